Source: an optimization exercise on an open RTL-to-GDS flow (aim: small area). Production flows keep margins and buffers that such runs may drop.
In this exercise RTL edits were held to simulation tests only and were not proved equivalent to the original.
Runs are listed by start time; runs that overlapped did not see each other's results, and the first one shown may already differ from the original design.
The series may have gaps, and a smaller design here may also do less where the tests do not look.
The clock port is modelled as an ideal driver; clocking choices that lean on that would not hold on a real chip.
No activity file was given, so power comes from the tool's default toggle rates.

<file path="design/flow/design.v">
module Projeto_lcd
(
	clk,	reset, enter, cima, esquerda, switch1,
	enable, rs, rw,
	data, on
);
	input clk, enter, reset, cima, esquerda, switch1;
	output reg enable, rs, rw, on;
	output reg [7:0]data;
	reg		[6:0]state;
	reg		[6:0]nstate;
	reg [2:0]counter;
	reg [2:0]counter2;
	reg clk_100hz;
	reg [1:0]controle;
	reg bit1; 
	reg [3:0]bit2;
	reg [3:0]bit3;
	reg [3:0]bit4;
	reg [3:0]bit5;
	reg [3:0]bit6;
	reg [3:0]bit7;
	reg [3:0]bit8;
	reg [3:0]bit_atual;
	wire baixo, direita; 
	assign baixo = (~switch1 || cima);  
	assign direita = (~switch1 || esquerda);  
	wire esq, dir, baix, cim;
	assign cim = (!cima && baixo); 
	assign dir = (!direita && !esquerda);
	assign baix = (!baixo && !cima);
	assign esq = (!esquerda && direita); 
	parameter power_on = 0, function_set = 1, function_set1 = 2, function_set2 = 3,
				function_set3 = 4,display_off = 5,display_clear = 6, display_on=7,
				entry_mode_set=8, write0 = 9, write1 = 10, write2 = 11, write3 = 12, 
				write4 = 13, write5 = 14, write6 = 15, write7 = 16, write8 = 17, 
				write9 = 18, write10 = 19, write11 = 20, write12 = 21, set_line2 = 22, 
				write13 = 23, write14 = 24, write15 = 25, write16 = 26, write17 = 27, 
				write18 = 28, write19 = 29, write20 = 30, write21 = 31, menu_1 = 32,
				display_clear2 = 33, write22 = 34, write23 = 35, write24 = 36, 
				write25 = 37, write26 = 38, write27 = 39, write28 = 40, write29 = 41,
				write30 = 42, write31 = 43, write32 = 44, set_line2_2 = 45, 
				write33 = 46, write34 = 47, write35 = 48, write36 = 49, write37 = 50,
				write38 = 51, write39 = 52, write40 = 53, menu_2 = 54, remove = 55, 
				set_line2_3 = 56, write41 = 57, display_clear3 = 58, write42 = 59, 
				write43 = 60, write44 = 61, write45 = 62, write46 = 63, write47 = 64,
				write48 = 65, write49 = 66, write50 = 67, write51 = 68, write52 = 69,
				write53 = 70, set_line2_4 = 71, write54 = 72, write55 = 73,
				write56 = 74, write57 = 75, write58 = 76, primeira_posicao = 77, 
				segunda_posicao = 78, terceira_posicao = 79, quarta_posicao = 80, 
				quinta_posicao = 81, sexta_posicao = 82, setima_posicao = 83, 
				oitava_posicao = 84, incrementar = 85, decrementar = 86, next = 87, 
				display_clear4 = 88, write59 = 89, write60 = 90, write61 = 91, write62 = 92,
				write63 = 93, write64 = 94, write65 = 95, write66 = 96, write67 = 97, 
				write68 = 98, write69 = 99, write70 = 100, write71 = 101, hold = 102
;
	 always @ (posedge clk or negedge reset) begin
		if(!reset)
		begin
		counter <= 3'd0;
		clk_100hz <= 1'b0;
		end
		else if(counter < 3'd4)  
	 begin									  
	 counter <= counter + 1'b1;
	 end
	 else
	 begin
	 counter <= 3'd0;
	 clk_100hz <= ~clk_100hz;
		end
		end
	wire tick;
	assign tick = (counter >= 3'd4) && !clk_100hz;
	always @ (posedge clk or negedge reset) begin
	if(!reset)
		begin
			state <= power_on;
			enable <= 1'b0;
			rs <= 1'b0;
			rw <= 1'b0;
			on <= 1'b0;
			data <= 8'h00;
			counter2 <= 3'd0;
			end
			else if(tick)
			begin
			case (state)	
				power_on:
				begin
					state <= next;
					nstate <= function_set;  
					end
				next:	 
				begin
				if((cim)||(baix)||(dir)||(esq))  
				state <= next;							 
				else
				begin
				enable <= 1'b0;  
				on <= 1'b1;		 
				state <= nstate;
				end
				end
				function_set:
				begin
					enable <= 1'b1;
					rs <= 1'b0;
					rw <= 1'b0;
					data <= 8'b00111000;
					state <= next;
					nstate <= function_set1;
					end
				function_set1:
				begin
					enable <= 1'b1;
					rs <= 1'b0;
					rw <= 1'b0;
					data <= 8'b00111000;
					state <= next;
					nstate <= function_set2;
				end
				function_set2:
				begin
					enable <= 1'b1;
					rs <= 1'b0;
					rw <= 1'b0;
					data <= 8'b00111000;
					state <= next;
					nstate <= function_set3;
				end
				function_set3:
				begin
					enable <= 1'b1;
					rs <= 1'b0;
					rw <= 1'b0;
					data <= 8'b00111000;
					state <= next;
					nstate <= display_off;
					end
				display_off:
				begin
					enable <= 1'b1;
					rs <= 1'b0;
					rw <= 1'b0;
					data <= 8'b00001000;
					state <= next;
					nstate <= display_clear;
				end
				display_clear:
				begin
					enable <= 1'b1;
					rs <= 1'b0;
					rw <= 1'b0;
					data <= 8'b00000001;
					state <= next;
					nstate <= display_on;
					end
				display_on:
				begin
					enable <= 1'b1;
					rs <= 1'b0;
					rw <= 1'b0;
					data <= 8'b00001100;
					state <= next;
					nstate <= entry_mode_set;
					end
				entry_mode_set:
				begin
					enable <= 1'b1;
					rs <= 1'b0;
					rw <= 1'b0;
					data <= 8'b00000110;
					state <= next;
					nstate <= write0;
					end
				write0:
				begin
					enable <= 1'b1;
					rs <= 1'b1;
					rw <= 1'b0;
					data <= 8'h54;  
					state <= next;
					nstate <= write1;
				end
				write1:
				begin
					enable <= 1'b1;
					rs <= 1'b1;
					rw <= 1'b0;
					data <= 8'h69;  
					state <= next;
					nstate <= write2;
				end
				write2:
				begin
					enable <= 1'b1;
					rs <= 1'b1;
					rw <= 1'b0;
					data <= 8'h70;  
					state <= next;
					nstate <= write3;
				end
				write3:
				begin
					enable <= 1'b1;
					rs <= 1'b1;
					rw <= 1'b0;
					data <= 8'h6F;  
					state <= next;
					nstate <= write4;
				end
				write4:
				begin
					enable <= 1'b1;
					rs <= 1'b1;
					rw <= 1'b0;
					data <= 8'h20;  
					state <= next;
					nstate <= write5;
				end
				write5:
				begin
					enable <= 1'b1;
					rs <= 1'b1;
					rw <= 1'b0;
					data <= 8'h64;  
					state <= next;
					nstate <= write6;
				end
				write6:
				begin
					enable <= 1'b1;
					rs <= 1'b1;
					rw <= 1'b0;
					data <= 8'h65;  
					state <= next;
					nstate <= write7;
				end
				write7:
				begin
					enable <= 1'b1;
					rs <= 1'b1;
					rw <= 1'b0;
					data <= 8'h20;  
					state <= next;
					nstate <= write8;
				end
					write8:
				begin
					enable <= 1'b1;
					rs <= 1'b1;
					rw <= 1'b0;
					data <= 8'h6F;  
					state <= next;
					nstate <= write9;
				end
				write9:
				begin
					enable <= 1'b1;
					rs <= 1'b1;
					rw <= 1'b0;
					data <= 8'h6E;  
					state <= next;
					nstate <= write10;
				end
				write10:
				begin
					enable <= 1'b1;
					rs <= 1'b1;
					rw <= 1'b0;
					data <= 8'h64;  
					state <= next;
					nstate <= write11;
				end
				write11:
				begin
					enable <= 1'b1;
					rs <= 1'b1;
					rw <= 1'b0;
					data <= 8'h61;  
					state <= next;
					nstate <= write12;
				end
				write12:
				begin
					enable <= 1'b1;
					rs <= 1'b1;
					rw <= 1'b0;
					data <= 8'h3A;  
					state <= next;
					nstate <= set_line2;
				end
				set_line2:
				begin
					enable <= 1'b1;
					rs <= 1'b0;
					rw <= 1'b0;
					data <= 8'b11000000;  
					state <= next;
					nstate <= write13;
				end
				write13:
				begin
					enable <= 1'b1;
					rs <= 1'b1;
					rw <= 1'b0;
					data <= 8'h3E;  
					state <= next;
					nstate <= write14;
				end
				write14:
				begin
					enable <= 1'b1;
					rs <= 1'b1;
					rw <= 1'b0;
					data <= 8'h51;  
					state <= next;
					nstate <= write15;
				end
				write15:
				begin
					enable <= 1'b1;
					rs <= 1'b1;
					rw <= 1'b0;
					data <= 8'h75;  
					state <= next;
					nstate <= write16;
				end
				write16:
				begin
					enable <= 1'b1;
					rs <= 1'b1;
					rw <= 1'b0;
					data <= 8'h61;  
					state <= next;
					nstate <= write17;
				end
				write17:
				begin
					enable <= 1'b1;
					rs <= 1'b1;
					rw <= 1'b0;
					data <= 8'h64;  
					state <= next;
					nstate <= write18;
				end
				write18:
				begin
					enable <= 1'b1;
					rs <= 1'b1;
					rw <= 1'b0;
					data <= 8'h72;  
					state <= next;
					nstate <= write19;
				end
				write19:
				begin
					enable <= 1'b1;
					rs <= 1'b1;
					rw <= 1'b0;
					data <= 8'h61;  
					state <= next;
					nstate <= write20;
				end
					write20:
				begin
					enable <= 1'b1;
					rs <= 1'b1;
					rw <= 1'b0;
					data <= 8'h64;  
					state <= next;
					nstate <= write21;
				end
				write21:
				begin
					enable <= 1'b1;
					rs <= 1'b1;
					rw <= 1'b0;
					data <= 8'h61;  
					state <= next;
					nstate <= menu_1;
				end
				menu_1:  
				begin
					enable <= 1'b1;
					rs <= 1'b0;
					rw <= 1'b0;
					data <= 8'h80;  
					if(baix)  
					begin
					state <= next;
					nstate <= display_clear2;
					controle <= 2'd0;
					end
					else if(!enter)
					begin
					state <= next;
					nstate <= display_clear3;
					end
					else
					state <= menu_1;
				end
				display_clear2:
					begin
					enable <= 1'b1;
					rs <= 1'b0;
					rw <= 1'b0;
					data <= 8'b00000001;
					state <= next;
					nstate <= write22;
					end
				write22:
				begin
					enable <= 1'b1;
					rs <= 1'b1;
					rw <= 1'b0;
					data <= 8'h3E;  
					state <= next;
					nstate <= write23;
				end
				write23:
				begin
					enable <= 1'b1;
					rs <= 1'b1;
					rw <= 1'b0;
					data <= 8'h54;  
					state <= next;
					nstate <= write24;
				end
				write24:
				begin
					enable <= 1'b1;
					rs <= 1'b1;
					rw <= 1'b0;
					data <= 8'h72;  
					state <= next;
					nstate <= write25;
				end
				write25:
				begin
					enable <= 1'b1;
					rs <= 1'b1;
					rw <= 1'b0;
					data <= 8'h69;  
					state <= next;
					nstate <= write26;
				end
				write26:
				begin
					enable <= 1'b1;
					rs <= 1'b1;
					rw <= 1'b0;
					data <= 8'h61;  
					state <= next;
					nstate <= write27;
				end
				write27:
				begin
					enable <= 1'b1;
					rs <= 1'b1;
					rw <= 1'b0;
					data <= 8'h6E;  
					state <= next;
					nstate <= write28;
				end
				write28:
				begin
					enable <= 1'b1;
					rs <= 1'b1;
					rw <= 1'b0;
					data <= 8'h67;  
					state <= next;
					nstate <= write29;
				end
					write29:
				begin
					enable <= 1'b1;
					rs <= 1'b1;
					rw <= 1'b0;
					data <= 8'h75;  
					state <= next;
					nstate <= write30;
				end
				write30:
				begin
					enable <= 1'b1;
					rs <= 1'b1;
					rw <= 1'b0;
					data <= 8'h6C;  
					state <= next;
					nstate <= write31;
				end
				write31:
				begin
					enable <= 1'b1;
					rs <= 1'b1;
					rw <= 1'b0;
					data <= 8'h61;  
					state <= next;
					nstate <= write32;
				end
				write32:
				begin
					enable <= 1'b1;
					rs <= 1'b1;
					rw <= 1'b0;
					data <= 8'h72;  
					state <= next;
					nstate <= set_line2_2;
				end				
				set_line2_2:
				begin
				enable <= 1'b1;
					rs <= 1'b0;
					rw <= 1'b0;
					data <= 8'b11000001;  
					state <= next;
					nstate <= write33;
				end
				write33:
				begin
					enable <= 1'b1;
					rs <= 1'b1;
					rw <= 1'b0;
					data <= 8'h53;  
					state <= next;
					nstate <= write34;
				end
				write34:
				begin
					enable <= 1'b1;
					rs <= 1'b1;
					rw <= 1'b0;
					data <= 8'h65;  
					state <= next;
					nstate <= write35;
				end
				write35:
				begin
					enable <= 1'b1;
					rs <= 1'b1;
					rw <= 1'b0;
					data <= 8'h6E;  
					state <= next;
					nstate <= write36;
				end
				write36:
				begin
					enable <= 1'b1;
					rs <= 1'b1;
					rw <= 1'b0;
					data <= 8'h6F;  
					state <= next;
					nstate <= write37;
				end
				write37:
				begin
					enable <= 1'b1;
					rs <= 1'b1;
					rw <= 1'b0;
					data <= 8'h69;  
					state <= next;
					nstate <= write38;
				end
				write38:
				begin
					enable <= 1'b1;
					rs <= 1'b1;
					rw <= 1'b0;
					data <= 8'h64;  
					state <= next;
					nstate <= write39;
				end
					write39:
				begin
					enable <= 1'b1;
					rs <= 1'b1;
					rw <= 1'b0;
					data <= 8'h61;  
					state <= next;
					nstate <= write40;
				end
				write40:
				begin
					enable <= 1'b1;
					rs <= 1'b1;
					rw <= 1'b0;
					data <= 8'h6C;  
					state <= next;
					nstate <= menu_2;
				end
				menu_2:
				begin
				enable <= 1'b1;
					rs <= 1'b0;
					rw <= 1'b0;
					data <= 8'b10000000;  
				if(cim)
				begin
				if(controle == 2'd0) 
				begin            
				state <= next;	  
				nstate <= display_clear;  
				end
				else if(controle == 2'd1)  
				begin								 
				data <= 8'b11000000;  
				state <= next;
				nstate <= remove;
				end
				end
				else if(baix)  
				begin
				state <= next;
				nstate <= remove;
				controle <= 2'd2;  
				end
				else if(!enter)  
				begin
				state <= next;
				nstate <= display_clear3;
				end
				else
				state <= menu_2;
				end
				remove:
				begin
					enable <= 1'b1;
					rs <= 1'b1;
					rw <= 1'b0;
					data <= 8'h20;  
					state <= next;
					nstate <= set_line2_3;
				end	
				set_line2_3:
				begin
				if(controle == 2'd1)
				begin
				enable <= 1'b1;
					rs <= 1'b0;
					rw <= 1'b0;
					data <= 8'b10000000;  
					controle <= 2'd0;  
					state <= next;
					nstate <= write41;
					end
				else if(controle == 2'd2)
				begin
				enable <= 1'b1;
					rs <= 1'b0;
					rw <= 1'b0;
					data <= 8'b11000000;  
					controle <= 2'd1;  
					state <= next;		 
					nstate <= write41;
					end
				end
				write41:
				begin
					enable <= 1'b1;
					rs <= 1'b1;
					rw <= 1'b0;
					data <= 8'h3E;  
					state <= next;
					nstate <= menu_2;
				end
				display_clear3:
				begin
					enable <= 1'b1;
					rs <= 1'b0;
					rw <= 1'b0;
					data <= 8'b00000001;
					state <= next;
					nstate <= write42;
					end
				write42:
				begin
					enable <= 1'b1;
					rs <= 1'b1;
					rw <= 1'b0;
					data <= 8'h46;  
					state <= next;
					nstate <= write43;
				end
				write43:
				begin
					enable <= 1'b1;
					rs <= 1'b1;
					rw <= 1'b0;
					data <= 8'h72;  
					state <= next;
					nstate <= write45;
				end
				write45:
				begin
					enable <= 1'b1;
					rs <= 1'b1;
					rw <= 1'b0;
					data <= 8'h65;  
					state <= next;
					nstate <= write46;
				end
				write46:
				begin
					enable <= 1'b1;
					rs <= 1'b1;
					rw <= 1'b0;
					data <= 8'h71;  
					state <= next;
					nstate <= write47;
				end
				write47:
				begin
					enable <= 1'b1;
					rs <= 1'b1;
					rw <= 1'b0;
					data <= 8'h75;  
					state <= next;
					nstate <= write48;
				end
				write48:
				begin
					enable <= 1'b1;
					rs <= 1'b1;
					rw <= 1'b0;
					data <= 8'h65;  
					state <= next;
					nstate <= write49;
				end
				write49:
				begin
					enable <= 1'b1;
					rs <= 1'b1;
					rw <= 1'b0;
					data <= 8'h6E;  
					state <= next;
					nstate <= write50;
				end
				write50:
				begin
					enable <= 1'b1;
					rs <= 1'b1;
					rw <= 1'b0;
					data <= 8'h63;  
					state <= next;
					nstate <= write51;
				end
					write51:
				begin
					enable <= 1'b1;
					rs <= 1'b1;
					rw <= 1'b0;
					data <= 8'h69;  
					state <= next;
					nstate <= write52;
				end
				write52:
				begin
					enable <= 1'b1;
					rs <= 1'b1;
					rw <= 1'b0;
					data <= 8'h61;  
					state <= next;
					nstate <= write53;
				end
				write53:
				begin
					enable <= 1'b1;
					rs <= 1'b1;
					rw <= 1'b0;
					data <= 8'h3A;  
					state <= next;
					nstate <= set_line2_4;
				end
				set_line2_4:
				begin
				enable <= 1'b1;
					rs <= 1'b0;
					rw <= 1'b0;
					data <= 8'b11000000;  
					state <= next;
					nstate <= write54;
				end
				write54:
				begin
					if(counter2 < 3'd7)  
					begin
					enable <= 1'b1;
					rs <= 1'b1;
					rw <= 1'b0;
					data <= 8'h30;  
					counter2 <= counter2 + 1'd1;
					state <= next;
					nstate <= write54;
					end
					else
					begin
					counter2 <= 3'd0;
					bit1 <= 1'd0;
					bit2 <= 1'd0;
					bit3 <= 1'd0;
					bit4 <= 1'd0;
					bit5 <= 1'd0;
					bit6 <= 1'd0;
					bit7 <= 1'd0;
					state <= next;
					nstate <= write55;
					end
				end
					write55:
				begin
					enable <= 1'b1;
					rs <= 1'b1;
					rw <= 1'b0;
					data <= 8'h31;  
					bit8 <= 4'd1;  
					state <= next;
					nstate <= write56;
				end
				write56:
				begin
					enable <= 1'b1;
					rs <= 1'b1;
					rw <= 1'b0;
					data <= 8'h20;  
					state <= next;
					nstate <= write57;
				end
				write57:
				begin
					enable <= 1'b1;
					rs <= 1'b1;
					rw <= 1'b0;
					data <= 8'h48;  
					state <= next;
					nstate <= write58;
				end
				write58:
				begin
					enable <= 1'b1;
					rs <= 1'b1;
					rw <= 1'b0;
					data <= 8'h7A;  
					state <= next;
					nstate <= primeira_posicao;
				end
				primeira_posicao: 
				begin
				enable <= 1'b1;
					rs <= 1'b0;
					rw <= 1'b0;
					data <= 8'b11000000;  
					bit_atual <= 4'd1;
				if(dir)  
				begin
				state <= next;
				nstate <= segunda_posicao;
				end
				else if(cim || baix)  
				begin						 
				state <= next;
				nstate <= incrementar;
				end
				else if(esq)  
				begin
				state <= next;
				nstate <= oitava_posicao;
				end
				else if(!enter)  
				begin
				state <= next;
				nstate <= display_clear4;
				end
				else
				state <= primeira_posicao;
				end
				segunda_posicao:
				begin
				enable <= 1'b1;
					rs <= 1'b0;
					rw <= 1'b0;
					data <= 8'b11000001;  
					bit_atual <= 4'd2; 
				if(baix)
				begin
				bit2 <= bit2 - 1'b1;
				state <= next;
				nstate <= decrementar;
				end
				else if(cim)
				begin
				bit2<=bit2 + 1'b1;
				state <= next;
				nstate <= incrementar;
				end
				else if(dir)
				begin
				state <= next;
				nstate <= terceira_posicao;
				end
				else if(esq)
				begin
				state <= next;
				nstate <= primeira_posicao;
				end
				else if(!enter)
				begin
				state <= next;
				nstate <= display_clear4;
				end
				else
				state <= segunda_posicao;
				end
					terceira_posicao:
				begin
				enable <= 1'b1;
					rs <= 1'b0;
					rw <= 1'b0;
					data <= 8'b11000010;  
					bit_atual <= 4'd3; 
				if(cim)
				begin
				bit3 <= bit3 + 1'b1;
				state <= next;
				nstate <= incrementar;
				end
				else if(baix)
				begin
				bit3 <= bit3 - 1'b1;
				state <= next;
				nstate <= decrementar;
				end
				else if(dir)
				begin
				state <= next;
				nstate <= quarta_posicao;
				end
				else if(esq)
				begin
				state <= next;
				nstate <= segunda_posicao;
				end
				else if(!enter)
				begin
				state <= next;
				nstate <= display_clear4;
				end
				else
				state <= terceira_posicao;
				end
				quarta_posicao:
				begin
				enable <= 1'b1;
					rs <= 1'b0;
					rw <= 1'b0;
					data <= 8'b11000011;  
					bit_atual <= 4'd4; 
				if(cim)
				begin
				bit4 <= bit4 + 1'b1;
				state <= next;
				nstate <= incrementar;
				end
				else if(baix)
				begin
				bit4 <= bit4 - 1'b1;
				state <= next;
				nstate <= decrementar;
				end
				else if(dir)
				begin
				state <= next;
				nstate <= quinta_posicao;
				end
				else if(esq)
				begin
				state <= next;
				nstate <= terceira_posicao;
				end
				else if(!enter)
				begin
				state <= next;
				nstate <= display_clear4;
				end
				else
				state <= quarta_posicao;
				end
				quinta_posicao:
				begin
				enable <= 1'b1;
					rs <= 1'b0;
					rw <= 1'b0;
					data <= 8'b11000100;  
					bit_atual <= 4'd5; 
				if(cim)
				begin
				bit5 <= bit5 + 1'b1;
				state <= next;
				nstate <= incrementar;
				end
				else if(baix)
				begin
				bit5 <= bit5 - 1'b1;
				state <= next;
				nstate <= decrementar;
				end
				else if(dir)
				begin
				state <= next;
				nstate <= sexta_posicao;
				end
				else if(esq)
				begin
				state <= next;
				nstate <= quarta_posicao;
				end
				else if(!enter)
				begin
				state <= next;
				nstate <= display_clear4;
				end
				else
				state <= quinta_posicao;
				end
				sexta_posicao:
				begin
				enable <= 1'b1;
					rs <= 1'b0;
					rw <= 1'b0;
					data <= 8'b11000101;  
					bit_atual <= 4'd6; 
				if(cim)
				begin
				bit6 <= bit6 + 1'b1;
				state <= next;
				nstate <= incrementar;
				end
				else if(baix)
				begin
				bit6 <= bit6 - 1'b1;
				state <= next;
				nstate <= decrementar;
				end
				else if(dir)
				begin
				state <= next;
				nstate <= setima_posicao;
				end
				else if(esq)
				begin
				state <= next;
				nstate <= quinta_posicao;
				end
				else if(!enter)
				begin
				state <= next;
				nstate <= display_clear4;
				end
				else
				state <= sexta_posicao;
				end
				setima_posicao:
				begin
				enable <= 1'b1;
					rs <= 1'b0;
					rw <= 1'b0;
					data <= 8'b11000110;  
					bit_atual <= 4'd7; 
				if(cim)
				begin
				bit7 <= bit7 + 1'b1;
				state <= next;
				nstate <= incrementar;
				end
				else if(baix)
				begin
				bit7 <= bit7 - 1'b1;
				state <= next;
				nstate <= decrementar;
				end
				else if(dir)
				begin
				state <= next;
				nstate <= oitava_posicao;
				end
				else if(esq)
				begin
				state <= next;
				nstate <= sexta_posicao;
				end
				else if(!enter)
				begin
				state <= next;
				nstate <= display_clear4;
				end
				else
				state <= setima_posicao;
				end
				oitava_posicao:  
				begin
				enable <= 1'b1;
					rs <= 1'b0;
					rw <= 1'b0;
					data <= 8'b11000111;  
					bit_atual <= 4'd8; 
				if(cim)
				begin
				bit8 <= bit8 + 1'b1;
				state <= next;
				nstate <= incrementar;
				end
				else if(baix)
				begin
				bit8 <= bit8 - 1'b1;
				state <= next;
				nstate <= decrementar;
				end
				else if(dir)
				begin
				state <= next;
				nstate <= primeira_posicao;
				end
				else if(esq)
				begin
				state <= next;
				nstate <= setima_posicao;
				end
				else if(!enter)
				begin
				state <= next;
				nstate <= display_clear4;
				end
				else
				state <= oitava_posicao;
				end
				incrementar:
				begin
				enable <= 1'b1;
					rs <= 1'b1;
					rw <= 1'b0;
				case(bit_atual)
				4'd1:	 
				begin
				if(bit1 == 1'b0)
				begin
				data <= 8'h31;  
				bit1 = 1'b1;  
				end
				else
				begin
				data <= 8'h30;  
				bit1 = 1'b0;  
				end 
				state <= next;
				nstate <= primeira_posicao;
				end
				4'd2:  
				begin
				data <= {4'h3, bit2};  
				if(bit2 == 4'd10)  
				begin
				bit2 <= 4'd0; 
				data <= 8'h30;
				end
				state <= next;
				nstate <= segunda_posicao;
				end
				4'd3:  
				begin
				data <= {4'h3, bit3};  
				if(bit3 == 4'd10)  
				begin
				bit3 <= 4'd0; 
				data <= 8'h30;
				end
				state <= next;
				nstate <= terceira_posicao;
				end
				4'd4:  
				begin
				data <= {4'h3, bit4};  
				if(bit4 == 4'd10)  
				begin
				bit4 <= 4'd0; 
				data <= 8'h30;
				end
				state <= next;
				nstate <= quarta_posicao;
				end
				4'd5:  
				begin
				data <= {4'h3, bit5};  
				if(bit5 == 4'd10)  
				begin
				bit5 <= 4'd0; 
				data <= 8'h30;
				end
				state <= next;
				nstate <= quinta_posicao;
				end
				4'd6:  
				begin
				data <= {4'h3, bit6};  
				if(bit6 == 4'd10)  
				begin
				bit6 <= 4'd0; 
				data <= 8'h30;
				end
				state <= next;
				nstate <= sexta_posicao;
				end
				4'd7:  
				begin
				data <= {4'h3, bit7};  
				if(bit7 == 4'd10)  
				begin
				bit7 <= 4'd0; 
				data <= 8'h30;
				end
				state <= next;
				nstate <= setima_posicao;
				end
				4'd8:  
				begin
				data <= {4'h3, bit8};  
				if(bit8 == 4'd10)  
				begin
				bit8 <= 4'd0; 
				data <= 8'h30;
				end
				state <= next;
				nstate <= oitava_posicao;
				end
				endcase
				end
				decrementar:
				begin
				enable <= 1'b1;
					rs <= 1'b1;
					rw <= 1'b0;
				case(bit_atual)
				4'd2:	 
				begin
				data <= {4'h3, bit2};  
				if(bit2 == -4'd1) 
				begin
				bit2 <= 4'd9;
				data <= 8'h39; 
				end
				state <= next;
				nstate <= segunda_posicao;
				end
				4'd3:	 
				begin
				data <= {4'h3, bit3};  
				if(bit3 == -4'd1) 
				begin
				bit3 <= 4'd9;
				data <= 8'h39; 
				end
				state <= next;
				nstate <= terceira_posicao;
				end
				4'd4:	 
				begin
				data <= {4'h3, bit4};  
				if(bit4 == -4'd1) 
				begin
				bit4 <= 4'd9;
				data <= 8'h39; 
				end
				state <= next;
				nstate <= quarta_posicao;
				end
				4'd5:	 
				begin
				data <= {4'h3, bit5};  
				if(bit5 == -4'd1) 
				begin
				bit5 <= 4'd9;
				data <= 8'h39; 
				end
				state <= next;
				nstate <= quinta_posicao;
				end
				4'd6:	 
				begin
				data <= {4'h3, bit6};  
				if(bit6 == -4'd1) 
				begin
				bit6 <= 4'd9;
				data <= 8'h39; 
				end
				state <= next;
				nstate <= sexta_posicao;
				end
				4'd7:	 
				begin
				data <= {4'h3, bit7};  
				if(bit7 == -4'd1) 
				begin
				bit7 <= 4'd9;
				data <= 8'h39; 
				end
				state <= next;
				nstate <= setima_posicao;
				end
				4'd8:	 
				begin
				data <= {4'h3, bit8};  
				if(bit8 == -4'd1) 
				begin
				bit8 <= 4'd9;
				data <= 8'h39; 
				end
				state <= next;
				nstate <= oitava_posicao;
				end
				endcase
				end
				display_clear4:
				begin
					enable <= 1'b1;
					rs <= 1'b0;
					rw <= 1'b0;
					data <= 8'b00000001;
					state <= next;
					nstate <= write59;
					end
				write59:	
					begin
					enable <= 1'b1;
					rs <= 1'b1;
					rw <= 1'b0;
					data <= 8'h45;  
					state <= next;
					nstate <= write60;
				end
				write60:	
					begin
					enable <= 1'b1;
					rs <= 1'b1;
					rw <= 1'b0;
					data <= 8'h78;  
					state <= next;
					nstate <= write61;
				end
				write61:	
					begin
					enable <= 1'b1;
					rs <= 1'b1;
					rw <= 1'b0;
					data <= 8'h65;  
					state <= next;
					nstate <= write62;
				end
				write62:	
					begin
					enable <= 1'b1;
					rs <= 1'b1;
					rw <= 1'b0;
					data <= 8'h63;  
					state <= next;
					nstate <= write63;
				end
				write63:	
					begin
					enable <= 1'b1;
					rs <= 1'b1;
					rw <= 1'b0;
					data <= 8'h75;  
					state <= next;
					nstate <= write64;
				end
				write64:	
					begin
					enable <= 1'b1;
					rs <= 1'b1;
					rw <= 1'b0;
					data <= 8'h74;  
					state <= next;
					nstate <= write65;
				end
			write65:	
					begin
					enable <= 1'b1;
					rs <= 1'b1;
					rw <= 1'b0;
					data <= 8'h61;  
					state <= next;
					nstate <= write66;
				end
			write66:	
					begin
					enable <= 1'b1;
					rs <= 1'b1;
					rw <= 1'b0;
					data <= 8'h6E;  
					state <= next;
					nstate <= write67;
				end
			write67:	
					begin
					enable <= 1'b1;
					rs <= 1'b1;
					rw <= 1'b0;
					data <= 8'h64;  
					state <= next;
					nstate <= write68;
				end
		write68:	
			begin
			enable <= 1'b1;
			rs <= 1'b1;
			rw <= 1'b0;
			data <= 8'h6F;  
			state <= next;
			nstate <= write69;
		end
		write69:	
			begin
			enable <= 1'b1;
			rs <= 1'b1;
			rw <= 1'b0;
			data <= 8'h2E;  
			state <= next;
			nstate <= write70;
			end
		write70:	
			begin
			enable <= 1'b1;
			rs <= 1'b1;
			rw <= 1'b0;
			data <= 8'h2E;  
			state <= next;
			nstate <= write71;
			end	
		write71:	
			begin
			enable <= 1'b1;
			rs <= 1'b1;
			rw <= 1'b0;
			data <= 8'h2E;  
			state <= next;
			nstate <= hold;
			end
		hold:	 
			begin
			state<=hold;
			enable <= 1'b1;
			rs <= 1'b0;
			rw <= 1'b0;
			data <= 8'h80;
		end
			endcase
			end
		end
endmodule
</file>
<file path="design/flow/run.sh">
#!/bin/bash
# synth_recipe.tcl (not shown) runs the flow's synth.tcl, then flattens the netlist and writes it again
# the make line also repeats each setting of config.mk as NAME=value (left out here)
make -C /OpenROAD-flow-scripts/flow DESIGN_CONFIG=/design/flow/config.mk WORK_HOME=/design/flow/orfs CLKGATE_MAP_FILE= SYNTH_SCRIPT=/design/flow/synth_recipe.tcl finish
</file>
<file path="design/flow/config.mk">
export PLATFORM = sky130hd
export DESIGN_NAME = Projeto_lcd
export DESIGN_NICKNAME = Projeto_lcd
export VERILOG_FILES = /design/flow/design.v
export SDC_FILE = /design/flow/constraint.sdc
export NUM_CORES = 4
export LEC_CHECK = 0
export CAP_MARGIN = 20
export CORE_MARGIN = 2
export CORE_UTILIZATION = 40
export SLEW_MARGIN = 20
</file>
<file path="design/flow/constraint.sdc">
create_clock -name core_clock -period 10.0 [get_ports {clk}]
set_input_delay 2.0000 -clock core_clock [delete_from_list [all_inputs] [get_ports {clk}]]
set_output_delay 2.0000 -clock core_clock [all_outputs]
set_load 0.01 [all_outputs]
</file>
==> run summary, run 1 <==
CP top delay family buffers and inverters; Tcrit/Tclk final 0.551; count of cell types in the netlist 106; clock skew slightly below 0.008 ns; clock sinks 67; Post-CTS Setup Inserts 0; worst min path class reg2reg; slowest stage delay, CP 1.07 ns; Max clock buf depth 2; post-route DRC violation count 0; Final Net Count ~1100; CP Capture Type register; Final HPWL DP ~26 mm; Synth Area in Compound Gates 0.300; Rel. slew slack 0.194; Hold WS 0.432 ns; Post-Synth XOR/XNOR Area 0.0303; # setup viols final 0; Vias/cell 7.13; aggregate global-route resource usage 0.329; Slew Viols, Final 0; mux contribution to synthesized area 0.0122; Die Height 149 um; Syn. warnings 1; DRT iter0 DRCs 1851; CTS root buf clkbuf_16; initial antenna violation count 0; maximum number of pins on one net before global-route repair 84; CP arrival ~5.6 ns; core region area about 20000 sq um; DP Worst Slack 4.12 ns; final wirelength 36.4 mm; drt wl/cell 27.6 um; final hold viol count 0; Total Power 2260 uW; Worst Max-Slew Pin Slew 1.19 ns; Vias between 9000 and 10000; sequential-to-total area share from yosys stat 0.225; Starting Density 0.411; R2R Setup Slk 5.61 ns; Post-synth EDFFs between 40 and 50; hold_buf cts 0; Pleak 0.00317 uW; GP Congestion 1.03; R2R cell count 6; Peak VDD IR 0.213 mV; ANT nets after route 0; first-pass GRT wire length 55.0 mm; worst-path cell chain clkdlybuf4s50_1, nor2_2, inv_1, ha_1, a21o_1, a21oi_1, xnor2_1, o21ai_0; Die ar. 22100 sq um; synthesized instance count 1094; Antenna Cells 0; Mapped Area roughly 8400 sq um; minimum clock period 5.51 ns; Post-synth top flop edfxtp_1; Reg clk slew, reported paths 0.06 ns; # IOs 18; port bufs 16; area grow syn2layout 5.00%; H-Tree Depth 3; Detailed Routing Iterations Pass 1 6; crit path max fanout 22; Required @ worst endpoint between 10 and 15 ns; syn avg cell area 7.67 sq um; worst setup slack after layout 4.49 ns; Sum Neg Setup Slack 0 ns; outcome complete, no violations; post-synthesis register bit count 67; Setup CP Type in2reg; top-area cell type share of the netlist area 0.150; Clk Latency, worst-skew pair between 0.3 and 0.4 ns; Synth Net Count between 1000 and 1500; max_cap viols 0; number of global-route vias before repair 8736; simple-gate portion of the synthesized area 0.304; chip width 149 um; RSZ-0062 raised after global routing false; CTS Buf Count 9; Power Density 256 nW/um^2; Post-synth ARST share 0.373; crit path max-delay cell type nor2_2; Synth area leaders edfxtp_1 (15%), dfrtp_1 (7.5%), a21oi_1 (4.8%); Worst path depth 8; fraction of layout cells with a size suffix above 1 0.0774; largest family of logic cells by synthesized area simple AND/OR/NAND/NOR gates; adder-cell share of the synthesized area 0.0435; post-synth top area cell edfxtp_1; post_cts resized 0; Cell Rows 52; Critical path buffers and inverters 2; CTS tree built; grt ovf 0; Hold Path Depth 1; timing-limited maximum frequency 181 MHz; Critical Path Source Type input pin
[state kept, by name, summed over array words and instances (netlist names)]
| name | flops |
|---|---|
| bit5 | 4 |
| bit2 | 4 |
| controle | 2 |
| rs | 1 |
| counter2 | 3 |
| data | 8 |
| bit_atual | 4 |
| enable | 1 |
| counter | 3 |
| bit3 | 4 |
| nstate | 7 |
| bit4 | 4 |
| clk_100hz | 1 |
| bit8 | 4 |
| on | 1 |
| bit6 | 4 |
| state | 7 |
| bit7 | 4 |
| bit1 | 1 |
[synthesized netlist by cell type, types with 26 or more instances]
cell / instances
nor3_1: 30
nor2_1: 97
nand3_1: 43
nand2_1: 83
a21oi_1: 80
inv_1: 37
o21ai_0: 80
a31oi_1: 26
nor2b_1: 26
buf_2: 32
edfxtp_1: 42
clkbuf_1: 34
[power breakdown]
group / switching (uW) / total [uW] / internal (uW)
Combinational: 1050 / 1520 / 464
Sequential: 42.9 / 387 / 344
Clock: 126 / 351 / 225
Total: 1220 / 2260 / 1030
[metrics by stage]
stage	utilization	instance area, sq um	cells
2_1_floorplan	-	8390	1094
3_3_place_gp	0.415	8490	1300
3_5_place_dp	0.415	8490	1300
4_1_cts	0.431	8810	1316
5_1_grt	0.431	8810	1316
6_report	0.431	8810	1316
[area by class of cell]
class | instances | area, sq um
fillers | 2123 | 11600
multi-input cells | 890 | 5810
flip-flops and latches | 67 | 1890
well taps | 270 | 338
repair buffers | 35 | 303
clock buffers | 12 | 246
inverters | 38 | 143
clock inverters | 4 | 73.8
[worst paths after layout]
path                                       from                    to
max                                        cima     bit7[3]$_DFFE_PP_
max reg2reg                state[1]$_DFFE_PN0P_     bit6[2]$_DFFE_PP_
min reg2reg                counter[0]$_DFF_PN0_  counter[0]$_DFF_PN0_
min                        counter[0]$_DFF_PN0_  counter[0]$_DFF_PN0_
max in group asynchronous                 reset  state[4]$_DFFE_PN0P_
min in group asynchronous                 reset  counter[0]$_DFF_PN0_
[metal layers]
| layer | global-route usage | up-vias | wire (um) |
|---|---|---|---|
| li1 | - | 4069 | - |
| met1 | 0.458 | 4445 | 15000 |
| met2 | 0.458 | 722 | 14600 |
| met3 | 0.108 | 151 | 4860 |
| met4 | 0.152 | 0 | 1910 |
| met5 | 0 | - | 0 |
[cell usage in the layout, fill, tap and decap left out, types with 7 or more instances in the layout]
master and n:
nand4_1 16, and2_1 9, nand2b_1 21, nor2b_1 26
nand3_1 43, nand4b_1 9, and3_1 9, or3_1 7
nor4b_1 8, o32ai_1 7, nor3_1 29, dfrtp_1 19
xnor2_1 14, a21oi_1 80, o22ai_1 25, nand3b_1 7
or4_1 7, mux2i_1 8, o211ai_1 12, nor2_1 96
ha_1 18, nand2_1 83, buf_4 19, a31oi_1 26
o21a_1 9, nor4bb_1 9, o21ai_0 80, xor2_1 15
or2_2 8, a211oi_1 16, clkdlybuf4s50_1 16, a21o_1 12
fa_1 7, inv_1 37, a22oi_1 10, nor4_1 11
edfxtp_1 42, clkbuf_16 9
[logic make-up (layout without fill, tap and decap cells)]
family / count (synthesis) / count (layout)
AND/OR/NAND/NOR: 449 / 449
AO/OA/AOI/OAI: 376 / 376
buffers and inverters: 137 / 89
flip-flops: 67 / 67
XOR/XNOR: 29 / 29
adder cells (fa/ha/maj): 25 / 25
multiplexers: 10 / 10
other: 1 / 1
==> run 2, diff against run 1 <==
==> design/flow/design.v (replaced) <==
module Projeto_lcd
(
	clk,	reset, enter, cima, esquerda, switch1,
	enable, rs, rw,
	data, on
);
	input clk, enter, reset, cima, esquerda, switch1;
	output reg enable, rs, on;
	output rw;
	output reg [7:0] data;
	assign rw = 1'b0;
	wire up = ~cima & ~switch1;
	wire dn = ~cima &  switch1;
	wire rt = ~esquerda &  switch1;
	wire lf = ~esquerda & ~switch1;
	wire key = ~cima | ~esquerda;
	reg [3:0] dv;
	wire tick = (dv == 4'd4);
	always @(posedge clk or negedge reset)
		if (!reset) dv <= 4'd0;
		else dv <= (dv == 4'd9) ? 4'd0 : dv + 4'd1;
	reg P;
	reg [6:0] st;
	reg [2:0] j;       
	reg [3:0] cur;     
	localparam PON = 7'd0;
	localparam M1 = 7'd32;
	localparam M2A = 7'd99;
	localparam M2B = 7'd100;
	localparam POS = 7'd101;
	localparam INC = 7'd102;
	localparam DEC = 7'd103;
	localparam HOLD = 7'd104;
	localparam A0 = 7'd1;
	localparam B0 = 7'd33;
	localparam U0 = 7'd54;
	localparam V0 = 7'd57;
	localparam C0 = 7'd60;
	localparam D0 = 7'd85;
	wire editing = (st == POS) | (st == INC) | (st == DEC);
	wire pend = ~P & ((st == INC) | (st == DEC));
	reg [3:0] nv;
	always @* begin
		if (st == DEC) nv = (cur == 4'd0) ? 4'd9 : cur - 4'd1;
		else nv = ((cur == 4'd9) | ((j == 3'd0) & cur[0])) ? 4'd0 : cur + 4'd1;
	end
	reg [31:0] ring;
	reg [2:0] rc;
	wire hit = (rc == j);
	wire [3:0] hin = ~editing ? {3'b000, rc == 3'd7} : (hit & pend) ? nv : ring[3:0];
	always @(posedge clk) begin
		ring <= {hin, ring[31:4]};
		if (hit & ~pend) cur <= ring[3:0];
	end
	always @(posedge clk or negedge reset)
		if (!reset) rc <= 3'd0;
		else rc <= rc + 3'd1;
	reg t_rs; reg [7:0] t_d; reg t_sil;
	reg [6:0] t_nx;
	always @* begin
		t_rs = 1'b0; t_d = 8'h80; t_sil = 1'b0; t_nx = st + 7'd1;
		case (st)
		7'd1: begin t_rs = 1'b0; t_d = 8'h38; end
		7'd2: begin t_rs = 1'b0; t_d = 8'h38; end
		7'd3: begin t_rs = 1'b0; t_d = 8'h38; end
		7'd4: begin t_rs = 1'b0; t_d = 8'h38; end
		7'd5: begin t_rs = 1'b0; t_d = 8'h08; end
		7'd6: begin t_rs = 1'b0; t_d = 8'h01; end
		7'd7: begin t_rs = 1'b0; t_d = 8'h0C; end
		7'd8: begin t_rs = 1'b0; t_d = 8'h06; end
		7'd9: begin t_rs = 1'b1; t_d = 8'h54; end
		7'd10: begin t_rs = 1'b1; t_d = 8'h69; end
		7'd11: begin t_rs = 1'b1; t_d = 8'h70; end
		7'd12: begin t_rs = 1'b1; t_d = 8'h6F; end
		7'd13: begin t_rs = 1'b1; t_d = 8'h20; end
		7'd14: begin t_rs = 1'b1; t_d = 8'h64; end
		7'd15: begin t_rs = 1'b1; t_d = 8'h65; end
		7'd16: begin t_rs = 1'b1; t_d = 8'h20; end
		7'd17: begin t_rs = 1'b1; t_d = 8'h6F; end
		7'd18: begin t_rs = 1'b1; t_d = 8'h6E; end
		7'd19: begin t_rs = 1'b1; t_d = 8'h64; end
		7'd20: begin t_rs = 1'b1; t_d = 8'h61; end
		7'd21: begin t_rs = 1'b1; t_d = 8'h3A; end
		7'd22: begin t_rs = 1'b0; t_d = 8'hC0; end
		7'd23: begin t_rs = 1'b1; t_d = 8'h3E; end
		7'd24: begin t_rs = 1'b1; t_d = 8'h51; end
		7'd25: begin t_rs = 1'b1; t_d = 8'h75; end
		7'd26: begin t_rs = 1'b1; t_d = 8'h61; end
		7'd27: begin t_rs = 1'b1; t_d = 8'h64; end
		7'd28: begin t_rs = 1'b1; t_d = 8'h72; end
		7'd29: begin t_rs = 1'b1; t_d = 8'h61; end
		7'd30: begin t_rs = 1'b1; t_d = 8'h64; end
		7'd31: begin t_rs = 1'b1; t_d = 8'h61; t_nx = M1; end
		7'd33: begin t_rs = 1'b0; t_d = 8'h01; end
		7'd34: begin t_rs = 1'b1; t_d = 8'h3E; end
		7'd35: begin t_rs = 1'b1; t_d = 8'h54; end
		7'd36: begin t_rs = 1'b1; t_d = 8'h72; end
		7'd37: begin t_rs = 1'b1; t_d = 8'h69; end
		7'd38: begin t_rs = 1'b1; t_d = 8'h61; end
		7'd39: begin t_rs = 1'b1; t_d = 8'h6E; end
		7'd40: begin t_rs = 1'b1; t_d = 8'h67; end
		7'd41: begin t_rs = 1'b1; t_d = 8'h75; end
		7'd42: begin t_rs = 1'b1; t_d = 8'h6C; end
		7'd43: begin t_rs = 1'b1; t_d = 8'h61; end
		7'd44: begin t_rs = 1'b1; t_d = 8'h72; end
		7'd45: begin t_rs = 1'b0; t_d = 8'hC1; end
		7'd46: begin t_rs = 1'b1; t_d = 8'h53; end
		7'd47: begin t_rs = 1'b1; t_d = 8'h65; end
		7'd48: begin t_rs = 1'b1; t_d = 8'h6E; end
		7'd49: begin t_rs = 1'b1; t_d = 8'h6F; end
		7'd50: begin t_rs = 1'b1; t_d = 8'h69; end
		7'd51: begin t_rs = 1'b1; t_d = 8'h64; end
		7'd52: begin t_rs = 1'b1; t_d = 8'h61; end
		7'd53: begin t_rs = 1'b1; t_d = 8'h6C; t_nx = M2A; end
		7'd54: begin t_rs = 1'b1; t_d = 8'h20; end
		7'd55: begin t_rs = 1'b0; t_d = 8'h80; end
		7'd56: begin t_rs = 1'b1; t_d = 8'h3E; t_nx = M2A; end
		7'd57: begin t_rs = 1'b1; t_d = 8'h20; end
		7'd58: begin t_rs = 1'b0; t_d = 8'hC0; end
		7'd59: begin t_rs = 1'b1; t_d = 8'h3E; t_nx = M2B; end
		7'd60: begin t_rs = 1'b0; t_d = 8'h01; end
		7'd61: begin t_rs = 1'b1; t_d = 8'h46; end
		7'd62: begin t_rs = 1'b1; t_d = 8'h72; end
		7'd63: begin t_rs = 1'b1; t_d = 8'h65; end
		7'd64: begin t_rs = 1'b1; t_d = 8'h71; end
		7'd65: begin t_rs = 1'b1; t_d = 8'h75; end
		7'd66: begin t_rs = 1'b1; t_d = 8'h65; end
		7'd67: begin t_rs = 1'b1; t_d = 8'h6E; end
		7'd68: begin t_rs = 1'b1; t_d = 8'h63; end
		7'd69: begin t_rs = 1'b1; t_d = 8'h69; end
		7'd70: begin t_rs = 1'b1; t_d = 8'h61; end
		7'd71: begin t_rs = 1'b1; t_d = 8'h3A; end
		7'd72: begin t_rs = 1'b0; t_d = 8'hC0; end
		7'd73: begin t_rs = 1'b1; t_d = 8'h30; end
		7'd74: begin t_rs = 1'b1; t_d = 8'h30; end
		7'd75: begin t_rs = 1'b1; t_d = 8'h30; end
		7'd76: begin t_rs = 1'b1; t_d = 8'h30; end
		7'd77: begin t_rs = 1'b1; t_d = 8'h30; end
		7'd78: begin t_rs = 1'b1; t_d = 8'h30; end
		7'd79: begin t_rs = 1'b1; t_d = 8'h30; end
		7'd80: begin t_sil = 1'b1; end
		7'd81: begin t_rs = 1'b1; t_d = 8'h31; end
		7'd82: begin t_rs = 1'b1; t_d = 8'h20; end
		7'd83: begin t_rs = 1'b1; t_d = 8'h48; end
		7'd84: begin t_rs = 1'b1; t_d = 8'h7A; t_nx = POS; end
		7'd85: begin t_rs = 1'b0; t_d = 8'h01; end
		7'd86: begin t_rs = 1'b1; t_d = 8'h45; end
		7'd87: begin t_rs = 1'b1; t_d = 8'h78; end
		7'd88: begin t_rs = 1'b1; t_d = 8'h65; end
		7'd89: begin t_rs = 1'b1; t_d = 8'h63; end
		7'd90: begin t_rs = 1'b1; t_d = 8'h75; end
		7'd91: begin t_rs = 1'b1; t_d = 8'h74; end
		7'd92: begin t_rs = 1'b1; t_d = 8'h61; end
		7'd93: begin t_rs = 1'b1; t_d = 8'h6E; end
		7'd94: begin t_rs = 1'b1; t_d = 8'h64; end
		7'd95: begin t_rs = 1'b1; t_d = 8'h6F; end
		7'd96: begin t_rs = 1'b1; t_d = 8'h2E; end
		7'd97: begin t_rs = 1'b1; t_d = 8'h2E; end
		7'd98: begin t_rs = 1'b1; t_d = 8'h2E; t_nx = HOLD; end
		default: ;
		endcase
	end
	always @(posedge clk or negedge reset)
		if (!reset) begin
			P <= 1'b0; st <= PON; enable <= 1'b0; rs <= 1'b0; on <= 1'b0; data <= 8'h00;
		end else if (tick) begin
			if (P) begin
				if (!key) begin P <= 1'b0; enable <= 1'b0; on <= 1'b1; end
			end else begin
				case (st)
				PON: begin P <= 1'b1; st <= A0; end
				M1: begin
					enable <= 1'b1; rs <= 1'b0; data <= 8'h80;
					if (dn) begin P <= 1'b1; st <= B0; end
					else if (!enter) begin P <= 1'b1; st <= C0; end
				end
				M2A, M2B: begin
					enable <= 1'b1; rs <= 1'b0; data <= 8'h80;
					if (up) begin P <= 1'b1; if (st == M2A) st <= 7'd6; else begin st <= U0; data <= 8'hC0; end end
					else if (dn) begin P <= 1'b1; st <= V0; end
					else if (!enter) begin P <= 1'b1; st <= C0; end
				end
				POS: begin
					enable <= 1'b1; rs <= 1'b0; data <= {5'b11000, j};
					if (rt & (j == 3'd0)) begin P <= 1'b1; end
					else if (up) begin P <= 1'b1; st <= INC; end
					else if (dn) begin P <= 1'b1; st <= (j == 3'd0) ? INC : DEC; end
					else if (rt | lf) begin P <= 1'b1; end
					else if (!enter) begin P <= 1'b1; st <= D0; end
				end
				INC, DEC: begin
					enable <= 1'b1; rs <= 1'b1; data <= {4'h3, nv}; P <= 1'b1; st <= POS;
				end
				HOLD: begin enable <= 1'b1; rs <= 1'b0; data <= 8'h80; end
				default: begin
					if (!t_sil) begin enable <= 1'b1; rs <= t_rs; data <= t_d; end
					P <= 1'b1; st <= t_nx;
				end
				endcase
			end
		end
	always @(posedge clk)
		if (!editing) j <= 3'd0;
		else if (tick & ~P & (st == POS)) begin
			if (rt & ((j == 3'd0) | ~(up | dn))) j <= j + 3'd1;
			else if (lf & ~(up | dn)) j <= j - 3'd1;
		end
endmodule
--- a/design/flow/config.mk
+++ b/design/flow/config.mk
@@ -7,2 +7,3 @@
 export LEC_CHECK = 0
+export ABC_AREA = 1
 export CAP_MARGIN = 20
==> run summary, run 2 <==
Vias/cell approximately 5.4; R2R Setup Slk 7.35 ns; CTS Buf Count 9; Worst Max-Slew Pin Slew 0.619 ns; final hold viol count 0; post_cts resized 0; Die ar. 11900 sq um; Synth area leaders dfxtp_1 (16%), dfrtp_1 (15%), nor2_1 (13%); Synth Net Count approximately 690; # placed instances between 800 and 900; Peak VDD IR 0.118 mV; chip width 109 um; hold_sp ring[11]$_DFF_P_; H-Tree Depth 3; syn avg cell area 6.60 sq um; Post-CTS Setup Inserts 0; max reg flops 32; Hold Path Sink ring[7]$_DFF_P_; CTS root buf clkbuf_8; Final Net Count between 700 and 800; Reg clk slew, reported paths roughly 0.080 ns; first-pass GRT wire length approximately 22 mm; top-area cell type share of the netlist area 0.159; initial antenna violation count 0; clock skew between 0.01 and 0.015 ns; GP Congestion 1.00; r2r startpoint st[3]$_DFFE_PN0P_; Sum Neg Setup Slack 0 ns; Vias 4452; Total Power 783 uW; synthesized instance count 669; Pleak about 0.0025 uW; CP Capture Type register; Rel. slew slack 0.587; most common cell after layout, fill and taps aside nor2_1; clock sinks between 60 and 70; sequential-to-total area share from yosys stat 0.333; Final HPWL DP 10.5 mm; ANT nets after route 0; post-synthesis register bit count 65; core region area 10800 sq um; most common cell in the netlist nor2_1; Non-Filler Instances 832; R2R cell count 9; top flop regs ring x32, data x8, st x7; outcome complete, no violations; # setup viols final 0; most frequent cells in the layout nor2_1 (157), nand2_1 (148), inv_1 (69); Syn. warnings 1; worst min path class reg2reg; r2r endpoint st[6]$_DFFE_PN0P_; Detailed Routing Iterations Pass 1 5; aggregate global-route resource usage 0.246; area grow syn2layout 10.1%; final wirelength 13.7 mm; post-route DRC violation count 0; fraction of layout cells with a size suffix above 1 0.0997; port bufs 16; # IOs 18; Mapped Area 4420 sq um; hold_buf cts 0; count of cell types in the netlist ~50; max_cap viols 0; Post-synth top flop dfxtp_1; Clk Latency, worst-skew pair 0.35 ns; DRT iter0 DRCs approximately 360; Power Density 161 nW/um^2; minimum clock period approximately 3.5 ns; Slew Viols, Final 0; CTS tree built; Antenna Cells 0; top cells by count, synth nor2_1 (157), nand2_1 (148), inv_1 (69), nand3_1 (39), dfxtp_1 (35); Setup CP Type in2reg; number of global-route vias before repair roughly 4300; Max clock buf depth 2; Required @ worst endpoint a little over 10 ns; maximum number of pins on one net before global-route repair 27; RSZ-0062 raised after global routing false; Cell Rows 38; Post-synth EDFFs 4; post-synth top area cell dfxtp_1; Die Height 109 um; grt ovf 0; fillers 1105; CP arrival 3.81 ns; Tcrit/Tclk final 0.355; drt wl/cell roughly 16 um; Critical Path Source Type input pin; Hold Path Depth 0; Top reg by flops ring; Post-synth ARST share 0.400; Starting Density 0.409; crit path max fanout 3; timing-limited maximum frequency 282 MHz
-- run 2: cell types whose count changed in the layout (fill, tap and decap cells not counted), sizes merged, moves of 38 or more --
cell,previous run,this run
a21oi,81,26
edfxtp,42,4
nand2,83,150
o21ai,87,41
inv,37,83
nor2,98,165
-- run 2: cell type report --
type                       count  area [sq um]  area share
clock buffer                  10           138      0.0283
clock inverter                 6          41.3     0.00849
inverter                      81           312      0.0640
multi-input combinational    513          2560       0.526
sequential                    65          1470       0.302
tap                          140           175      0.0360
timing repair buffer          17           168      0.0345
-- run 2: how the worst max path moves through the flow --
stage	startpoint	to	slack, ns
6_report	switch1	j[2]$_SDFFE_PP0P_	6.45
5_1_grt	switch1	j[2]$_SDFFE_PP0P_	6.30
4_1_cts	switch1	j[2]$_SDFFE_PP0P_	6.47
3_5_place_dp	switch1	j[2]$_SDFFE_PP0P_	6.08
3_3_place_gp	switch1	j[2]$_SDFFE_PP0P_	6.10
2_1_floorplan	cima	j[2]$_SDFFE_PP0P_	6.58
-- run 2: cell families after synthesis --
group                      synth area share
buffers and inverters                0.0872
and+or+nand+nor                       0.417
xor gates and xnor gates             0.0198
AOI/OAI and AO/OA                     0.110
other                              0.000849
muxes                               0.00227
DFF                                   0.333
adders and majority gates            0.0300
-- run 2: metrics by stage --
step | utilization | worst slack [ns] | instance area (sq um) | hold slack, ns
after floorplan | - | 6.58 | 4420 | 0.310
after global placement | 0.434 | 6.10 | 4690 | 0.310
after detailed placement | 0.434 | 6.08 | 4690 | 0.312
after CTS | 0.451 | 6.47 | 4870 | 0.324
after global routing | 0.451 | 6.30 | 4870 | 0.332
final | 0.451 | 6.45 | 4870 | 0.324
-- run 2: metal layers --
| metal | share of wire | wire, um | vias up | GRT usage |
|---|---|---|---|---|
| met2 | 0.43 | 5950 | 147 | 0.380 |
| met5 | 0 | 0 | - | 0 |
| met1 | 0.46 | 6340 | 2075 | 0.328 |
| met3 | 0.055 | 749 | 48 | 0.0418 |
| li1 | - | - | 2182 | - |
| met4 | 0.048 | 664 | 0 | 0.130 |
-- run 2: power by group --
| part | switching (uW) | internal, uW | total, uW |
|---|---|---|---|
| registers | 25.8 | 279 | 304 |
| clock network | 109 | 97.1 | 206 |
| logic | 178 | 94.3 | 272 |
| total | 313 | 470 | 783 |
-- run 2: worst max-delay path, cell delays in order --
cell             delay, ns
clkdlybuf4s50_1       0.48
inv_1                 0.07
nor2_1                0.11
o21ai_0               0.17
fa_1                  0.41
or2_2                 0.29
nand3_1               0.10
a21oi_1               0.07
o21a_1                0.10
==> run 3, diff against run 2 <==
==> design/flow/flow/run.sh (new file) <==
#!/bin/bash
# Own layout flow: the standard synthesis, then the combinational logic between the
# standard synthesis's registers re-optimised for area with ABC (registers, their names
# and cell types untouched, checked equivalent with Yosys), then the standard ORFS
# layout steps with smaller port buffers and a clock tree without dummy loads.
set -uo pipefail
W=$(pwd)
F=$W/flow
R=$W/orfs/results/sky130hd/Projeto_lcd/base
LIB=$FLOW_HOME/platforms/sky130hd/lib/sky130_fd_sc_hd__tt_025C_1v80.lib
YOSYS=$(command -v yosys || echo $FLOW_HOME/../tools/install/yosys/bin/yosys)

# 1. standard synthesis
bash standard.sh synth > $W/log_1_synth_std.txt 2>&1 || exit 1
cp $R/1_2_yosys.v $W/std_1_2_yosys.v

# 2. re-optimise the combinational logic
cat > $W/resyn.ys <<EOY
read_liberty -ignore_miss_func $LIB
read_verilog $W/std_1_2_yosys.v
hierarchy -top Projeto_lcd
setattr -mod -set keep_hierarchy 1 sky130_fd_sc_hd__dfrtp_1 sky130_fd_sc_hd__dfxtp_1 sky130_fd_sc_hd__edfxtp_1 sky130_fd_sc_hd__conb_1 sky130_fd_sc_hd__dfstp_1 sky130_fd_sc_hd__dfrtn_1 sky130_fd_sc_hd__dfbbn_1 sky130_fd_sc_hd__dfsbp_1 sky130_fd_sc_hd__dfrbp_1 sky130_fd_sc_hd__dfxbp_1
flatten
rename -hide w:*.*
opt -purge
abc -liberty $LIB $(cat $F/dontuse.txt) -script $F/resyn.abc
opt_clean -purge
stat -liberty $LIB
select Projeto_lcd
write_verilog -noattr -selected $W/resyn_1_2_yosys.v
EOY
cat > $W/equiv.ys <<EOY
read_liberty -ignore_miss_func $LIB
read_verilog $W/std_1_2_yosys.v
rename Projeto_lcd gold
read_verilog $W/resyn_1_2_yosys.v
rename Projeto_lcd gate
hierarchy -check
flatten
async2sync
opt_clean
equiv_make gold gate equiv
hierarchy -top equiv
equiv_simple -seq 2
equiv_induct -seq 2
equiv_status -assert
EOY
ok=0
if (cd $W && timeout 1200 $YOSYS -l $W/log_2_resyn.txt -q $W/resyn.ys > /dev/null 2>&1); then
  if (cd $W && timeout 1200 $YOSYS -l $W/log_3_equiv.txt -q $W/equiv.ys > /dev/null 2>&1); then
    # same register instances as the standard synthesis
    grep -oE '^\s*sky130_fd_sc_hd__(df|edf|sdf|dl)[a-z0-9_]* \S+' $W/std_1_2_yosys.v | awk '{print $1,$2}' | sort > $W/regs_std.txt
    grep -oE '^\s*sky130_fd_sc_hd__(df|edf|sdf|dl)[a-z0-9_]* \S+' $W/resyn_1_2_yosys.v | awk '{print $1,$2}' | sort > $W/regs_resyn.txt
    if cmp -s $W/regs_std.txt $W/regs_resyn.txt; then ok=1; fi
  fi
fi
echo "resynthesis used: $ok" > $W/log_resyn_status.txt
if [[ $ok == 1 ]]; then
  cp $W/resyn_1_2_yosys.v $R/1_2_yosys.v
  rm -f $R/1_synth.odb $R/1_synth.sdc
  bash standard.sh synth > $W/log_4_synth_odb.txt 2>&1 || exit 1
fi

# 3. layout
export BUFFER_PORTS_ARGS="-buffer_cell sky130_fd_sc_hd__buf_1"
export CTS_ARGS="-sink_clustering_enable -repair_clock_nets -dont_use_dummy_load"
bash standard.sh > $W/log_5_layout.txt 2>&1 || exit 1
==> design/flow/flow/dontuse.txt (new file) <==
-dont_use sky130_fd_sc_hd__lpflow_bleeder_1 -dont_use sky130_fd_sc_hd__lpflow_clkbufkapwr_1 -dont_use sky130_fd_sc_hd__lpflow_clkbufkapwr_16 -dont_use sky130_fd_sc_hd__lpflow_clkbufkapwr_2 -dont_use sky130_fd_sc_hd__lpflow_clkbufkapwr_4 -dont_use sky130_fd_sc_hd__lpflow_clkbufkapwr_8 -dont_use sky130_fd_sc_hd__lpflow_clkinvkapwr_1 -dont_use sky130_fd_sc_hd__lpflow_clkinvkapwr_16 -dont_use sky130_fd_sc_hd__lpflow_clkinvkapwr_2 -dont_use sky130_fd_sc_hd__lpflow_clkinvkapwr_4 -dont_use sky130_fd_sc_hd__lpflow_clkinvkapwr_8 -dont_use sky130_fd_sc_hd__lpflow_decapkapwr_12 -dont_use sky130_fd_sc_hd__lpflow_decapkapwr_3 -dont_use sky130_fd_sc_hd__lpflow_decapkapwr_4 -dont_use sky130_fd_sc_hd__lpflow_decapkapwr_6 -dont_use sky130_fd_sc_hd__lpflow_decapkapwr_8 -dont_use sky130_fd_sc_hd__lpflow_inputiso0n_1 -dont_use sky130_fd_sc_hd__lpflow_inputiso0p_1 -dont_use sky130_fd_sc_hd__lpflow_inputiso1n_1 -dont_use sky130_fd_sc_hd__lpflow_inputiso1p_1 -dont_use sky130_fd_sc_hd__lpflow_inputisolatch_1 -dont_use sky130_fd_sc_hd__lpflow_isobufsrc_1 -dont_use sky130_fd_sc_hd__lpflow_isobufsrc_16 -dont_use sky130_fd_sc_hd__lpflow_isobufsrc_2 -dont_use sky130_fd_sc_hd__lpflow_isobufsrc_4 -dont_use sky130_fd_sc_hd__lpflow_isobufsrc_8 -dont_use sky130_fd_sc_hd__lpflow_isobufsrckapwr_16 -dont_use sky130_fd_sc_hd__lpflow_lsbuf_lh_hl_isowell_tap_1 -dont_use sky130_fd_sc_hd__lpflow_lsbuf_lh_hl_isowell_tap_2 -dont_use sky130_fd_sc_hd__lpflow_lsbuf_lh_hl_isowell_tap_4 -dont_use sky130_fd_sc_hd__lpflow_lsbuf_lh_isowell_4 -dont_use sky130_fd_sc_hd__lpflow_lsbuf_lh_isowell_tap_1 -dont_use sky130_fd_sc_hd__lpflow_lsbuf_lh_isowell_tap_2 -dont_use sky130_fd_sc_hd__lpflow_lsbuf_lh_isowell_tap_4 -dont_use sky130_fd_sc_hd__probe_p_8 -dont_use sky130_fd_sc_hd__probec_p_8 
==> design/flow/flow/resyn.abc (new file) <==
strash; &get -n; &deepsyn -T 60; &put; balance -l; resub -K 6 -l; rewrite -l; resub -K 6 -N 2 -l; refactor -l; resub -K 8 -l; balance -l; resub -K 8 -N 2 -l; rewrite -l; resub -K 10 -l; rewrite -z -l; resub -K 10 -N 2 -l; balance -l; resub -K 12 -l; refactor -z -l; resub -K 12 -N 2 -l; rewrite -z -l; balance -l; dch -f; amap; topo
==> design/flow/standard.sh (new file) <==
#!/bin/bash
# synth_recipe.tcl (not shown) runs the flow's synth.tcl, then flattens the netlist and writes it again
# the make line also repeats each setting of config.mk as NAME=value (left out here)
make -C /OpenROAD-flow-scripts/flow DESIGN_CONFIG=/design/flow/config.mk WORK_HOME=/design/flow/orfs CLKGATE_MAP_FILE= SYNTH_SCRIPT=/design/flow/synth_recipe.tcl "${@:-finish}"
removed: design/flow/run.sh
==> run summary, run 3 <==
port bufs 16; hold_sp ring[17]$_DFF_P_; Critical Path Start st[1]$_DFFE_PN0P_; drt wl/cell 18.5 um; # setup viols final 0; DRT iter0 DRCs 418; Rel. slew slack 0.526; Worst Max-Slew Pin Slew 0.704 ns; most frequent cells in the layout nor2_1 (72), clkinv_1 (55), dfxtp_1 (35); Vias 3098; post-route DRC violation count 0; Setup CP Type reg2reg; Final Net Count 417; Peak VDD IR between 0.09 and 0.1 mV; Sum Neg Setup Slack 0 ns; clock skew roughly 0.027 ns; Max clock buf depth 2; outcome complete, no violations; area grow syn2layout 10.8%; fraction of layout cells with a size suffix above 1 0.0293; Post-CTS Setup Inserts 0; Critical Path Source Type register; post_cts resized 0; Die Height 91.6 um; Die ar. 8390 sq um; minimum clock period slightly below 4 ns; Required @ worst endpoint approximately 10 ns; ANT nets after route 0; placed inst area ~3300 sq um; maximum number of pins on one net before global-route repair 27; RSZ-0062 raised after global routing false; Cell Rows 31; aggregate global-route resource usage 0.237; Detailed Routing Iterations Pass 1 6; core region area 7330 sq um; Synth Net Count 387; synthesized instance count 381; CTS Buf Count 9; worst-path cell chain clkinv_1, nor2_1, clkinv_1, nand3_1, o21ai_0, o21ai_0, o21ai_0, nor2_1, o21ai_0, nor3_1, o2111ai_1, nand2b_1, nor4_1, a31oi_1; Slew Viols, Final 0; crit path max-delay cell type dfrtp_1; Reg clk slew, reported paths roughly 0.08 ns; Clk Latency, worst-skew pair 0.35 ns; final core utilization 0.464; Starting Density 0.419; hold_buf cts 0; Syn. warnings 1; r2r startpoint st[1]$_DFFE_PN0P_; chip width 91.6 um; timing-limited maximum frequency 253 MHz; Power Density 201 nW/um^2; number of global-route vias before repair between 2000 and 3000; # IOs 18; clock sinks 65; most common cell after layout, fill and taps aside nor2_1; first-pass GRT wire length between 15 and 20 mm; Vias/cell 6.10; CTS tree built; initial antenna violation count 0; top flop regs ring x32, data x8, st x7; Top reg by flops ring; syn avg cell area 8.05 sq um; crit path max fanout 18; final hold viol count 0; max reg flops 32; Tcrit/Tclk final 0.396; final wirelength roughly 9.4 mm; max_cap viols 0; worst min path class reg2reg; GP Congestion 1.10; Pleak 0.00121 uW; CTS root buf clkbuf_8; CP Capture Type register; Total Power 683 uW; Antenna Cells 0; Final HPWL DP 6.89 mm; Final Instance Area 3400 sq um; grt ovf 0; most frequent cell on the critical path o21ai_0; slowest stage delay, CP 0.75 ns; CP arrival approximately 4.2 ns; Hold WS approximately 0.31 ns; Mapped Area 3070 sq um; H-Tree Depth 3
## run 3: area by class of cell
class | count | area (sq um)
Clock buffer | 9 | 124
Fill cell | 715 | 3930
Inverter | 55 | 206
Multi-Input combinational cell | 261 | 1390
Sequential cell | 65 | 1470
Tap cell | 99 | 124
Timing Repair Buffer | 19 | 82.6
## run 3: per-stage QoR
stage	cells	setup slack (ns)
2_1_floorplan	381	6.71
3_3_place_gp	499	5.99
3_5_place_dp	499	6.19
4_1_cts	508	6.25
5_1_grt	508	5.69
6_report	508	6.04
## run 3: power breakdown
| group | internal (uW) | leakage [uW] | switching (uW) |
|---|---|---|---|
| Sequential | 282 | 0.000629 | 33.4 |
| Combinational | 63.3 | 0.000512 | 140 |
| Clock | 79.8 | 0.0000647 | 84.7 |
| Total | 425 | 0.00121 | 259 |
## run 3: per-layer routing
metal  GRT usage  part of all wire  vias to the layer above
met1       0.303              0.41                     1413
met5           0                 0                        -
met2       0.358              0.44                      215
li1            -                 -                     1419
met3      0.0639             0.098                       51
met4       0.136             0.049                        0
## run 3: final timing paths
kind	to	slack [ns]	depth (start not counted)
setup / recovery	data[6]$_DFFE_PN0P_	6.04	14
hold / removal	ring[13]$_DFF_P_	0.31	0
setup reg to reg	data[6]$_DFFE_PN0P_	6.04	14
hold reg to reg	ring[13]$_DFF_P_	0.31	0
max in group asynchronous	dv[3]$_DFF_PN0_	8.07	2
min in group asynchronous	st[4]$_DFFE_PN0P_	1.65	2
## run 3: worst max-delay path: cells and delay by family, from the launching register on
family	cells	cell delay, ns
AOI/OAI and AO/OA	6	0.91
and+or+nand+nor	6	1.58
buffers and inverters	2	0.60
DFF	1	0.75
==> run 4, diff against run 3 <==
==> design/flow/design.v (replaced) <==
module Projeto_lcd
(
	clk,	reset, enter, cima, esquerda, switch1,
	enable, rs, rw,
	data, on
);
	input clk, enter, reset, cima, esquerda, switch1;
	output reg enable, rs, on;
	output rw;
	output reg [7:0] data;
	assign rw = 1'b0;
	wire up = ~cima & ~switch1;
	wire dn = ~cima &  switch1;
	wire rt = ~esquerda &  switch1;
	wire lf = ~esquerda & ~switch1;
	wire key = ~cima | ~esquerda;
	reg [2:0] dv;
	reg [2:0] rc;
	wire tick = ~rc[0] & dv[2] & ~dv[1];
	always @(posedge clk or negedge reset)
		if (!reset) dv <= 3'd0;
		else dv <= {dv[1:0], ~(dv[1] | dv[2])};
	localparam RST0 = 7'd0;
	localparam PWR = 7'd1;
	localparam M1_S = 7'd104;
	localparam M1_DN = 7'd33;
	localparam M_EN = 7'd63;
	localparam M2A_S = 7'd105;
	localparam M2B_S = 7'd106;
	localparam M2_UPA = 7'd107;
	localparam M2_UPB = 7'd55;
	localparam M2_DN = 7'd59;
	localparam HOLD = 7'd108;
	localparam POS_S = 7'd109;
	localparam POS_UP = 7'd112;
	localparam POS_DN = 7'd114;
	localparam POS_RT = 7'd110;
	localparam POS_LF = 7'd111;
	localparam POS_EN = 7'd89;
	localparam INCX = 7'd113;
	localparam DECX = 7'd115;
	localparam A_FIRST = 7'd2;
	localparam A_LAST = 7'd32;
	localparam B_FIRST = 7'd34;
	localparam B_LAST = 7'd54;
	localparam U_FIRST = 7'd56;
	localparam U_LAST = 7'd58;
	localparam V_FIRST = 7'd60;
	localparam V_LAST = 7'd62;
	localparam C_FIRST = 7'd64;
	localparam C_LAST = 7'd88;
	localparam D_FIRST = 7'd90;
	localparam D_LAST = 7'd103;
	localparam A_CLEAR = 7'd7;
	reg [6:0] st;    
	reg P;           
	reg [2:0] j;     
	reg [3:0] cur;   
	wire editing = (st == POS_S) | (st == POS_UP) | (st == POS_DN) | (st == POS_RT) | (st == POS_LF) | (st == POS_EN) | (st == INCX) | (st == DECX);
	wire wr = (st == INCX) | (st == DECX);
	wire [2:0] jn = (st == POS_RT) ? j + 3'd1 : (st == POS_LF) ? j - 3'd1 : j;
	wire [3:0] inc = ((cur == 4'd9) | ((j == 3'd0) & cur[0])) ? 4'd0 : cur + 4'd1;
	wire [3:0] dec = (cur == 4'd0) ? 4'd9 : cur - 4'd1;
	reg [31:0] ring;
	wire hit = (rc == j);
	wire [3:0] hin = ~editing ? {3'b000, rc == 3'd7} : (hit & wr) ? cur : ring[3:0];
	always @(posedge clk)
		ring <= {hin, ring[31:4]};
	always @(posedge clk or negedge reset)
		if (!reset) rc <= 3'd0;
		else rc <= rc + 3'd1;
	reg [6:0] nx;
	reg np;
	always @* begin
		nx = st + 7'd1;
		np = 1'b1;
		case (st)
		M1_S, A_LAST: if (dn) nx = M1_DN; else if (!enter) nx = M_EN; else begin nx = M1_S; np = 1'b0; end
		M2A_S, B_LAST, U_LAST: if (up) nx = M2_UPA; else if (dn) nx = M2_DN; else if (!enter) nx = M_EN; else begin nx = M2A_S; np = 1'b0; end
		M2B_S, V_LAST: if (up) nx = M2_UPB; else if (dn) nx = M2_DN; else if (!enter) nx = M_EN; else begin nx = M2B_S; np = 1'b0; end
		POS_S, POS_RT, POS_LF, INCX, DECX, C_LAST: if (rt & (jn == 3'd0)) nx = POS_RT; else if (up | (dn & (jn == 3'd0))) nx = POS_UP; else if (dn) nx = POS_DN; else if (rt) nx = POS_RT; else if (lf) nx = POS_LF; else if (!enter) nx = POS_EN; else begin nx = POS_S; np = 1'b0; end
		HOLD, D_LAST: begin nx = HOLD; np = 1'b0; end
		M2_UPA: nx = A_CLEAR;
		default: ;
		endcase
	end
	always @(posedge clk or negedge reset)
		if (!reset) begin
			st <= RST0; P <= 1'b0;
		end else if (tick) begin
			if (P) begin
				if (!key) P <= 1'b0;
			end else begin
				st <= nx; P <= np;
			end
		end
	always @(posedge clk) begin
		if (~editing) j <= 3'd0;
		else if (tick & ~P) j <= jn;
		if (tick & ~P & (st == POS_UP)) cur <= inc;
		else if (tick & ~P & (st == POS_DN)) cur <= dec;
		else if (hit & ~wr) cur <= ring[3:0];
	end
	always @* begin
		on = ~((st == RST0) | ((st == PWR) & P));
		enable = (P & (st != PWR) & (st != 7'd84)) | (st == M1_S) | (st == M2A_S) | (st == M2B_S) | (st == POS_S) | (st == HOLD);
		rs = 1'b0; data = 8'h80;
		case (st)
		RST0, PWR: data = 8'h00;
		M2_UPB: data = 8'hC0;
		POS_S, POS_UP, POS_DN, POS_RT, POS_LF, POS_EN: data = {5'b11000, j};
		INCX, DECX: begin rs = 1'b1; data = {4'h3, cur}; end
		7'd2: begin rs = 1'b0; data = 8'h38; end
		7'd3: begin rs = 1'b0; data = 8'h38; end
		7'd4: begin rs = 1'b0; data = 8'h38; end
		7'd5: begin rs = 1'b0; data = 8'h38; end
		7'd6: begin rs = 1'b0; data = 8'h08; end
		7'd7: begin rs = 1'b0; data = 8'h01; end
		7'd8: begin rs = 1'b0; data = 8'h0C; end
		7'd9: begin rs = 1'b0; data = 8'h06; end
		7'd10: begin rs = 1'b1; data = 8'h54; end
		7'd11: begin rs = 1'b1; data = 8'h69; end
		7'd12: begin rs = 1'b1; data = 8'h70; end
		7'd13: begin rs = 1'b1; data = 8'h6F; end
		7'd14: begin rs = 1'b1; data = 8'h20; end
		7'd15: begin rs = 1'b1; data = 8'h64; end
		7'd16: begin rs = 1'b1; data = 8'h65; end
		7'd17: begin rs = 1'b1; data = 8'h20; end
		7'd18: begin rs = 1'b1; data = 8'h6F; end
		7'd19: begin rs = 1'b1; data = 8'h6E; end
		7'd20: begin rs = 1'b1; data = 8'h64; end
		7'd21: begin rs = 1'b1; data = 8'h61; end
		7'd22: begin rs = 1'b1; data = 8'h3A; end
		7'd23: begin rs = 1'b0; data = 8'hC0; end
		7'd24: begin rs = 1'b1; data = 8'h3E; end
		7'd25: begin rs = 1'b1; data = 8'h51; end
		7'd26: begin rs = 1'b1; data = 8'h75; end
		7'd27: begin rs = 1'b1; data = 8'h61; end
		7'd28: begin rs = 1'b1; data = 8'h64; end
		7'd29: begin rs = 1'b1; data = 8'h72; end
		7'd30: begin rs = 1'b1; data = 8'h61; end
		7'd31: begin rs = 1'b1; data = 8'h64; end
		7'd32: begin rs = 1'b1; data = 8'h61; end
		7'd34: begin rs = 1'b0; data = 8'h01; end
		7'd35: begin rs = 1'b1; data = 8'h3E; end
		7'd36: begin rs = 1'b1; data = 8'h54; end
		7'd37: begin rs = 1'b1; data = 8'h72; end
		7'd38: begin rs = 1'b1; data = 8'h69; end
		7'd39: begin rs = 1'b1; data = 8'h61; end
		7'd40: begin rs = 1'b1; data = 8'h6E; end
		7'd41: begin rs = 1'b1; data = 8'h67; end
		7'd42: begin rs = 1'b1; data = 8'h75; end
		7'd43: begin rs = 1'b1; data = 8'h6C; end
		7'd44: begin rs = 1'b1; data = 8'h61; end
		7'd45: begin rs = 1'b1; data = 8'h72; end
		7'd46: begin rs = 1'b0; data = 8'hC1; end
		7'd47: begin rs = 1'b1; data = 8'h53; end
		7'd48: begin rs = 1'b1; data = 8'h65; end
		7'd49: begin rs = 1'b1; data = 8'h6E; end
		7'd50: begin rs = 1'b1; data = 8'h6F; end
		7'd51: begin rs = 1'b1; data = 8'h69; end
		7'd52: begin rs = 1'b1; data = 8'h64; end
		7'd53: begin rs = 1'b1; data = 8'h61; end
		7'd54: begin rs = 1'b1; data = 8'h6C; end
		7'd56: begin rs = 1'b1; data = 8'h20; end
		7'd57: begin rs = 1'b0; data = 8'h80; end
		7'd58: begin rs = 1'b1; data = 8'h3E; end
		7'd60: begin rs = 1'b1; data = 8'h20; end
		7'd61: begin rs = 1'b0; data = 8'hC0; end
		7'd62: begin rs = 1'b1; data = 8'h3E; end
		7'd64: begin rs = 1'b0; data = 8'h01; end
		7'd65: begin rs = 1'b1; data = 8'h46; end
		7'd66: begin rs = 1'b1; data = 8'h72; end
		7'd67: begin rs = 1'b1; data = 8'h65; end
		7'd68: begin rs = 1'b1; data = 8'h71; end
		7'd69: begin rs = 1'b1; data = 8'h75; end
		7'd70: begin rs = 1'b1; data = 8'h65; end
		7'd71: begin rs = 1'b1; data = 8'h6E; end
		7'd72: begin rs = 1'b1; data = 8'h63; end
		7'd73: begin rs = 1'b1; data = 8'h69; end
		7'd74: begin rs = 1'b1; data = 8'h61; end
		7'd75: begin rs = 1'b1; data = 8'h3A; end
		7'd76: begin rs = 1'b0; data = 8'hC0; end
		7'd77: begin rs = 1'b1; data = 8'h30; end
		7'd78: begin rs = 1'b1; data = 8'h30; end
		7'd79: begin rs = 1'b1; data = 8'h30; end
		7'd80: begin rs = 1'b1; data = 8'h30; end
		7'd81: begin rs = 1'b1; data = 8'h30; end
		7'd82: begin rs = 1'b1; data = 8'h30; end
		7'd83: begin rs = 1'b1; data = 8'h30; end
		7'd84: begin rs = 1'b1; data = 8'h30; end
		7'd85: begin rs = 1'b1; data = 8'h31; end
		7'd86: begin rs = 1'b1; data = 8'h20; end
		7'd87: begin rs = 1'b1; data = 8'h48; end
		7'd88: begin rs = 1'b1; data = 8'h7A; end
		7'd90: begin rs = 1'b0; data = 8'h01; end
		7'd91: begin rs = 1'b1; data = 8'h45; end
		7'd92: begin rs = 1'b1; data = 8'h78; end
		7'd93: begin rs = 1'b1; data = 8'h65; end
		7'd94: begin rs = 1'b1; data = 8'h63; end
		7'd95: begin rs = 1'b1; data = 8'h75; end
		7'd96: begin rs = 1'b1; data = 8'h74; end
		7'd97: begin rs = 1'b1; data = 8'h61; end
		7'd98: begin rs = 1'b1; data = 8'h6E; end
		7'd99: begin rs = 1'b1; data = 8'h64; end
		7'd100: begin rs = 1'b1; data = 8'h6F; end
		7'd101: begin rs = 1'b1; data = 8'h2E; end
		7'd102: begin rs = 1'b1; data = 8'h2E; end
		7'd103: begin rs = 1'b1; data = 8'h2E; end
		default: ;
		endcase
	end
endmodule
==> design/flow/flow/run.sh (replaced) <==
#!/bin/bash
# Own layout flow: the standard synthesis, then the combinational logic between the
# standard synthesis's registers re-optimised for area with ABC (registers, their names
# and cell types untouched; the result is checked equivalent with Yosys and the standard
# netlist is kept if the check fails), then the standard ORFS layout steps with smaller
# port buffers and a clock tree without dummy loads.
set -uo pipefail
W=$(pwd)
F=$W/flow
R=$W/orfs/results/sky130hd/Projeto_lcd/base
LIB=$FLOW_HOME/platforms/sky130hd/lib/sky130_fd_sc_hd__tt_025C_1v80.lib
YOSYS=$(command -v yosys || echo $FLOW_HOME/../tools/install/yosys/bin/yosys)

# 1. standard synthesis
bash standard.sh synth > $W/log_1_synth_std.txt 2>&1 || exit 1
cp $R/1_2_yosys.v $W/std_1_2_yosys.v

# 2. re-optimise the combinational logic, with each ABC script in flow/resyn*.abc
KEEP=$(grep -oE 'sky130_fd_sc_hd__(df|edf|sdf|sedf|dl|conb)[a-z0-9_]*' $W/std_1_2_yosys.v | sort -u | tr '\n' ' ')
for S in $F/resyn*.abc; do
  n=$(basename $S .abc)
  cat > $W/$n.ys <<EOY
read_liberty -ignore_miss_func $LIB
read_verilog $W/std_1_2_yosys.v
hierarchy -top Projeto_lcd
setattr -mod -set keep_hierarchy 1 $KEEP
flatten
rename -hide w:*.*
opt -purge
abc -liberty $LIB $(cat $F/dontuse.txt) -script $S
opt_clean -purge
tee -o $W/$n.area.txt stat -liberty $LIB
select Projeto_lcd
write_verilog -noattr -selected $W/$n.v
EOY
  (cd $W && timeout 1200 $YOSYS -l $W/log_2_$n.txt -q $W/$n.ys > /dev/null 2>&1) &
done
wait
# candidates, smallest first
for S in $F/resyn*.abc; do
  n=$(basename $S .abc)
  a=$(grep "Chip area for top" $W/$n.area.txt 2>/dev/null | awk '{print $NF}')
  [[ -n "$a" && -s $W/$n.v ]] && echo "$a $n"
done | sort -g > $W/resyn_candidates.txt
used=none
grep -oE '^\s*sky130_fd_sc_hd__(df|edf|sdf|sedf|dl)[a-z0-9_]* \S+' $W/std_1_2_yosys.v | awk '{print $1,$2}' | sort > $W/regs_std.txt
while read -r a n; do
  cat > $W/equiv_$n.ys <<EOY
read_liberty -ignore_miss_func $LIB
read_verilog $W/std_1_2_yosys.v
rename Projeto_lcd gold
read_verilog $W/$n.v
rename Projeto_lcd gate
hierarchy -check
proc
flatten
async2sync
opt_clean
equiv_make gold gate equiv
hierarchy -top equiv
equiv_simple -seq 2
equiv_induct -seq 2
equiv_status -assert
EOY
  if (cd $W && timeout 1200 $YOSYS -l $W/log_3_equiv_$n.txt -q $W/equiv_$n.ys > /dev/null 2>&1); then
    grep -oE '^\s*sky130_fd_sc_hd__(df|edf|sdf|sedf|dl)[a-z0-9_]* \S+' $W/$n.v | awk '{print $1,$2}' | sort > $W/regs_$n.txt
    if cmp -s $W/regs_std.txt $W/regs_$n.txt; then used=$n; break; fi
  fi
done < $W/resyn_candidates.txt
echo "resynthesis used: $used" > $W/log_resyn_status.txt
if [[ $used != none ]]; then
  cp $W/$used.v $R/1_2_yosys.v
  rm -f $R/1_synth.odb $R/1_synth.sdc
  bash standard.sh synth > $W/log_4_synth_odb.txt 2>&1 || exit 1
fi

# 3. layout
export BUFFER_PORTS_ARGS="-buffer_cell sky130_fd_sc_hd__buf_1"
export CTS_ARGS="-sink_clustering_enable -repair_clock_nets -dont_use_dummy_load"
bash standard.sh > $W/log_5_layout.txt 2>&1 || exit 1
==> design/flow/flow/resyn1.abc (new file) <==
strash; &get -n; &deepsyn -T 60; &put; balance -l; resub -K 6 -l; rewrite -l; resub -K 6 -N 2 -l; refactor -l; resub -K 8 -l; balance -l; resub -K 8 -N 2 -l; rewrite -l; resub -K 10 -l; rewrite -z -l; resub -K 10 -N 2 -l; balance -l; resub -K 12 -l; refactor -z -l; resub -K 12 -N 2 -l; rewrite -z -l; balance -l; dch -f; amap; topo
==> design/flow/flow/resyn2.abc (new file) <==
strash; &get -n; &deepsyn -T 60; &put; dch -f; amap; strash; &get -n; &deepsyn -T 60; &put; dch -f; amap; topo
==> design/flow/flow/resyn3.abc (new file) <==
strash; &get -n; &deepsyn -T 120; &put; balance -l; resub -K 6 -l; rewrite -l; resub -K 6 -N 2 -l; refactor -l; resub -K 8 -l; balance -l; resub -K 8 -N 2 -l; rewrite -l; resub -K 10 -l; rewrite -z -l; resub -K 10 -N 2 -l; balance -l; resub -K 12 -l; refactor -z -l; resub -K 12 -N 2 -l; rewrite -z -l; balance -l; dch -f; amap; topo
removed: design/flow/flow/resyn.abc
==> run summary, run 4 <==
hold_buf cts 0; hold_sp ring[18]$_DFF_P_; Die Height 87.5 um; CP top delay family simple AND/OR/NAND/NOR gates; DRT iter0 DRCs 663; Hold WS 0.319 ns; # setup viols final 0; worst min path class reg2reg; H-Tree Depth 2; Final HPWL DP 7.39 mm; clock skew 0.0256 ns; port bufs 16; maximum number of pins on one net before global-route repair 18; Final Instance Area about 3000 sq um; most frequent cells in the layout nor2_1 (78), clkinv_1 (48), dfxtp_1 (35); CP arrival 5.98 ns; Die ar. 7650 sq um; minimum clock period 7.98 ns; Pleak 0.00106 uW; R2R Setup Slk 4.42 ns; Mapped Area 2790 sq um; Power Density ~320 nW/um^2; Hold Path Sink ring[14]$_DFF_P_; Tcrit/Tclk final 0.798; number of global-route vias before repair 2872; area grow syn2layout 8.21%; crit path max-delay cell type dfrtp_1; placed inst area 2950 sq um; core region area roughly 6800 sq um; post-route DRC violation count 0; synthesized instance count 371; Vias 3011; Reg clk slew, reported paths 0.09 ns; most used routing layer met2; fillers 719; fraction of layout cells with a size suffix above 1 0.0128; Vias/cell 6.38; aggregate global-route resource usage 0.264; worst-path cell chain clkinv_1, nor2_1, clkinv_1, o22ai_1, nor3_1, o311ai_0, clkinv_1, o221ai_1, nor2_1, nor2_1, nand4_1, nor2_1, nand2_1, or4b_1, or3_1, o221ai_1, nor3_1, or4_1, buf_1; r2r startpoint st[6]$_DFFE_PN0P_; max reg flops 32; Required @ worst endpoint 8.00 ns; Top reg by flops ring; met3 Use GR 0.0474; drt wl/cell approximately 21 um; Antenna Cells 0; Rel. slew slack 0.422; slowest stage delay, CP approximately 0.78 ns; RSZ-0062 raised after global routing false; met2 usage 0.407; ANT nets after route 0; DP Worst Slack 2.47 ns; clock sinks 53; Critical path buffers and inverters 4; timing-limited maximum frequency 125 MHz; Post-CTS Setup Inserts 0; Sum Neg Setup Slack 0 ns; most common cell after layout, fill and taps aside nor2_1; CP Capture Type output port; Synth Net Count 377; top flop regs ring x32, st x7, cur x4; grt met1 use 0.361; crit path max fanout 16; max_cap viols 0; final wirelength 9.73 mm; Max clock buf depth 2; Critical Path Source Type register; grt ovf 0; Peak VDD IR 0.165 mV; Starting Density 0.413; Final Net Count 400; # IOs 18; Syn. warnings 1; Detailed Routing Iterations Pass 1 6; Clk Latency, worst-skew pair 0.31 ns; post_cts resized 0; CTS Buf Count 5; final core utilization 0.446; initial antenna violation count 0; outcome complete, no violations; chip width 87.5 um; R2R cell count 21; first-pass GRT wire length 15.3 mm; Hold Path Depth 0; most frequent cell on the critical path nor2_1; GP Congestion between 1 and 1.5; Slew Viols, Final 0; Setup CP Type reg2out; Worst Max-Slew Pin Slew 0.867 ns; worst setup slack after layout 2.02 ns; syn avg cell area 7.51 sq um; CTS tree built; Cell Rows 30; final hold viol count 0; CTS root buf clkbuf_8; r2r endpoint st[4]$_DFFE_PN0P_
## run 4: final cells by class
type | count | area [sq um] | share of cell area
Clock buffer | 5 | 68.8 | 0.0228
Inverter | 48 | 180 | 0.0597
Multi-Input combinational cell | 270 | 1440 | 0.476
Sequential cell | 53 | 1170 | 0.388
Tap cell | 80 | 100 | 0.0332
Timing Repair Buffer | 16 | 60.1 | 0.0199
## run 4: per-stage QoR
step                cells  total power (uW)
detailed placement    467               841
global route          472              1020
floorplan             371               658
global placement      467               858
finish                472               963
CTS                   472               947
## run 4: power by group
| part | switching, uW | total [uW] | internal, uW |
|---|---|---|---|
| Clock | 60.8 | 106 | 45.3 |
| Sequential | 66.6 | 345 | 278 |
| Combinational | 358 | 512 | 155 |
| Total | 485 | 963 | 478 |
## run 4: how the worst max path moves through the flow
stage                           start       to  cells past startpoint
detailed placement  st[0]$_DFFE_PN0P_  data[6]                     19
CTS                 st[0]$_DFFE_PN0P_  data[6]                     19
floorplan           st[6]$_DFFE_PN0P_  data[6]                     22
finish              st[0]$_DFFE_PN0P_  data[6]                     19
global placement    st[0]$_DFFE_PN0P_  data[6]                     19
global route        st[0]$_DFFE_PN0P_  data[6]                     19
## run 4: per-layer routing
metal | up-vias | part of all wire
met3 | 45 | 0.074
met4 | 0 | 0.040
met5 | - | 0
met1 | 1402 | 0.46
li1 | 1382 | -
met2 | 182 | 0.43
==> run 5, diff against run 4 <==
--- a/design/flow/flow/run.sh
+++ b/design/flow/flow/run.sh
@@ -5,3 +5,3 @@
 # netlist is kept if the check fails), then the standard ORFS layout steps with smaller
-# port buffers and a clock tree without dummy loads.
+# port buffers and two clock buffers in place of the clock tree.
 set -uo pipefail
@@ -79,2 +79,4 @@
 export CTS_ARGS="-sink_clustering_enable -repair_clock_nets -dont_use_dummy_load"
+# two clock buffers, each at the centre of the registers it drives (flow/pre_cts.tcl)
+export PRE_CTS_TCL=$F/pre_cts.tcl CLK_NBUF=2 CLK_BUF_CELL=sky130_fd_sc_hd__clkbuf_16
 bash standard.sh > $W/log_5_layout.txt 2>&1 || exit 1
==> design/flow/flow/pre_cts.tcl (new file) <==
# Clock buffering: split the registers into NBUF groups by position (k-means) and drive
# each group from its own buffer placed at the group's centre.
set nbuf $::env(CLK_NBUF)
set cell $::env(CLK_BUF_CELL)
set block [ord::get_db_block]
set dbu [$block getDbUnitsPerMicron]
set pins {}
foreach it [[$block findNet clk] getITerms] {
  set inst [$it getInst]
  set bb [$inst getBBox]
  lappend pins [list [$inst getName] [$it getMTerm] [expr {([$bb xMin] + [$bb xMax]) / 2.0 / $dbu}] [expr {([$bb yMin] + [$bb yMax]) / 2.0 / $dbu}]]
}
set pins [lsort -real -index 2 $pins]
set n [llength $pins]
# initial centres: evenly spaced along x
set cx {}; set cy {}
for {set k 0} {$k < $nbuf} {incr k} {
  set p [lindex $pins [expr {int(($k + 0.5) * $n / $nbuf)}]]
  lappend cx [lindex $p 2]; lappend cy [lindex $p 3]
}
for {set iter 0} {$iter < 20} {incr iter} {
  set sx [lrepeat $nbuf 0.0]; set sy [lrepeat $nbuf 0.0]; set sn [lrepeat $nbuf 0]
  set asg {}
  foreach p $pins {
    set best 0; set bd 1e18
    for {set k 0} {$k < $nbuf} {incr k} {
      set d [expr {abs([lindex $p 2] - [lindex $cx $k]) + abs([lindex $p 3] - [lindex $cy $k])}]
      if {$d < $bd} { set bd $d; set best $k }
    }
    lappend asg $best
    lset sx $best [expr {[lindex $sx $best] + [lindex $p 2]}]
    lset sy $best [expr {[lindex $sy $best] + [lindex $p 3]}]
    lset sn $best [expr {[lindex $sn $best] + 1}]
  }
  for {set k 0} {$k < $nbuf} {incr k} {
    if {[lindex $sn $k] > 0} {
      lset cx $k [expr {[lindex $sx $k] / [lindex $sn $k]}]
      lset cy $k [expr {[lindex $sy $k] / [lindex $sn $k]}]
    }
  }
}
for {set k 0} {$k < $nbuf} {incr k} {
  set loads {}
  set i 0
  foreach p $pins {
    if {[lindex $asg $i] == $k} { lappend loads [get_pins "[lindex $p 0]/CLK"] }
    incr i
  }
  if {[llength $loads] == 0} continue
  puts "clock buffer $k at [lindex $cx $k] [lindex $cy $k] drives [llength $loads] registers"
  insert_buffer -buffer_cell $cell -net clk -load_pins $loads -buffer_name clkbuf_$k -location [list [lindex $cx $k] [lindex $cy $k]]
}
==> design/flow/flow/resyn0.abc (new file) <==
strash; &get -n; &deepsyn -T 150 -S 0; &put; balance -l; resub -K 6 -l; rewrite -l; resub -K 6 -N 2 -l; refactor -l; resub -K 8 -l; balance -l; resub -K 8 -N 2 -l; rewrite -l; resub -K 10 -l; rewrite -z -l; resub -K 10 -N 2 -l; balance -l; resub -K 12 -l; refactor -z -l; resub -K 12 -N 2 -l; rewrite -z -l; balance -l; dch -f; amap; topo
==> design/flow/flow/resyn1.abc (replaced) <==
strash; &get -n; &deepsyn -T 150 -S 1; &put; balance -l; resub -K 6 -l; rewrite -l; resub -K 6 -N 2 -l; refactor -l; resub -K 8 -l; balance -l; resub -K 8 -N 2 -l; rewrite -l; resub -K 10 -l; rewrite -z -l; resub -K 10 -N 2 -l; balance -l; resub -K 12 -l; refactor -z -l; resub -K 12 -N 2 -l; rewrite -z -l; balance -l; dch -f; amap; topo
==> design/flow/flow/resyn2.abc (replaced) <==
strash; &get -n; &deepsyn -T 150 -S 2; &put; balance -l; resub -K 6 -l; rewrite -l; resub -K 6 -N 2 -l; refactor -l; resub -K 8 -l; balance -l; resub -K 8 -N 2 -l; rewrite -l; resub -K 10 -l; rewrite -z -l; resub -K 10 -N 2 -l; balance -l; resub -K 12 -l; refactor -z -l; resub -K 12 -N 2 -l; rewrite -z -l; balance -l; dch -f; amap; topo
==> design/flow/flow/resyn3.abc (replaced) <==
strash; &get -n; &deepsyn -T 150 -S 3; &put; balance -l; resub -K 6 -l; rewrite -l; resub -K 6 -N 2 -l; refactor -l; resub -K 8 -l; balance -l; resub -K 8 -N 2 -l; rewrite -l; resub -K 10 -l; rewrite -z -l; resub -K 10 -N 2 -l; balance -l; resub -K 12 -l; refactor -z -l; resub -K 12 -N 2 -l; rewrite -z -l; balance -l; dch -f; amap; topo
==> run summary, run 5 <==
outcome complete, no violations; Cell Rows 30; port bufs 16; Detailed Routing Iterations Pass 1 6; most common cell after layout, fill and taps aside nor2_1; Starting Density 0.413; Worst Max-Slew Pin Slew roughly 0.84 ns; # IOs 18; Top reg by flops ring; hold_sp ring[30]$_SDFF_PP0_; Tcrit/Tclk final 0.792; most frequent cell on the critical path nor2_1; initial antenna violation count 0; Final Instance Area 3000 sq um; Vias 3001; chip width just under 90 um; logic gate share of total power 0.543; number of global-route vias before repair 2821; top flop regs ring x32, st x7, cur x4; Hold Path Depth 0; core region area 6760 sq um; Post-CTS Setup Inserts 0; Syn. warnings 1; Die ar. between 7000 and 8000 sq um; crit path max fanout 16; Non-Filler Instances 469; CP top delay family simple AND/OR/NAND/NOR gates; R2R cell count 16; max_cap viols 0; fillers 720; R2R Setup Slk 4.42 ns; DP Worst Slack 2.47 ns; Required @ worst endpoint 8.00 ns; slowest stage delay, CP approximately 0.79 ns; Vias/cell between 6 and 7; synthesized instance count 371; hold_buf cts 0; grt ovf 0; final wirelength 9.58 mm; CP Capture Type output port; placed inst area 2950 sq um; Reg clk slew, reported paths between 0.1 and 0.15 ns; Clk Latency, worst-skew pair 0.17 ns; post-route DRC violation count 0; DRT iter0 DRCs 565; worst setup slack after layout 2.08 ns; Clk pwr share 0.090; maximum number of pins on one net before global-route repair 35; Mapped Area 2790 sq um; drt wl/cell 20.4 um; max reg flops 32; r2r endpoint st[3]$_DFFE_PN0P_; final hold viol count 0; Rel. slew slack 0.443; Final HPWL DP 7.39 mm; Synth Net Count 377; Peak VDD IR ~0.16 mV; sequential power share 0.367; area grow syn2layout 7.54%; ANT nets after route 0; r2r startpoint st[0]$_DFFE_PN0P_; Sum Neg Setup Slack 0 ns; Slew Viols, Final 0; Critical path buffers and inverters 4; Critical Path Source Type register; post_cts resized 0; Power Density ~310 nW/um^2; CP arrival 5.92 ns; Die Height 87.5 um; Antenna Cells 0; # setup viols final 0; # placed instances 467; worst-path cell chain clkinv_1, nor2_1, clkinv_1, o22ai_1, nor3_1, o311ai_0, clkinv_1, o221ai_1, nor2_1, nor2_1, nand4_1, nor2_1, nand2_1, or4b_1, or3_1, o221ai_1, nor3_1, or4_1, buf_1; most frequent cells in the layout nor2_1 (78), clkinv_1 (48), dfxtp_1 (35); timing-limited maximum frequency 126 MHz; Sw Pwr 470 uW; syn avg cell area ~7.5 sq um; Hold Path Sink ring[26]$_DFF_P_; GP Congestion 1.01; worst min path class reg2reg; minimum clock period ~7.9 ns; aggregate global-route resource usage 0.252; fraction of layout cells with a size suffix above 1 0.00514; RSZ-0062 raised after global routing false; Internal about 470 uW; crit path max-delay cell type dfrtp_1; first-pass GRT wire length 15.1 mm; Final Net Count 397; Setup CP Type reg2out; Pleak 0.00105 uW; clock skew 0.0304 ns; switch share 0.500
## run 5: how the worst max path moves through the flow
stage                            startpoint      end  depth (start not counted)
after floorplan           st[6]$_DFFE_PN0P_  data[6]                         22
after global placement    st[0]$_DFFE_PN0P_  data[6]                         19
after detailed placement  st[0]$_DFFE_PN0P_  data[6]                         19
after CTS                 st[0]$_DFFE_PN0P_  data[6]                         19
after global routing      st[0]$_DFFE_PN0P_  data[6]                         19
final                     st[0]$_DFFE_PN0P_  data[6]                         19
## run 5: cell type report, clock buffers not listed
type,instances,area (sq um),share of cell area
inverter,48,180,0.0601
multi-input combinational,270,1440,0.479
sequential,53,1170,0.391
tap,80,100,0.0334
timing repair buffer,16,60.1,0.0200
## run 5: power by group through the flow
stage | Clock (uW) | Sequential (uW) | Combinational, uW
detailed placement | 0 | 347 | 494
global placement | 0 | 347 | 512
global route | 94.0 | 353 | 547
CTS | 68.2 | 348 | 497
floorplan | 0 | 322 | 336
finish | 84.5 | 344 | 510
## run 5: per-stage QoR
| step | hold slack [ns] | total power, uW | utilization |
|---|---|---|---|
| 2_1_floorplan | 0.310 | 658 | - |
| 3_3_place_gp | 0.310 | 858 | 0.436 |
| 3_5_place_dp | 0.312 | 841 | 0.436 |
| 4_1_cts | 0.312 | 913 | 0.444 |
| 5_1_grt | 0.337 | 995 | 0.444 |
| 6_report | 0.329 | 939 | 0.444 |
## run 5: metal layers
metal  GRT usage  wire [um]  vias up
met5           0          0        -
met4      0.0783        380        0
met3      0.0227        832       46
met2       0.404       4230      184
met1       0.357       4140     1397
li1            -          -     1374
==> run 6, diff against run 5 <==
--- a/design/flow/flow/run.sh
+++ b/design/flow/flow/run.sh
@@ -36,2 +36,4 @@
   (cd $W && timeout 1200 $YOSYS -l $W/log_2_$n.txt -q $W/$n.ys > /dev/null 2>&1) &
+  # at most NUM_CORES at a time
+  while (( $(jobs -rp | wc -l) >= ${NUM_CORES:-4} )); do sleep 1; done
 done
==> design/flow/flow/resyn0.abc (replaced) <==
strash; &get -n; &deepsyn -T 300 -S 0; &put; balance -l; resub -K 6 -l; rewrite -l; resub -K 6 -N 2 -l; refactor -l; resub -K 8 -l; balance -l; resub -K 8 -N 2 -l; rewrite -l; resub -K 10 -l; rewrite -z -l; resub -K 10 -N 2 -l; balance -l; resub -K 12 -l; refactor -z -l; resub -K 12 -N 2 -l; rewrite -z -l; balance -l; dch -f; amap; topo
==> design/flow/flow/resyn1.abc (replaced) <==
strash; &get -n; &deepsyn -T 300 -S 1; &put; balance -l; resub -K 6 -l; rewrite -l; resub -K 6 -N 2 -l; refactor -l; resub -K 8 -l; balance -l; resub -K 8 -N 2 -l; rewrite -l; resub -K 10 -l; rewrite -z -l; resub -K 10 -N 2 -l; balance -l; resub -K 12 -l; refactor -z -l; resub -K 12 -N 2 -l; rewrite -z -l; balance -l; dch -f; amap; topo
==> design/flow/flow/resyn2.abc (replaced) <==
strash; &get -n; &deepsyn -T 300 -S 2; &put; balance -l; resub -K 6 -l; rewrite -l; resub -K 6 -N 2 -l; refactor -l; resub -K 8 -l; balance -l; resub -K 8 -N 2 -l; rewrite -l; resub -K 10 -l; rewrite -z -l; resub -K 10 -N 2 -l; balance -l; resub -K 12 -l; refactor -z -l; resub -K 12 -N 2 -l; rewrite -z -l; balance -l; dch -f; amap; topo
==> design/flow/flow/resyn3.abc (replaced) <==
strash; &get -n; &deepsyn -T 300 -S 3; &put; balance -l; resub -K 6 -l; rewrite -l; resub -K 6 -N 2 -l; refactor -l; resub -K 8 -l; balance -l; resub -K 8 -N 2 -l; rewrite -l; resub -K 10 -l; rewrite -z -l; resub -K 10 -N 2 -l; balance -l; resub -K 12 -l; refactor -z -l; resub -K 12 -N 2 -l; rewrite -z -l; balance -l; dch -f; amap; topo
==> design/flow/flow/resyn4.abc (new file) <==
strash; &get -n; &deepsyn -T 300 -S 4; &put; balance -l; resub -K 6 -l; rewrite -l; resub -K 6 -N 2 -l; refactor -l; resub -K 8 -l; balance -l; resub -K 8 -N 2 -l; rewrite -l; resub -K 10 -l; rewrite -z -l; resub -K 10 -N 2 -l; balance -l; resub -K 12 -l; refactor -z -l; resub -K 12 -N 2 -l; rewrite -z -l; balance -l; dch -f; amap; topo
==> design/flow/flow/resyn5.abc (new file) <==
strash; &get -n; &deepsyn -T 300 -S 5; &put; balance -l; resub -K 6 -l; rewrite -l; resub -K 6 -N 2 -l; refactor -l; resub -K 8 -l; balance -l; resub -K 8 -N 2 -l; rewrite -l; resub -K 10 -l; rewrite -z -l; resub -K 10 -N 2 -l; balance -l; resub -K 12 -l; refactor -z -l; resub -K 12 -N 2 -l; rewrite -z -l; balance -l; dch -f; amap; topo
==> design/flow/flow/resyn6.abc (new file) <==
strash; &get -n; &deepsyn -T 300 -S 6; &put; balance -l; resub -K 6 -l; rewrite -l; resub -K 6 -N 2 -l; refactor -l; resub -K 8 -l; balance -l; resub -K 8 -N 2 -l; rewrite -l; resub -K 10 -l; rewrite -z -l; resub -K 10 -N 2 -l; balance -l; resub -K 12 -l; refactor -z -l; resub -K 12 -N 2 -l; rewrite -z -l; balance -l; dch -f; amap; topo
==> design/flow/flow/resyn7.abc (new file) <==
strash; &get -n; &deepsyn -T 300 -S 7; &put; balance -l; resub -K 6 -l; rewrite -l; resub -K 6 -N 2 -l; refactor -l; resub -K 8 -l; balance -l; resub -K 8 -N 2 -l; rewrite -l; resub -K 10 -l; rewrite -z -l; resub -K 10 -N 2 -l; balance -l; resub -K 12 -l; refactor -z -l; resub -K 12 -N 2 -l; rewrite -z -l; balance -l; dch -f; amap; topo
==> run summary, run 6 <==
outcome complete, no violations; fillers approximately 700; Clk Latency, worst-skew pair 0.16 ns; max reg flops 32; Vias 2871; core region area 6720 sq um; r2r endpoint ring[28]$_DFF_P_; number of global-route vias before repair 2534; Vias/cell 6.20; Tcrit/Tclk final 0.888; aggregate global-route resource usage 0.224; Final Net Count 391; chip width 86.8 um; Pleak 0.00106 uW; Sum Neg Setup Slack 0 ns; minimum clock period just under 9 ns; top flop regs ring x32, st x7, cur x4; Hold Path Sink ring[22]$_DFF_P_; crit path max-delay cell type dfrtp_1; post_cts resized 0; timing-limited maximum frequency between 100 and 150 MHz; Sequential cell area 1170 sq um; DRT iter0 DRCs about 470; Cell Rows 30; area of the multi-input gates 1400 sq um; maximum number of pins on one net before global-route repair 31; most frequent cell on the critical path clkinv_1; hold_buf cts 0; Hold Path Depth 0; most frequent cells in the layout nor2_1 (89), clkinv_1 (47), dfxtp_1 (35); # setup viols final 0; Rel. slew slack 0.469; r2r startpoint st[5]$_DFFE_PN0P_; Slew Viols, Final 0; area grow syn2layout 7.66%; Total Power 885 uW; post-route DRC violation count 0; slowest stage delay, CP 0.62 ns; Syn. warnings 1; GP Congestion 1.03; RSZ-0062 raised after global routing false; CP top delay family compound AO/OA/AOI/OAI gates; syn avg cell area ~7.5 sq um; Starting Density 0.408; Mapped Area approximately 2700 sq um; Setup CP Type reg2out; Detailed Routing Iterations Pass 1 5; R2R Setup Slk between 4 and 5 ns; drt wl/cell between 15 and 20 um; port bufs 16; final hold viol count 0; final wirelength 8.67 mm; Synth Net Count 371; Die ar. roughly 7500 sq um; fraction of layout cells with a size suffix above 1 0.00522; first-pass GRT wire length roughly 13 mm; crit path max fanout 11; Die Height 86.8 um; Peak VDD IR about 0.093 mV; Top reg by flops ring; Antenna Cells 0; hold_sp ring[26]$_DFF_P_; Worst Max-Slew Pin Slew a little under 0.8 ns; Power Density 300 nW/um^2; max_cap viols 0; initial antenna violation count 0; grt ovf 0; Required @ worst endpoint 8.00 ns; synthesized instance count ~370; CP Capture Type output port; CP arrival 6.88 ns; Reg clk slew, reported paths approximately 0.10 ns; # IOs 18; Critical Path Source Type register; Final HPWL DP 6.70 mm; ANT nets after route 0; Non-Filler Instances 463; most common cell after layout, fill and taps aside nor2_1; # placed instances 461; worst min path class reg2reg; Post-CTS Setup Inserts 0; final core utilization 0.439; Critical path buffers and inverters 6; clock skew 0.0165 ns; R2R cell count 23
run 6: cell types whose count changed in the layout (fill, tap and decap cells not counted), moves of 5 or more:
cell,delta
o21ai_0,+11
nor2_1,+11
o32ai_1,-5
nand2_1,-7
run 6: how the worst max path moves through the flow:
stage / from / to / slack, ns / depth (start not counted)
6_report: st[5]$_DFFE_PN0P_ / data[7] / 1.12 / 27
4_1_cts: st[5]$_DFFE_PN0P_ / data[7] / 1.51 / 27
2_1_floorplan: st[5]$_DFFE_PN0P_ / data[2] / 2.78 / 25
3_5_place_dp: st[5]$_DFFE_PN0P_ / data[7] / 1.51 / 27
5_1_grt: st[5]$_DFFE_PN0P_ / data[7] / 0.56 / 27
3_3_place_gp: st[3]$_DFFE_PN0P_ / data[2] / 1.65 / 26
run 6: stage by stage:
stage / hold WS (ns) / setup WS, ns / area [sq um]
CTS: 0.312 / 1.51 / 2950
finish: 0.332 / 1.12 / 2950
global route: 0.340 / 0.557 / 2950
floorplan: 0.310 / 2.78 / 2740
detailed placement: 0.312 / 1.51 / 2900
global placement: 0.310 / 1.65 / 2900
run 6: routing by layer:
metal / share of wire / global-route usage
met5: 0 / 0
met4: 0.032 / 0.0369
met3: 0.11 / 0.0286
met2: 0.44 / 0.356
met1: 0.42 / 0.331
run 6: layout make-up, clock buffers not listed:
type | instances | share of cell area
multi-input cells | 265 | 0.472
flip-flops and latches | 53 | 0.397
inverters | 47 | 0.0597
well taps | 80 | 0.0339
repair buffers | 16 | 0.0203
run 6: power by group:
part / total, uW / internal (uW) / leakage [uW] / switching [uW]
clock network: 83.8 / 36.7 / 0.0000246 / 47.1
registers: 293 / 248 / 0.000496 / 45.2
logic: 508 / 156 / 0.000537 / 352
==> run 7, diff against run 6 <==
--- a/design/flow/design.v
+++ b/design/flow/design.v
@@ -17,4 +17,5 @@
 	reg [2:0] dv;
-	reg [2:0] rc;
-	wire tick = ~rc[0] & dv[2] & ~dv[1];
+	reg [2:0] rcn;    
+	wire [2:0] rc = ~rcn;
+	wire tick = rcn[0] & dv[2] & ~dv[1];
 	always @(posedge clk or negedge reset)
@@ -69,4 +70,4 @@
 	always @(posedge clk or negedge reset)
-		if (!reset) rc <= 3'd0;
-		else rc <= rc + 3'd1;
+		if (!reset) rcn <= 3'd7;
+		else rcn <= rcn - 3'd1;
 	reg [6:0] nx;
==> run summary, run 7 <==
final hold viol count 0; Total Power approximately 890 uW; Non-Filler Instances between 400 and 500; most frequent cells in the layout nor2_1 (82), clkinv_1 (52), dfxtp_1 (35); timing-limited maximum frequency 128 MHz; Post-CTS Setup Inserts 0; fraction of layout cells with a size suffix above 1 0.0179; ANT nets after route 0; first-pass GRT wire length 13.8 mm; minimum clock period 7.82 ns; Hold WS 0.334 ns; Worst Max-Slew Pin Slew 0.797 ns; Sequential cell area 1170 sq um; DRT iter0 DRCs 369; # IOs 18; initial antenna violation count 0; RSZ-0062 raised after global routing false; DP Worst Slack between 2 and 3 ns; Top reg by flops ring; CP Capture Type output port; area grow syn2layout 8.17%; Peak VDD IR 0.127 mV; Required @ worst endpoint 8.00 ns; GP Congestion 0.994; hold_buf cts 0; fillers 697; max_cap viols 0; Syn. warnings 1; Power Density 297 nW/um^2; number of global-route vias before repair 2789; Vias/cell 6.17; met3 Use GR 0.0313; Rel. slew slack 0.469; drt wl/cell 18.3 um; # placed instances 469; grt ovf 0; crit path max fanout 17; Detailed Routing Iterations Pass 1 7; most common cell after layout, fill and taps aside nor2_1; Antenna Cells 0; Clk Latency, worst-skew pair 0.16 ns; Final HPWL DP between 6 and 7 mm; most used routing layer met2; port bufs 16; Cell Rows 30; Reg clk slew, reported paths roughly 0.1 ns; Die Height 87.0 um; worst setup slack after layout roughly 2.2 ns; worst min path class reg2reg; Starting Density 0.410; post-route DRC violation count 0; post_cts resized 0; grt met1 use 0.286; Synth Net Count roughly 380; # setup viols final 0; Pleak approximately 0.0010 uW; syn avg cell area 7.43 sq um; outcome complete, no violations; final wirelength about 8.6 mm; area of the multi-input gates 1390 sq um; CP arrival 5.82 ns; top flop regs ring x32, st x7, cur x4; Sum Neg Setup Slack 0 ns; Mapped Area 2760 sq um; clock skew slightly above 0.006 ns; synthesized instance count 371; max reg flops 32; maximum number of pins on one net before global-route repair 29; Die ar. 7570 sq um; Setup CP Type reg2out; core region area about 6700 sq um; Tcrit/Tclk final 0.782; Slew Viols, Final 0; chip width a little under 90 um; aggregate global-route resource usage 0.227; Final Net Count approximately 400; Vias 2906; Critical Path Source Type register; met2 usage 0.380
## run 7: changes by cell type in the layout (fill, tap and decap cells not counted), sizes merged, moves of 4 or more
cell / delta
a211oi: -5
a31oi: -5
a32oi: +4
clkinv: +5
nor2: -7
o21ai: +4
or2: +4
## run 7: path summary, 6_finish.rpt
kind	start	endpoint	slack (ns)	cells past startpoint
setup / recovery	st[0]$_DFFE_PN0P_	enable	2.18	22
hold / removal	ring[25]$_DFF_P_	ring[21]$_DFF_P_	0.33	0
setup reg to reg	st[0]$_DFFE_PN0P_	P$_DFFE_PN0P_	3.58	24
hold reg to reg	ring[25]$_DFF_P_	ring[21]$_DFF_P_	0.33	0
max in group asynchronous	reset	dv[2]$_DFF_PN0_	7.62	1
min in group asynchronous	reset	st[3]$_DFFE_PN0P_	1.89	1
## run 7: routing by layer
| metal | routed length (um) | vias up | share of wire |
|---|---|---|---|
| met1 | 3480 | 1328 | 0.40 |
| met4 | 468 | 0 | 0.054 |
| met5 | 0 | - | 0 |
| li1 | - | 1363 | - |
| met2 | 3960 | 170 | 0.46 |
| met3 | 693 | 45 | 0.081 |
## run 7: critical path: stages (launching register included)
cell and delay (ns):
dfrtp_1 0.55, clkinv_1 0.54, nor2_1 0.35, clkinv_1 0.17, nor2_1 0.21, nor2_1 0.08
o21ai_0 0.23, nor2_1 0.08, a211oi_1 0.45, o211ai_1 0.24, nor4_1 0.53, nor4bb_1 0.46
clkinv_1 0.15, a21oi_1 0.19, o21ai_0 0.12, buf_4 0.20, o32ai_1 0.26, buf_4 0.21
nor2b_1 0.10, nor3_1 0.16, a21oi_1 0.06, a31oi_1 0.15, buf_1 0.17
## run 7: area by class of cell, clock buffers not listed
class / count / share of cell area
multi-input combinational: 266 / 0.465
sequential: 53 / 0.394
inverter: 52 / 0.0654
tap: 80 / 0.0336
timing repair buffer: 18 / 0.0252
## run 7: metrics by stage
step	cell area, sq um	utilization
finish	2980	0.444
global placement	2930	0.436
global route	2980	0.444
CTS	2980	0.444
detailed placement	2930	0.436
floorplan	2760	-
## run 7: power breakdown
group / internal [uW] / total (uW) / switching [uW]
Clock: 36.8 / 86.1 / 49.3
Sequential: 229 / 267 / 38.0
Combinational: 162 / 534 / 372
==> run 8, diff against run 7 <==
--- a/design/flow/design.v
+++ b/design/flow/design.v
@@ -17,5 +17,4 @@
 	reg [2:0] dv;
-	reg [2:0] rcn;    
-	wire [2:0] rc = ~rcn;
-	wire tick = rcn[0] & dv[2] & ~dv[1];
+	reg [2:0] rc;
+	wire tick = ~rc[0] & dv[2] & ~dv[1];
 	always @(posedge clk or negedge reset)
@@ -70,4 +69,4 @@
 	always @(posedge clk or negedge reset)
-		if (!reset) rcn <= 3'd7;
-		else rcn <= rcn - 3'd1;
+		if (!reset) rc <= 3'd0;
+		else rc <= rc + 3'd1;
 	reg [6:0] nx;
==> design/flow/flow/resyn00.abc (new file) <==
strash; &get -n; &deepsyn -T 300 -S 0; &put; balance -l; resub -K 6 -l; rewrite -l; resub -K 6 -N 2 -l; refactor -l; resub -K 8 -l; balance -l; resub -K 8 -N 2 -l; rewrite -l; resub -K 10 -l; rewrite -z -l; resub -K 10 -N 2 -l; balance -l; resub -K 12 -l; refactor -z -l; resub -K 12 -N 2 -l; rewrite -z -l; balance -l; dch -f; amap; topo
==> design/flow/flow/resyn01.abc (new file) <==
strash; &get -n; &deepsyn -T 300 -S 1; &put; balance -l; resub -K 6 -l; rewrite -l; resub -K 6 -N 2 -l; refactor -l; resub -K 8 -l; balance -l; resub -K 8 -N 2 -l; rewrite -l; resub -K 10 -l; rewrite -z -l; resub -K 10 -N 2 -l; balance -l; resub -K 12 -l; refactor -z -l; resub -K 12 -N 2 -l; rewrite -z -l; balance -l; dch -f; amap; topo
==> design/flow/flow/resyn02.abc (new file) <==
strash; &get -n; &deepsyn -T 300 -S 2; &put; balance -l; resub -K 6 -l; rewrite -l; resub -K 6 -N 2 -l; refactor -l; resub -K 8 -l; balance -l; resub -K 8 -N 2 -l; rewrite -l; resub -K 10 -l; rewrite -z -l; resub -K 10 -N 2 -l; balance -l; resub -K 12 -l; refactor -z -l; resub -K 12 -N 2 -l; rewrite -z -l; balance -l; dch -f; amap; topo
==> design/flow/flow/resyn03.abc (new file) <==
strash; &get -n; &deepsyn -T 300 -S 3; &put; balance -l; resub -K 6 -l; rewrite -l; resub -K 6 -N 2 -l; refactor -l; resub -K 8 -l; balance -l; resub -K 8 -N 2 -l; rewrite -l; resub -K 10 -l; rewrite -z -l; resub -K 10 -N 2 -l; balance -l; resub -K 12 -l; refactor -z -l; resub -K 12 -N 2 -l; rewrite -z -l; balance -l; dch -f; amap; topo
==> design/flow/flow/resyn04.abc (new file) <==
strash; &get -n; &deepsyn -T 300 -S 4; &put; balance -l; resub -K 6 -l; rewrite -l; resub -K 6 -N 2 -l; refactor -l; resub -K 8 -l; balance -l; resub -K 8 -N 2 -l; rewrite -l; resub -K 10 -l; rewrite -z -l; resub -K 10 -N 2 -l; balance -l; resub -K 12 -l; refactor -z -l; resub -K 12 -N 2 -l; rewrite -z -l; balance -l; dch -f; amap; topo
==> design/flow/flow/resyn05.abc (new file) <==
strash; &get -n; &deepsyn -T 300 -S 5; &put; balance -l; resub -K 6 -l; rewrite -l; resub -K 6 -N 2 -l; refactor -l; resub -K 8 -l; balance -l; resub -K 8 -N 2 -l; rewrite -l; resub -K 10 -l; rewrite -z -l; resub -K 10 -N 2 -l; balance -l; resub -K 12 -l; refactor -z -l; resub -K 12 -N 2 -l; rewrite -z -l; balance -l; dch -f; amap; topo
==> design/flow/flow/resyn06.abc (new file) <==
strash; &get -n; &deepsyn -T 300 -S 6; &put; balance -l; resub -K 6 -l; rewrite -l; resub -K 6 -N 2 -l; refactor -l; resub -K 8 -l; balance -l; resub -K 8 -N 2 -l; rewrite -l; resub -K 10 -l; rewrite -z -l; resub -K 10 -N 2 -l; balance -l; resub -K 12 -l; refactor -z -l; resub -K 12 -N 2 -l; rewrite -z -l; balance -l; dch -f; amap; topo
==> design/flow/flow/resyn07.abc (new file) <==
strash; &get -n; &deepsyn -T 300 -S 7; &put; balance -l; resub -K 6 -l; rewrite -l; resub -K 6 -N 2 -l; refactor -l; resub -K 8 -l; balance -l; resub -K 8 -N 2 -l; rewrite -l; resub -K 10 -l; rewrite -z -l; resub -K 10 -N 2 -l; balance -l; resub -K 12 -l; refactor -z -l; resub -K 12 -N 2 -l; rewrite -z -l; balance -l; dch -f; amap; topo
==> design/flow/flow/resyn08.abc (new file) <==
strash; &get -n; &deepsyn -T 300 -S 8; &put; balance -l; resub -K 6 -l; rewrite -l; resub -K 6 -N 2 -l; refactor -l; resub -K 8 -l; balance -l; resub -K 8 -N 2 -l; rewrite -l; resub -K 10 -l; rewrite -z -l; resub -K 10 -N 2 -l; balance -l; resub -K 12 -l; refactor -z -l; resub -K 12 -N 2 -l; rewrite -z -l; balance -l; dch -f; amap; topo
==> design/flow/flow/resyn09.abc (new file) <==
strash; &get -n; &deepsyn -T 300 -S 9; &put; balance -l; resub -K 6 -l; rewrite -l; resub -K 6 -N 2 -l; refactor -l; resub -K 8 -l; balance -l; resub -K 8 -N 2 -l; rewrite -l; resub -K 10 -l; rewrite -z -l; resub -K 10 -N 2 -l; balance -l; resub -K 12 -l; refactor -z -l; resub -K 12 -N 2 -l; rewrite -z -l; balance -l; dch -f; amap; topo
==> design/flow/flow/resyn10.abc (new file) <==
strash; &get -n; &deepsyn -T 300 -S 10; &put; balance -l; resub -K 6 -l; rewrite -l; resub -K 6 -N 2 -l; refactor -l; resub -K 8 -l; balance -l; resub -K 8 -N 2 -l; rewrite -l; resub -K 10 -l; rewrite -z -l; resub -K 10 -N 2 -l; balance -l; resub -K 12 -l; refactor -z -l; resub -K 12 -N 2 -l; rewrite -z -l; balance -l; dch -f; amap; topo
==> design/flow/flow/resyn11.abc (new file) <==
strash; &get -n; &deepsyn -T 300 -S 11; &put; balance -l; resub -K 6 -l; rewrite -l; resub -K 6 -N 2 -l; refactor -l; resub -K 8 -l; balance -l; resub -K 8 -N 2 -l; rewrite -l; resub -K 10 -l; rewrite -z -l; resub -K 10 -N 2 -l; balance -l; resub -K 12 -l; refactor -z -l; resub -K 12 -N 2 -l; rewrite -z -l; balance -l; dch -f; amap; topo
==> design/flow/flow/resyn12.abc (new file) <==
strash; &get -n; &deepsyn -T 300 -S 12; &put; balance -l; resub -K 6 -l; rewrite -l; resub -K 6 -N 2 -l; refactor -l; resub -K 8 -l; balance -l; resub -K 8 -N 2 -l; rewrite -l; resub -K 10 -l; rewrite -z -l; resub -K 10 -N 2 -l; balance -l; resub -K 12 -l; refactor -z -l; resub -K 12 -N 2 -l; rewrite -z -l; balance -l; dch -f; amap; topo
==> design/flow/flow/resyn13.abc (new file) <==
strash; &get -n; &deepsyn -T 300 -S 13; &put; balance -l; resub -K 6 -l; rewrite -l; resub -K 6 -N 2 -l; refactor -l; resub -K 8 -l; balance -l; resub -K 8 -N 2 -l; rewrite -l; resub -K 10 -l; rewrite -z -l; resub -K 10 -N 2 -l; balance -l; resub -K 12 -l; refactor -z -l; resub -K 12 -N 2 -l; rewrite -z -l; balance -l; dch -f; amap; topo
==> design/flow/flow/resyn14.abc (new file) <==
strash; &get -n; &deepsyn -T 300 -S 14; &put; balance -l; resub -K 6 -l; rewrite -l; resub -K 6 -N 2 -l; refactor -l; resub -K 8 -l; balance -l; resub -K 8 -N 2 -l; rewrite -l; resub -K 10 -l; rewrite -z -l; resub -K 10 -N 2 -l; balance -l; resub -K 12 -l; refactor -z -l; resub -K 12 -N 2 -l; rewrite -z -l; balance -l; dch -f; amap; topo
==> design/flow/flow/resyn15.abc (new file) <==
strash; &get -n; &deepsyn -T 300 -S 15; &put; balance -l; resub -K 6 -l; rewrite -l; resub -K 6 -N 2 -l; refactor -l; resub -K 8 -l; balance -l; resub -K 8 -N 2 -l; rewrite -l; resub -K 10 -l; rewrite -z -l; resub -K 10 -N 2 -l; balance -l; resub -K 12 -l; refactor -z -l; resub -K 12 -N 2 -l; rewrite -z -l; balance -l; dch -f; amap; topo
removed: design/flow/flow/resyn0.abc
removed: design/flow/flow/resyn1.abc
removed: design/flow/flow/resyn2.abc
removed: design/flow/flow/resyn3.abc
removed: design/flow/flow/resyn4.abc
removed: design/flow/flow/resyn5.abc
removed: design/flow/flow/resyn6.abc
removed: design/flow/flow/resyn7.abc
==> run summary, run 8 <==
final hold viol count 0; Tcrit/Tclk final 0.888; fraction of layout cells with a size suffix above 1 0.00522; worst min path class reg2reg; syn avg cell area about 7.5 sq um; Required @ worst endpoint 8.00 ns; CP arrival 6.88 ns; grt ovf 0; area grow syn2layout 7.66%; clock skew ~0.016 ns; RSZ-0062 raised after global routing false; max reg flops 32; port bufs 16; GP Congestion about 1.0; maximum number of pins on one net before global-route repair 31; Critical path buffers and inverters 6; crit path max fanout 11; core region area 6720 sq um; Total Power slightly below 900 uW; ANT nets after route 0; hold_sp ring[26]$_DFF_P_; Final Instance Area 2950 sq um; outcome complete, no violations; Die Height 86.8 um; minimum clock period 8.88 ns; top flop regs ring x32, st x7, cur x4; timing-limited maximum frequency 113 MHz; Rel. slew slack 0.469; Pleak roughly 0.0011 uW; Peak VDD IR just over 0.09 mV; hold_buf cts 0; r2r startpoint st[5]$_DFFE_PN0P_; final wirelength 8.67 mm; final core utilization 0.439; Synth Net Count 371; initial antenna violation count 0; Sum Neg Setup Slack 0 ns; Slew Viols, Final 0; Final HPWL DP 6.70 mm; Critical Path Start st[5]$_DFFE_PN0P_; CP top delay family compound AO/OA/AOI/OAI gates; aggregate global-route resource usage 0.224; Clk Latency, worst-skew pair between 0.15 and 0.2 ns; Setup CP Type reg2out; # IOs 18; most frequent cell on the critical path clkinv_1; placed inst area 2900 sq um; max_cap viols 0; number of global-route vias before repair 2534; Power Density between 200 and 300 nW/um^2; Detailed Routing Iterations Pass 1 5; Critical Path Source Type register; Top reg by flops ring; Vias/cell 6.20; Reg clk slew, reported paths 0.10 ns; Starting Density 0.408; drt wl/cell approximately 19 um; Mapped Area 2740 sq um; Antenna Cells 0; fillers 712; Post-CTS Setup Inserts 0; Vias 2871; post-route DRC violation count 0; crit path max-delay cell type dfrtp_1; Syn. warnings 1; DRT iter0 DRCs about 470; synthesized instance count 365; Final Net Count roughly 400; Die ar. 7540 sq um; first-pass GRT wire length around 13 mm; CP Capture Type output port; post_cts resized 0; chip width 86.8 um; most common cell after layout, fill and taps aside nor2_1; most frequent cells in the layout nor2_1 (89), clkinv_1 (47), dfxtp_1 (35); Worst Max-Slew Pin Slew between 0.7 and 0.8 ns; Cell Rows 30; # setup viols final 0; slowest stage delay, CP 0.62 ns
[run 8: power breakdown]
group	internal [uW]	total (uW)	switching, uW	leakage (uW)
clock network	36.7	83.8	47.1	0.0000246
logic	156	508	352	0.000537
registers	248	293	45.2	0.000496
total	441	885	444	0.00106
[run 8: metal layers]
layer / GRT usage / wire (um) / vias to the layer above
li1: - / - / 1344
met1: 0.331 / 3600 / 1308
met2: 0.356 / 3830 / 184
met3: 0.0286 / 957 / 35
met4: 0.0369 / 279 / 0
met5: 0 / 0 / -
[run 8: worst reg2reg max path: stages (launching register included)]
cell and delay (ns):
dfrtp_1 0.62, clkinv_1 0.47, nand2_1 0.22, nor3_1 0.09
o21ai_0 0.35, clkinv_1 0.18, o211ai_1 0.35, clkinv_1 0.24
nor2_1 0.24, clkinv_1 0.16, a211o_1 0.31, or3_1 0.40
o22a_1 0.22, nor4_1 0.28, clkinv_1 0.16, nand3_1 0.15
o21bai_1 0.16, or3b_1 0.17, a21oi_1 0.06, clkinv_1 0.19
nor2_1 0.10, clkinv_1 0.08, nor2_1 0.04, a221oi_1 0.35
[run 8: path summary, 6_finish.rpt]
| path | end | slack [ns] | depth (start not counted) |
|---|---|---|---|
| setup / recovery | data[7] | 1.12 | 27 |
| hold / removal | ring[22]$_DFF_P_ | 0.33 | 0 |
| setup reg to reg | ring[28]$_DFF_P_ | 4.27 | 23 |
| hold reg to reg | ring[22]$_DFF_P_ | 0.33 | 0 |
| max in group asynchronous | rc[2]$_DFF_PN0_ | 7.67 | 1 |
| min in group asynchronous | dv[0]$_DFF_PN0_ | 1.86 | 1 |
[run 8: cell type report, clock buffers not listed]
cell class              instances  area, sq um  share of cell area
repair buffers                 16         60.1              0.0203
multi-input cells             265         1400               0.472
well taps                      80          100              0.0339
flip-flops and latches         53         1170               0.397
inverters                      47          176              0.0597
[run 8: through the flow]
stage	setup slack, ns	instances	hold slack, ns
3_3_place_gp	1.65	461	0.310
6_report	1.12	463	0.332
5_1_grt	0.557	463	0.340
4_1_cts	1.51	463	0.312
2_1_floorplan	2.78	365	0.310
3_5_place_dp	1.51	461	0.312

[what the ideal ports hide]
In the flow no input, the clock included, has a driving cell. The finished layouts below were timed again as built, in two steps. Step 1 assumes that a clkbuf_16 drives the clock port and a buf_2 every other input. Step 2 moves the port delays by t, midway between the first and last clock arrival at a register: inputs arrive t later, outputs are due t later. That takes back most of the time a late clock gives input paths. Slacks: no drivers / after step 1 / after step 2; pairs: no drivers / after step 1.
| run | t, ns | setup WS [ns] | clock arrival spread, ns | worst register clock-pin slew, ns | worst data-port slew with drivers (ns) |
|---|---|---|---|---|---|
| run 1 | 0.390 | 4.489 / 4.506 / 4.116 | 0.008 / 0.007 | 0.06 / 0.06 | 0.03 |
| run 2 | 0.382 | 6.451 / 6.463 / 6.081 | 0.012 / 0.012 | 0.08 / 0.08 | 0.03 |
| run 3 | 0.367 | 6.042 / 6.042 / 6.042 | 0.028 / 0.028 | 0.08 / 0.08 | 0.03 |
| run 4 | 0.324 | 2.018 / 1.989 / 2.312 | 0.026 / 0.025 | 0.10 / 0.10 | 0.03 |
| run 5 | 0.203 | 2.077 / 2.027 / 2.230 | 0.032 / 0.032 | 0.11 / 0.11 | 0.03 |
| run 6 | 0.198 | 1.118 / 1.075 / 1.272 | 0.017 / 0.017 | 0.10 / 0.10 | 0.03 |
| run 7 | 0.202 | 2.183 / 2.136 / 2.337 | 0.007 / 0.007 | 0.10 / 0.10 | 0.03 |
| run 8 | 0.198 | 1.118 / 1.075 / 1.272 | 0.017 / 0.017 | 0.10 / 0.10 | 0.03 |
After both steps every run listed still meets setup and hold. For run 1, which loses most, drivers alone change the setup slack by +0.017 ns; drivers and shift together by -0.373 ns.
